This design comes from an exercise in tuning for small area and a short achievable clock period on the open sky130 flow, not from production work.
At most, simulation tests tie the RTL to the original design; equivalence was not proved.
The runs stand in the order in which they began. Some may have run side by side, so a run need not build on the results above it, and the first need not be the original design.
Not every run is shown, and edits may drop behaviour that the tests do not exercise.
Function not checked in runs 10 and 12: the RTL went through the layout flow alone.
Power is estimated from default activity; no workload was simulated.

--- design.v ---
`timescale 1ns / 1ps
module dsp_mult #
(
    parameter WIDTH = 32
)
(
    input  wire                  clk,
    input  wire                  rst,
    input  wire [WIDTH-1:0]      input_a_tdata,
    input  wire                  input_a_tvalid,
    output wire                  input_a_tready,
    input  wire [WIDTH-1:0]      input_b_tdata,
    input  wire                  input_b_tvalid,
    output wire                  input_b_tready,
    input  wire [WIDTH-1:0]      input_c_tdata,
    input  wire                  input_c_tvalid,
    output wire                  input_c_tready,
    output wire [(WIDTH*2)-1:0]  output_tdata,
    output reg                   output_tvalid,
    input  wire                  output_tready
);
reg [WIDTH-1:0] input_a_reg_0;
reg [WIDTH-1:0] input_a_reg_1;
reg [WIDTH-1:0] input_b_reg_0;
reg [WIDTH-1:0] input_b_reg_1;
reg [WIDTH-1:0] input_c_reg_0;
reg [WIDTH-1:0] input_c_reg_1;
reg [(WIDTH*2)-1:0] output_reg_0;
reg [(WIDTH*2)-1:0] output_reg_1;
reg output_tvalid_reg1 , output_tvalid_reg2,output_tvalid_reg3;
assign input_a_tready = input_b_tvalid & output_tready?1:0;
assign input_b_tready = input_a_tvalid & output_tready?1:0;
assign input_c_tready = input_c_tvalid & output_tready?1:0;
assign output_tdata = output_reg_1;
always @(posedge clk) begin
    if (rst) begin
        input_a_reg_0 <= 0;
        input_a_reg_1 <= 0;
        input_b_reg_0 <= 0;
        input_b_reg_1 <= 0;
        input_c_reg_0 <= 0;
        input_c_reg_1 <= 0;
        output_reg_0 <= 0;
        output_reg_1 <= 0;
        output_tvalid_reg1<=0;
        output_tvalid_reg2<=0;
        output_tvalid_reg3<=0;
        output_tvalid <=0;
    end else begin
        if (input_a_tvalid & input_b_tvalid &input_c_tvalid & output_tready) begin
            input_a_reg_0 <= input_a_tdata;
            input_b_reg_0 <= input_b_tdata;
            input_c_reg_0 <= input_c_tdata;
            input_a_reg_1 <= input_a_reg_0;
            input_b_reg_1 <= input_b_reg_0;
            input_c_reg_1 <= input_c_reg_0;
            output_reg_0 <= ($signed(input_a_reg_1) * $signed(input_b_reg_1)) +  $signed(input_c_reg_1);
            output_reg_1 <= output_reg_0;
            output_tvalid_reg1<=input_a_tvalid & input_b_tvalid & input_c_tvalid;
            output_tvalid_reg2<=output_tvalid_reg1;
            output_tvalid_reg3<=output_tvalid_reg2;
            output_tvalid <= output_tvalid_reg3;
        end
        else begin 
        input_a_reg_0 <= 0;
        input_a_reg_1 <= 0;
        input_b_reg_0 <= 0;
        input_b_reg_1 <= 0;
        input_c_reg_0 <= 0;
        input_c_reg_1 <= 0;
        output_reg_0 <= 0;
        output_reg_1 <= 0;
        output_tvalid_reg1<=0;
        output_tvalid_reg2<=0;
        output_tvalid_reg3<=0;
        output_tvalid<=0;
        end
    end
end
endmodule
--- run.sh ---
#!/bin/bash
# synth_recipe.tcl (not shown) runs the flow's synth.tcl, then flattens the netlist and writes it again
# the make line also repeats each setting of config.mk as NAME=value (left out here)
make -C /OpenROAD-flow-scripts/flow DESIGN_CONFIG=/design/flow/config.mk WORK_HOME=/design/flow/orfs CLKGATE_MAP_FILE= SYNTH_SCRIPT=/design/flow/synth_recipe.tcl finish
--- config.mk ---
export PLATFORM = sky130hd
export DESIGN_NAME = dsp_mult
export DESIGN_NICKNAME = dsp_mult
export VERILOG_FILES = /design/flow/design.v
export SDC_FILE = /design/flow/constraint.sdc
export NUM_CORES = 4
export LEC_CHECK = 0
export CAP_MARGIN = 20
export CORE_MARGIN = 2
export CORE_UTILIZATION = 40
export SLEW_MARGIN = 20
--- constraint.sdc ---
create_clock -name core_clock -period 9.5 [get_ports {clk}]
set_input_delay 1.9000 -clock core_clock [delete_from_list [all_inputs] [get_ports {clk}]]
set_output_delay 1.9000 -clock core_clock [all_outputs]
set_load 0.01 [all_outputs]
==> results of run 1 <==
## cell usage in the layout (no fill, tap or decap), types with 9 or more instances in the layout
master	n
fa_1	1113
ha_1	215
nand2_1	574
a31oi_1	9
xor2_1	21
inv_1	1126
buf_4	70
clkbuf_16	40
a21o_1	26
a21oi_1	62
nand2b_1	9
dfxtp_1	294
and2_1	730
xnor2_1	43
dfxtp_2	30
nand4_1	12
o21bai_1	14
o21a_1	14
nand3_1	11
o21ai_0	25
nor2_1	101
clkdlybuf4s50_1	169
nor3_1	19
## flip-flops by register name, indices dropped and copies added (netlist names)
| signal | flops |
|---|---|
| output_reg_0 | 64 |
| output_reg_1 | 64 |
| input_a_reg_0 | 32 |
| input_a_reg_1 | 32 |
| input_b_reg_0 | 32 |
| input_b_reg_1 | 32 |
| input_c_reg_0 | 32 |
| input_c_reg_1 | 32 |
| output_tvalid | 1 |
| output_tvalid_reg1 | 1 |
| output_tvalid_reg2 | 1 |
| output_tvalid_reg3 | 1 |
## synthesized netlist by cell type, types with 7 or more instances
| cell | number |
|---|---|
| a21o_1 | 26 |
| a21oi_1 | 62 |
| inv_1 | 1127 |
| a31oi_1 | 9 |
| and2_1 | 730 |
| xnor2_1 | 43 |
| nor2_1 | 101 |
| o21bai_1 | 14 |
| and3_1 | 7 |
| o21ai_0 | 25 |
| nand3_1 | 11 |
| xor2_1 | 21 |
| clkbuf_1 | 240 |
| nor3_1 | 19 |
| nand2_1 | 574 |
| o21ai_1 | 8 |
| fa_1 | 1114 |
| nand4_1 | 12 |
| ha_1 | 215 |
| nand2b_1 | 9 |
| dfxtp_1 | 324 |
| o21a_1 | 14 |
## kinds of logic after synthesis
kind of cell / share of synthesized area [%]
xor gates and xnor gates: 1.21
AOI/OAI and AO/OA: 3.12
muxes: 0.0433
adders and majority gates: 54.1
DFF: 14.0
and+or+nand+nor: 16.4
buffers and inverters: 11.1
## worst paths after layout
check,to,cells past startpoint
worst min register to register,input_c_reg_1[30],1
worst max register to register,output_reg_0[57],26
worst max-delay path,output_reg_0[57],26
worst min-delay path,input_c_reg_1[30],1
## area by class of cell
cell class | count | area, um2
clock buffer | 53 | 1130
tap | 1512 | 1890
sequential | 324 | 6520
inverter | 1127 | 4240
timing repair buffer | 242 | 2280
multi-input combinational | 3089 | 34600
fill | 11100 | 63700
clock inverter | 18 | 198
antenna | 1 | 2.50
## what timing repair did
action | in CTS | in global routing
resized for setup | 0 | 1
endpoints found under the setup margin | 0 | 7
buffers inserted | 0 | 0
## through the flow
| stage | setup WS, ns | util (%) |
|---|---|---|
| finish | 0.692 | 44.4 |
| global route | 0.0805 | 44.4 |
| global placement | 0.648 | 43.2 |
| floorplan | 1.71 | - |
| detailed placement | 0.462 | 43.2 |
| CTS | 0.323 | 44.4 |
## routing by layer
layer,wire length [um],up-vias
met2,63700,766
met1,45500,16300
met4,6080,0
li1,-,13700
met5,0,-
met3,5810,219
## worst max-delay path, stage by stage (launching register included)
cell and delay [ns]:
dfxtp_2 0.71, nand2_1 0.24, inv_1 0.14, fa_1 0.41, inv_1 0.26, fa_1 0.52
fa_1 0.56, inv_1 0.07, fa_1 0.75, inv_1 0.37, fa_1 0.58, inv_1 0.05
fa_1 0.49, fa_1 0.49, inv_1 0.05, fa_1 0.47, inv_1 0.04, ha_1 0.39
nand3_1 0.13, nor2_1 0.15, and2_1 0.19, nand3_1 0.12, o41ai_1 0.72, or2_1 0.22
a31oi_1 0.13, a21oi_1 0.21, mux2i_1 0.21
==> results.yml, run 1 <==
setup_path:
  path_class: "flop to flop"
  cp_data_required_time_ns: 10.01
  crit_path_max_fanout: 32
  r2r-start: "input_b_reg_1[5]"
  critPathArrivalTime_ns: 9.32
  start_kind: "flop"
  crit_start: "input_b_reg_1[5]"
  reg2reg_slack_ns: 0.69
  worstSetupEndpointType: "flop"
logic_synthesis:
  yosysTopAreaCell: "fa_1"
  postSynth.asyncResetShare_pct: 0
  synth_edf_count: 0
  yosysSeqAreaShare_pct: 14.0
  synth_top_cell_area_share_pct: 48.3
  avgSynthCellArea_um2: 9.66
  synth_area_leaders: "fa_1 48%, dfxtp_1 14%, and2_1 9.9%"
  synth-seq-cells: 324
  synth.cell_area_um2: 46200
  synthCells: 4782
  synth_flop_cell: "dfxtp_1"
  ys_types: 63
  synth_nets: 6213
  yosysWarningCount: 1
die:
  core.rowCount: 124
  die_area_um2: 118000
  start_util_pct: 40.4
  core_um2: 115000
  ios: 170
  die_w_um: 344
  die_y_um: 344
finish:
  layoutNonFillerInstCount: 6366
  drive_above_1_share_pct: 4.00
  syn2layout_area_growth_pct: 10.0
  final_cell_area_um2: 50800
  final_nets: 6255
clock_network:
  numCtsBuffers: 40
  cts_tree: "built"
  path_clk_slew_ns: 0.07
  cts_sinks: 324
  clock_latency_ns: 0.63
  cts_hold_buf: 0
  h-tree-depth: 2
  clockRootBuffer: "clkbuf_16"
  clock_path_buffers: 3
sta:
  finalSetupViolCount: 0
  slew_headroom_pct: 26.4
  fin_crit_sh_pct: 92.7
  maxSlewViolCount: 0
  tightest_slew_ns: 1.10
  finalHoldViolations: 0
  period_minus_slack_ns: 8.81
  hold_ws_ns: 0.399
  fmax_mhz: 114
  tns_ns: 0
  rsz0062_at_grt: "false"
  finalClockSkew_ns: 0.0450
grt:
  met2_usage_pct: 38.6
  grt_pass1_vias: 33800
  grt_max_degree: 240
  grt_remaining_overflow: 0
  met3_usage_pct: 2.56
  grt_pass1_wl_um: 191000
  antenna_found_initial: 2
  busiest_layer: "met2"
  grt.total_usage_pct: 21.3
  grt.met1_usage_pct: 25.3
route:
  dr.pass1.iters: 5
  ant_nets: 0
  vias: 31000
  drc_errors: 0
  drt_iter0_drc: 1675
  routed_via_density: 4.86
  wl_per_cell_um: 19.0
  wl_um: 121000
placement:
  dpl_cell_area_um2: 49500
  dp.cells: 6294
  dp_hpwl_um: 97000
  gp_congestion: 0.869
  portBuffers: 169
flow_run:
  maxCapViolCount: 0
hold_path:
  hp-start: "input_c_reg_0[30]"
  hold_class: "flop to flop"
status:
  status: "no timing/DRC/antenna violations"
Power of run 1 is not shown: the default activity estimate is doubtful for this run.
## Run 2: large edit since run 1, in outline
design.v: 80 -> 2066 lines; modules unchanged: 0
  dsp_mult: edited, 79 -> 2046 lines, shown in part
  fa: new, 10 lines
  ha: new, 9 lines
==> module dsp_mult, changes in run 2, first 44 of 2085 lines <==
@@ -18,62 +18,2029 @@
     output reg                   output_tvalid,
     input  wire                  output_tready
 );
-reg [WIDTH-1:0] input_a_reg_0;
-reg [WIDTH-1:0] input_a_reg_1;
-reg [WIDTH-1:0] input_b_reg_0;
-reg [WIDTH-1:0] input_b_reg_1;
-reg [WIDTH-1:0] input_c_reg_0;
-reg [WIDTH-1:0] input_c_reg_1;
-reg [(WIDTH*2)-1:0] output_reg_0;
-reg [(WIDTH*2)-1:0] output_reg_1;
-reg output_tvalid_reg1 , output_tvalid_reg2,output_tvalid_reg3;
-assign input_a_tready = input_b_tvalid & output_tready?1:0;
-assign input_b_tready = input_a_tvalid & output_tready?1:0;
-assign input_c_tready = input_c_tvalid & output_tready?1:0;
-assign output_tdata = output_reg_1;
+assign input_a_tready = input_b_tvalid & output_tready;
+assign input_b_tready = input_a_tvalid & output_tready;
+assign input_c_tready = input_c_tvalid & output_tready;
+wire go = input_a_tvalid & input_b_tvalid & input_c_tvalid & output_tready;
+reg v1, v2, v3;
 always @(posedge clk) begin
-    if (rst) begin
-        input_a_reg_0 <= 0;
-        input_a_reg_1 <= 0;
-        input_b_reg_0 <= 0;
-        input_b_reg_1 <= 0;
-        input_c_reg_0 <= 0;
-        input_c_reg_1 <= 0;
-        output_reg_0 <= 0;
-        output_reg_1 <= 0;
-        output_tvalid_reg1<=0;
-        output_tvalid_reg2<=0;
-        output_tvalid_reg3<=0;
-        output_tvalid <=0;
-    end else begin
-        if (input_a_tvalid & input_b_tvalid &input_c_tvalid & output_tready) begin
-            input_a_reg_0 <= input_a_tdata;
-            input_b_reg_0 <= input_b_tdata;
-            input_c_reg_0 <= input_c_tdata;
-            input_a_reg_1 <= input_a_reg_0;
-            input_b_reg_1 <= input_b_reg_0;
-            input_c_reg_1 <= input_c_reg_0;
==> module fa as of run 2 <==
module fa (
    input  wire a,
    input  wire b,
    input  wire ci,
    output wire s,
    output wire co
);
assign s  = a ^ b ^ ci;
assign co = (a & b) | (a & ci) | (b & ci);
endmodule
==> module ha as of run 2 <==
module ha (
    input  wire a,
    input  wire b,
    output wire s,
    output wire co
);
assign s  = a ^ b;
assign co = a & b;
endmodule
removed: run.sh
==> flow/run.sh (new file) <==
#!/bin/bash
# The standard layout (standard.sh, unchanged synthesis) with two changes:
#  - the port buffers that global placement inserts are plain buf_1 cells instead
#    of the delay buffers buffer_ports picks by default;
#  - timing repair aims for a setup margin of 5.5 ns (the period less 5.5 ns).
set -euo pipefail
export BUFFER_PORTS_ARGS="-buffer_cell sky130_fd_sc_hd__buf_1"
export SETUP_SLACK_MARGIN=5.5
bash standard.sh > standard.log 2>&1
==> standard.sh (new file) <==
#!/bin/bash
# synth_recipe.tcl (not shown) runs the flow's synth.tcl, then flattens the netlist and writes it again
# the make line also repeats each setting of config.mk as NAME=value (left out here)
make -C /OpenROAD-flow-scripts/flow DESIGN_CONFIG=/design/flow/config.mk WORK_HOME=/design/flow/orfs CLKGATE_MAP_FILE= SYNTH_SCRIPT=/design/flow/synth_recipe.tcl "${@:-finish}"
--- a/config.mk
+++ b/config.mk
@@ -5,7 +5,11 @@
 export SDC_FILE = /design/flow/constraint.sdc
 export NUM_CORES = 4
 export LEC_CHECK = 0
+export ABC_AREA = 1
 export CAP_MARGIN = 20
 export CORE_MARGIN = 2
 export CORE_UTILIZATION = 40
+export CTS_BUF_LIST = sky130_fd_sc_hd__clkbuf_8
+export CTS_CLUSTER_SIZE = 40
 export SLEW_MARGIN = 20
+export SYNTH_HIERARCHICAL = 1
==> run 2 against run 1 <==
Against the previous run: still clean on timing, DRC and antenna; synthesized cell count fell by 42%; final cell count is 39% lower; flip-flop and latch count is 93 higher; first-iteration DRC count is 54% higher; via count is 26% lower; setup slack better by 4.7 ns; sequential share of layout area increased by 12 points; critical path type is now input pin to output pin.
==> results.yml, run 2 <==
setup_path:
  rr_worst_depth: 9
  crit_chain: "buf_8, nand2_2, inv_2, buf_6"
  cp_data_required_time_ns: 7.60
  cp_num_buf_inv: 3
  crit_start: "output_tready"
  path_class: "input pin to output pin"
  crit_path_max_fanout: 3
  slowest_stage: "buf_6"
  start_kind: "input pin"
  worstSetupEndpointType: "output pin"
  reg2reg_to: "cs2_30"
  cp_top_family: "buffers and inverters"
  r2r-start: "neg[13]"
  critPathArrivalTime_ns: 2.21
  reg2reg_slack_ns: 5.43
  cpPeakStageDelay_ns: 0.11
grt:
  met3_usage_pct: 8.73
  grt_remaining_overflow: 0
  grt_pass1_vias: 24600
  met2_usage_pct: 39.1
  grt_pass1_wl_um: 150000
  grt.met1_usage_pct: 30.9
  busiest_layer: "met2"
  antenna_found_initial: 5
  grt.total_usage_pct: 25.5
  grt_max_degree: 35
clock_network:
  numCtsBuffers: 78
  clock_path_buffers: 3
  cts_hold_buf: 0
  path_clk_slew_ns: 0.05
  clockRootBuffer: "clkbuf_8"
  cts_sinks: 417
  h-tree-depth: 3
  cts_tree: "built"
  clock_latency_ns: 0.74
logic_synthesis:
  synth_top_cell_area_share_pct: 32.1
  synth.most_common_cell: "xor2_1"
  synth_flop_cell: "dfxtp_1"
  ys_types: 34
  synth_nets: 3449
  synth.cell_area_um2: 30400
  avgSynthCellArea_um2: 11.0
  synth_edf_count: 0
  yosysSeqAreaShare_pct: 27.4
  synth-seq-cells: 417
  postSynth.asyncResetShare_pct: 0
  yosysTopAreaCell: "fa_1"
  synth_common_cells: "530 x xor2_1, 496 x o22ai_1, 487 x fa_1"
  synthCells: 2754
  synth_area_leaders: "fa_1 32%, dfxtp_1 27%, xor2_1 15%"
  yosysWarningCount: 7
die:
  core_um2: 75600
  die_y_um: 280
  die_area_um2: 78300
  ios: 170
  core.rowCount: 101
  die_w_um: 280
  start_util_pct: 40.2
sta:
  finalClockSkew_ns: 0.0555
  fin_crit_sh_pct: 43.3
  slew_headroom_pct: 46.6
  finalHoldViolations: 0
  period_minus_slack_ns: 4.11
  maxSlewViolCount: 0
  finalSetupViolCount: 0
  fmax_mhz: 243
  tightest_slew_ns: 0.800
  rsz0062_at_grt: "true"
  tns_ns: 0
route:
  wl_per_cell_um: 25.6
  wl_um: 100000
  routed_via_density: 5.89
  drc_errors: 0
  vias: 23000
  drt_iter0_drc: 2583
  dr.pass1.iters: 7
  ant_nets: 0
finish:
  postLayoutCoreUtil_pct: 45.2
  drive_above_1_share_pct: 11.0
  fillCellCount: 7015
  mostFrequentLayoutCells: "530 x xor2_1, 496 x o22ai_1, 487 x fa_1, 400 x dfxtp_1, 197 x inv_1"
  largest_registers: "r3: 64 flops, r4: 64 flops"
  syn2layout_area_growth_pct: 12.3
  final_nets: 3559
  layoutNonFillerInstCount: 3907
  final_cell_area_um2: 34100
  layout_commonest_cell: "xor2_1"
placement:
  dp_hpwl_um: 65500
  portBuffers: 169
  dpl_cell_area_um2: 31800
  gp_congestion: 0.977
  dp.cells: 3723
hold_path:
  hp-start: "r3[16]"
  min_path_cells: 0
  min_to: "r4[16]"
  hold_class: "flop to flop"
power_and_ir_drop:
  p_leak_nw: 14.4
  ir_worst_vdd_v: 0.000171
  power.density_nw_per_um2: 377
  finalPower_w: 0.0129
flow_run:
  maxCapViolCount: 0
status:
  status: "no timing/DRC/antenna violations"
## run 2: changes by cell type in the layout (fill, tap and decap cells not counted), moves of 86 or more
| cell | previous run | this run |
|---|---|---|
| inv_1 | 1126 | 197 |
| and2_1 | 730 | 0 |
| fa_1 | 1113 | 487 |
| xor2_1 | 21 | 530 |
| o22ai_1 | 1 | 496 |
| nand2_1 | 574 | 86 |
| clkdlybuf4s50_1 | 169 | 0 |
| buf_1 | 0 | 163 |
| ha_1 | 215 | 106 |
| dfxtp_1 | 294 | 400 |
| clkbuf_8 | 8 | 94 |
## run 2: worst reg2reg max path, cell delays in order, from the launching register on
cell and delay [ns]:
dfxtp_2 0.33, buf_8 0.37, inv_1 0.19, xor2_1 0.41, fa_1 0.50, fa_1 0.50
fa_1 0.49, fa_1 0.43, fa_1 0.38, ha_1 0.30
## run 2: how the worst max path moves through the flow
| stage | to | cells past startpoint |
|---|---|---|
| after floorplan | input_c_tready | 2 |
| after global placement | cs2_29 | 9 |
| after detailed placement | cs2_29 | 9 |
| after CTS | input_b_tready | 4 |
| after global routing | input_c_tready | 4 |
| final | input_c_tready | 4 |
## run 2: logic make-up after synthesis
kind of cell / Yosys count / synth area share (%)
AO/OA/AOI/OAI: 556 / 11.4
buffers and inverters: 452 / 5.78
flip-flops: 417 / 27.4
multiplexers: 15 / 0.555
XOR/XNOR: 555 / 16.0
adder cells (fa/ha/maj): 593 / 36.4
AND/OR/NAND/NOR: 166 / 2.43
## run 2: through the flow
step | worst slack [ns] | hold slack [ns]
after CTS | 5.39 | 0.313
after floorplan | 5.57 | 0.310
after global placement | 5.19 | 0.312
after detailed placement | 5.04 | 0.312
final | 5.39 | 0.313
after global routing | 5.37 | 0.328
## run 2: final cells by class
cell class / count / area, um2 / share of cell area, %
repair buffers: 284 / 1580 / 4.64
well taps: 978 / 1220 / 3.58
flip-flops and latches: 417 / 8370 / 24.5
clock inverters: 47 / 559 / 1.64
clock buffers: 93 / 1280 / 3.75
inverters: 197 / 788 / 2.31
multi-input cells: 1885 / 20300 / 59.5
diodes: 5 / 12.5 / 0.0366
repair inverters: 1 / 7.51 / 0.0220
## run 2: repair_timing
item / in CTS / in global routing
buffers inserted: 22 / 16
gates cloned: 1 / 0
pin swaps: 2 / 2
endpoints found under the setup margin: 42 / 17
resized for setup: 26 / 22
## run 2: modules after synthesis, one instance, submodules excluded
module | copies in the design | cells inside
dsp_mult | 1 | 2258
ha | 37 | 1
fa | 459 | 1
## run 2: report_power, final
part           internal, W  switching (W)  total, W
clock network      0.00120       0.000823   0.00203
logic              0.00339        0.00451   0.00790
registers          0.00265       0.000290   0.00294
## run 2: layer usage
layer / share of wire [%] / vias up
li1: - / 9365
met1: 37 / 11400
met4: 6.7 / 2
met2: 44 / 1673
met3: 12 / 519
met5: 0.046 / -
==> run 3, diff against run 2 <==
--- a/config.mk
+++ b/config.mk
@@ -9,7 +9,6 @@
 export CAP_MARGIN = 20
 export CORE_MARGIN = 2
 export CORE_UTILIZATION = 40
-export CTS_BUF_LIST = sky130_fd_sc_hd__clkbuf_8
-export CTS_CLUSTER_SIZE = 40
+export CTS_BUF_LIST = sky130_fd_sc_hd__clkbuf_4
 export SLEW_MARGIN = 20
 export SYNTH_HIERARCHICAL = 1
==> run 3 against run 2 <==
Against the previous run: still clean; synthesized cell count stayed put; combinational power hardly changed; die area stayed put; non-clock buffer count is 4 higher; synthesized area stayed put; worst hold slack worse by 0.039 ns; clock skew is 0.025 ns higher; first-iteration DRC count is 5.9% higher; clock power is 22% lower; setup slack better by 0.0037 ns.
==> results.yml, run 3 <==
status:
  status: "no timing/DRC/antenna violations"
die:
  start_util_pct: 40.2
  die_w_um: 280
  die_area_um2: 78300
  core_um2: 75600
  die_y_um: 280
  core.rowCount: 101
  ios: 170
flow_run:
  maxCapViolCount: 0
setup_path:
  critPathArrivalTime_ns: 2.21
  worstSetupEndpointType: "output pin"
  reg2reg_to: "cs2_30"
  crit_chain: "buf_8, nand2_2, inv_2, buf_6"
  path_class: "input pin to output pin"
  cp_data_required_time_ns: 7.60
  slowest_stage: "buf_6"
  rr_worst_depth: 10
  start_kind: "input pin"
  crit_path_max_fanout: 3
  cpPeakStageDelay_ns: 0.11
  reg2reg_slack_ns: 5.47
  r2r-start: "one[12]"
logic_synthesis:
  yosys-mux-area-fraction_pct: 0.555
  synthCells: 2754
  yosysTopAreaCell: "fa_1"
  synth_top_family_by_area: "adder cells"
  synth_edf_count: 0
  synthAdderAreaFrac_pct: 36.4
  synth_compound_area_share_pct: 11.4
  synth_top_cell_area_share_pct: 32.1
  synth.cell_area_um2: 30400
  ys_types: 34
  synth-xor-area-share_pct: 16.0
  postSynth.asyncResetShare_pct: 0
  avgSynthCellArea_um2: 11.0
  synthSimpleGateAreaFrac_pct: 2.43
  synth_flop_cell: "dfxtp_1"
  synth_nets: 3449
  yosysSeqAreaShare_pct: 27.4
  synth-seq-cells: 417
  synth_area_leaders: "fa_1 32%, dfxtp_1 27%, xor2_1 15%"
  synth_common_cells: "530 x xor2_1, 496 x o22ai_1, 487 x fa_1"
  synth.most_common_cell: "xor2_1"
  yosysWarningCount: 7
sta:
  maxSlewViolCount: 0
  fin_ws_ns: 5.39
  finalSetupViolCount: 0
  fin_crit_sh_pct: 43.3
  tns_ns: 0
  finalClockSkew_ns: 0.0809
  tightest_slew_ns: 0.850
  period_minus_slack_ns: 4.11
  hold_ws_ns: 0.274
  slew_headroom_pct: 42.7
  finalHoldViolations: 0
  rsz0062_at_grt: "true"
  fmax_mhz: 243
grt:
  antenna_found_initial: 6
  grt_pass1_wl_um: 151000
  grt_pass1_vias: 24900
  grt_max_degree: 35
  grt.total_usage_pct: 25.5
  grt_remaining_overflow: 0
clock_network:
  cts_tree: "built"
  cts_sinks: 417
  path_clk_slew_ns: 0.06
  clockRootBuffer: "clkbuf_4"
  numCtsBuffers: 113
  h-tree-depth: 3
  cts_hold_buf: 0
  clock_path_buffers: 3
  clock_latency_ns: 0.95
power_and_ir_drop:
  p_leak_nw: 14.2
  ir_worst_vdd_v: 0.000161
  power.density_nw_per_um2: 369
route:
  wl_per_cell_um: 25.1
  vias: 23400
  wl_um: 99900
  routed_via_density: 5.88
  drt_iter0_drc: 2736
  drc_errors: 0
  dr.pass1.iters: 19
  ant_nets: 0
hold_path:
  min_to: "r4[31]"
  min_path_cells: 0
  hold_class: "flop to flop"
  hp-start: "r3[31]"
finish:
  syn2layout_area_growth_pct: 11.1
  final_nets: 3598
  final_cell_area_um2: 33800
  layoutNonFillerInstCount: 3976
  layout_commonest_cell: "xor2_1"
  mostFrequentLayoutCells: "529 x xor2_1, 496 x o22ai_1, 487 x fa_1, 400 x dfxtp_1, 180 x inv_1"
  drive_above_1_share_pct: 12.5
  largest_registers: "r3: 64 flops, r4: 64 flops"
placement:
  dpl_cell_area_um2: 31800
  dp.cells: 3723
  gp_congestion: 0.977
  dp_hpwl_um: 65500
  portBuffers: 169
  place_ws_ns: 5.04
==> run 3: cell counts after synthesis <==
No cell type changed its count.
==> run 3: where the power goes <==
group / internal (W) / leakage [nW] / switching, W / total (W)
registers: 0.00265 / 3.51 / 0.000289 / 0.00294
clock network: 0.000785 / 0.845 / 0.000808 / 0.00159
logic: 0.00339 / 9.87 / 0.00453 / 0.00792
==> run 3: worst max path at each step <==
| stage | depth (start not counted) | slack [ns] | start | endpoint |
|---|---|---|---|---|
| after detailed placement | 9 | 5.04 | a1[0] | cs2_29 |
| after CTS | 4 | 5.39 | input_a_tvalid | input_b_tready |
| after global placement | 9 | 5.19 | a1[0] | cs2_29 |
| after floorplan | 2 | 5.57 | input_c_tvalid | input_c_tready |
| after global routing | 4 | 5.36 | input_b_tvalid | input_a_tready |
| final | 4 | 5.39 | output_tready | input_c_tready |
==> run 3: through the flow <==
step	power [W]	util (%)
final	0.0125	44.7
after global routing	0.0138	44.7
after CTS	0.0126	44.3
after detailed placement	0.0109	42.1
after global placement	0.0108	42.1
after floorplan	0.00834	-
==> run 3: cell families after synthesis <==
group                      after synthesis
DFF                                    417
and+or+nand+nor                        166
xor gates and xnor gates               555
adders and majority gates              593
muxes                                   15
AOI/OAI and AO/OA                      556
buffers and inverters                  452
==> run 3: critical path, delay by kind of cell <==
kind / cells / cell delay, ns
buf+inv: 3 / 0.25
simple gates: 1 / 0.06
==> run 3: timing repair <==
action                     CTS  global route
setup endpoints to repair   42            21
gates resized for setup     23            26
pin swaps                    2             1
gates cloned                 1             0
buffers inserted            18            24
==> run 3: area by class of cell <==
class | instances | area, um2
antenna | 6 | 15.0
clock buffer | 152 | 1140
clock inverter | 52 | 285
fill | 7083 | 41800
inverter | 197 | 788
multi-input combinational | 1885 | 20300
sequential | 417 | 8370
tap | 978 | 1220
timing repair buffer | 288 | 1620
timing repair inverter | 1 | 5.00
==> run 3: routing by layer <==
layer,up-vias,global-route usage [%],routed length (um)
met5,-,0,19
met4,2,15.4,6240
met3,526,8.94,12100
met2,1733,39.2,44600
met1,11600,30.8,37000
li1,9520,-,-
==> run 3: per-module statistics from Yosys (local to each module, per instance) <==
module	times used	flip-flops and latches	cell area, um2	cells
ha	37	0	12.5	1
fa	459	0	20.0	1
dsp_mult	1	417	20800	2258
==> run 4: too many edits to list; what changed since run 3 <==
design.v: 2066 -> 2062 lines; modules unchanged: 2
  dsp_mult: edited, 2046 -> 2042 lines, shown in part
==> module dsp_mult, changes in run 4, first 40 of 1906 lines <==
@@ -619,1180 +619,1176 @@
 fa u_fa13 (.a(pp1_4), .b(pp2_2), .ci(pp3_0), .s(fs13), .co(fc13));
 wire fs14, fc14;
 fa u_fa14 (.a(fc9), .b(fs12), .ci(fs13), .s(fs14), .co(fc14));
+wire hs0, hc0;
+ha u_ha0 (.a(fc10), .b(fs14), .s(hs0), .co(hc0));
 wire fs15, fc15;
 fa u_fa15 (.a(c1[7]), .b(pp0_7), .ci(pp1_5), .s(fs15), .co(fc15));
 wire fs16, fc16;
 fa u_fa16 (.a(pp2_3), .b(pp3_1), .ci(fc12), .s(fs16), .co(fc16));
-wire hs0, hc0;
-ha u_ha0 (.a(fc13), .b(fs15), .s(hs0), .co(hc0));
 wire fs17, fc17;
-fa u_fa17 (.a(c1[8]), .b(neg[4]), .ci(pp0_8), .s(fs17), .co(fc17));
+fa u_fa17 (.a(fc13), .b(fs15), .ci(fs16), .s(fs17), .co(fc17));
+wire hs1, hc1;
+ha u_ha1 (.a(fc14), .b(hc0), .s(hs1), .co(hc1));
 wire fs18, fc18;
-fa u_fa18 (.a(pp1_6), .b(pp2_4), .ci(pp3_2), .s(fs18), .co(fc18));
+fa u_fa18 (.a(c1[8]), .b(neg[4]), .ci(pp0_8), .s(fs18), .co(fc18));
 wire fs19, fc19;
-fa u_fa19 (.a(pp4_0), .b(fc15), .ci(fs17), .s(fs19), .co(fc19));
-wire hs1, hc1;
-ha u_ha1 (.a(fs18), .b(hc0), .s(hs1), .co(hc1));
+fa u_fa19 (.a(pp1_6), .b(pp2_4), .ci(pp3_2), .s(fs19), .co(fc19));
 wire fs20, fc20;
-fa u_fa20 (.a(c1[9]), .b(pp0_9), .ci(pp1_7), .s(fs20), .co(fc20));
+fa u_fa20 (.a(pp4_0), .b(fc15), .ci(fs18), .s(fs20), .co(fc20));
 wire fs21, fc21;
-fa u_fa21 (.a(pp2_5), .b(pp3_3), .ci(pp4_1), .s(fs21), .co(fc21));
-wire fs22, fc22;
-fa u_fa22 (.a(fc17), .b(fc18), .ci(fs20), .s(fs22), .co(fc22));
+fa u_fa21 (.a(fs19), .b(fc16), .ci(fs20), .s(fs21), .co(fc21));
 wire hs2, hc2;
-ha u_ha2 (.a(fs21), .b(fc19), .s(hs2), .co(hc2));
+ha u_ha2 (.a(fc17), .b(fs21), .s(hs2), .co(hc2));
+wire fs22, fc22;
+fa u_fa22 (.a(c1[9]), .b(pp0_9), .ci(pp1_7), .s(fs22), .co(fc22));
 wire fs23, fc23;
-fa u_fa23 (.a(c1[10]), .b(neg[5]), .ci(pp0_10), .s(fs23), .co(fc23));
==> run 4 against run 3 <==
Against the previous run: clock-buffer cell count is 7 lower; worst hold slack better by 0.047 ns; maximum frequency hardly changed; setup slack better by 0.0012 ns; utilization is essentially flat; total power decreased by 6.1%; synthesized area shrank 1.7%; largest cell class unchanged; highest routed layer unchanged.
==> results.yml, run 4 <==
route:
  ant_nets: 0
  vias: 22500
  wl_um: 97500
  drt_iter0_drc: 2267
  wl_per_cell_um: 24.9
  routed_via_density: 5.75
  dr.pass1.iters: 6
  drc_errors: 0
die:
  start_util_pct: 40.3
  die_y_um: 277
  die_w_um: 277
  core.rowCount: 100
  core_um2: 74200
  ios: 170
  die_area_um2: 77000
sta:
  tightest_slew_ns: 0.993
  finalHoldViolations: 0
  period_minus_slack_ns: 4.11
  rsz0062_at_grt: "true"
  finalSetupViolCount: 0
  maxSlewViolCount: 0
  finalClockSkew_ns: 0.0727
  fmax_mhz: 243
  slew_headroom_pct: 33.6
  fin_ws_ns: 5.39
  fin_crit_sh_pct: 43.3
  tns_ns: 0
logic_synthesis:
  synth.most_common_cell: "xor2_1"
  synth.cell_area_um2: 29900
  synth_nets: 3456
  avgSynthCellArea_um2: 10.9
  synth_edf_count: 0
  postSynth.asyncResetShare_pct: 0
  synth_common_cells: "529 x xor2_1, 496 x o22ai_1, 485 x fa_1"
  yosysWarningCount: 7
  ys_types: 33
  yosysTopAreaCell: "fa_1"
  synth-seq-cells: 380
  synth_flop_cell: "dfxtp_1"
  synthCells: 2742
  synth_top_cell_area_share_pct: 32.5
  synth_area_leaders: "fa_1 32%, dfxtp_1 25%, xor2_1 15%"
  yosysSeqAreaShare_pct: 25.4
placement:
  gp_congestion: 0.957
  portBuffers: 169
  dpl_cell_area_um2: 31300
  dp_hpwl_um: 64300
  place_ws_ns: 5.25
power_and_ir_drop:
  p_leak_nw: 14.0
  ir_worst_vdd_v: 0.000155
  finalPower_w: 0.0117
  combPwrFrac_pct: 64.6
  power.net_switching_w: 0.00522
  seqPwrFrac_pct: 22.7
  clkPwrFrac_pct: 12.6
  p_sw_share_pct: 44.6
  internal_power_w: 0.00648
  power.density_nw_per_um2: 353
clock_network:
  h-tree-depth: 3
  path_clk_slew_ns: 0.06
  clockRootBuffer: "clkbuf_4"
  cts_tree: "built"
  cts_sinks: 380
  cts_hold_buf: 0
  clock_latency_ns: 0.93
  numCtsBuffers: 104
  clock_path_buffers: 3
finish:
  syn2layout_area_growth_pct: 10.9
  drive_above_1_share_pct: 11.7
  largest_registers: "r3: 64 flops, r4: 64 flops"
  mostFrequentLayoutCells: "529 x xor2_1, 496 x o22ai_1, 484 x fa_1, 365 x dfxtp_1, 185 x inv_1"
  final_nets: 3584
  final_cell_area_um2: 33200
  layout_commonest_cell: "xor2_1"
  postLayoutCoreUtil_pct: 44.7
setup_path:
  rr_worst_depth: 9
  critPathArrivalTime_ns: 2.21
  cp_data_required_time_ns: 7.60
  crit_path_max_fanout: 3
  worstSetupEndpointType: "output pin"
  path_class: "input pin to output pin"
  start_kind: "input pin"
status:
  status: "no timing/DRC/antenna violations"
flow_run:
  maxCapViolCount: 0
grt:
  grt.total_usage_pct: 25.4
  grt_pass1_wl_um: 149000
  grt_pass1_vias: 24700
  antenna_found_initial: 2
  grt_remaining_overflow: 0
  grt_max_degree: 35
hold_path:
  hold_class: "flop to flop"
  min_path_cells: 0
==> run 4: cell count changes in the layout (fill, tap and decap cells not counted), moves of 3 or more <==
| cell | previous run | this run |
|---|---|---|
| clkinv_1 | 34 | 23 |
| clkbuf_4 | 152 | 145 |
| nor2_1 | 41 | 44 |
| fa_1 | 487 | 484 |
| ha_1 | 106 | 127 |
| dfxtp_1 | 400 | 365 |
| inv_1 | 180 | 185 |
| dfxtp_2 | 16 | 12 |
| clkinv_2 | 11 | 8 |
| nor2_2 | 6 | 3 |
| nand2_2 | 9 | 5 |
| buf_6 | 17 | 35 |
| buf_4 | 104 | 76 |
==> run 4: Yosys stat by module (local to each module, per instance) <==
module,flip-flops and latches,times used,cell area (um2)
fa,0,456,20.0
ha,0,56,12.5
dsp_mult,380,1,20100
==> run 4: logic make-up (layout without fill, tap and decap cells) <==
| family | Yosys count | in the layout | share of synthesized area (%) |
|---|---|---|---|
| other | 0 | 4 | 0 |
| AOI/OAI and AO/OA | 556 | 556 | 11.6 |
| adders and majority gates | 612 | 612 | 37.8 |
| DFF | 380 | 380 | 25.4 |
| muxes | 15 | 15 | 0.565 |
| xor gates and xnor gates | 555 | 555 | 16.3 |
| buffers and inverters | 458 | 662 | 5.95 |
| and+or+nand+nor | 166 | 166 | 2.42 |
==> run 4: stage by stage <==
stage / hold slack [ns] / cells
after floorplan: 0.310 / 2742
after global placement: 0.312 / 3704
after detailed placement: 0.312 / 3704
after CTS: 0.318 / 3906
after global routing: 0.329 / 3919
final: 0.321 / 3919
==> run 4: worst paths after layout <==
check / from / end / slack (ns)
setup / recovery: output_tready / input_c_tready / 5.39
hold / removal: r3[27] / r4[27] / 0.32
setup reg to reg: a1[10] / cs2_31 / 5.54
hold reg to reg: r3[27] / r4[27] / 0.32
==> run 4: final cells by class <==
type,instances,area (um2)
fillers,6915,41000
multi-input cells,1904,20500
flip-flops and latches,380,7630
repair buffers,277,1630
well taps,969,1210
clock buffers,145,1090
inverters,203,815
clock inverters,37,245
diodes,4,10.0
==> run 4: critical path, cell delays in order <==
cell and delay, ns:
buf_8 0.11, nand2_4 0.05, inv_2 0.04, buf_6 0.11
==> run 4: routing by layer <==
layer | vias to the layer above | GRT usage, % | share of wire (%)
met5 | - | 0 | 0.040
met4 | 2 | 13.0 | 4.8
met3 | 367 | 8.93 | 12
met2 | 1563 | 38.8 | 45
met1 | 11200 | 31.6 | 38
li1 | 9434 | - | -
==> run 4: power groups by stage <==
stage,registers [W],logic (W),clock network [W]
floorplan,0.00270,0.00512,0
global placement,0.00269,0.00740,0
detailed placement,0.00270,0.00760,0
CTS,0.00267,0.00767,0.00155
global route,0.00272,0.00868,0.00164
finish,0.00266,0.00756,0.00148
==> run 4: repair_timing <==
item	in CTS	in global routing
pin swaps	2	3
gates resized for setup	26	54
endpoints found under the setup margin	49	30
setup buffers	20	9
endpoints found under the hold margin	0	0
==> run 5, diff against run 4 <==
--- a/config.mk
+++ b/config.mk
@@ -9,6 +9,8 @@
 export CAP_MARGIN = 20
 export CORE_MARGIN = 2
 export CORE_UTILIZATION = 40
-export CTS_BUF_LIST = sky130_fd_sc_hd__clkbuf_4
+export CTS_BUF_LIST = sky130_fd_sc_hd__clkbuf_8
+export CTS_CLUSTER_DIAMETER = 50
+export CTS_CLUSTER_SIZE = 24
 export SLEW_MARGIN = 20
 export SYNTH_HIERARCHICAL = 1
==> run 5 against run 4 <==
Against the previous run: still clean on timing, DRC and antenna; clock-buffer cell count decreased by 88; total power decreased by 0.13%; synthesized cell count unchanged; non-clock buffer count unchanged; largest cell class unchanged.
==> results.yml, run 5 <==
logic_synthesis:
  synthCells: 2742
  synth_compound_area_share_pct: 11.6
  yosysSeqAreaShare_pct: 25.4
  synth_top_family_by_area: "adder cells"
  synthAdderAreaFrac_pct: 37.8
  synth_common_cells: "529 x xor2_1, 496 x o22ai_1, 485 x fa_1"
  ys_types: 33
  synth_area_leaders: "fa_1 32%, dfxtp_1 25%, xor2_1 15%"
  yosysWarningCount: 7
  synth.most_common_cell: "xor2_1"
  synth_edf_count: 0
  postSynth.asyncResetShare_pct: 0
  synth-seq-cells: 380
  avgSynthCellArea_um2: 10.9
  synth-xor-area-share_pct: 16.3
  yosysTopAreaCell: "fa_1"
  synth_flop_cell: "dfxtp_1"
  synth_nets: 3456
  synth.cell_area_um2: 29900
  synth_top_cell_area_share_pct: 32.5
  yosys-mux-area-fraction_pct: 0.565
  synthSimpleGateAreaFrac_pct: 2.42
route:
  drc_errors: 0
  drt_iter0_drc: 2461
  ant_nets: 0
  vias: 22200
  dr.pass1.iters: 6
  routed_via_density: 5.79
  wl_per_cell_um: 25.1
  wl_um: 96400
setup_path:
  cp_data_required_time_ns: 7.60
  path_class: "input pin to output pin"
  critPathArrivalTime_ns: 2.21
  start_kind: "input pin"
  worstSetupEndpointType: "output pin"
  crit_path_max_fanout: 3
finish:
  fillCellCount: 6864
  drive_above_1_share_pct: 9.68
  multi_input_area_um2: 20500
  ff_latch_area_um2: 7630
  final_nets: 3534
  layout_commonest_cell: "xor2_1"
  syn2layout_area_growth_pct: 10.8
  largest_registers: "r3: 64 flops, r4: 64 flops"
  mostFrequentLayoutCells: "529 x xor2_1, 496 x o22ai_1, 484 x fa_1, 365 x dfxtp_1, 191 x inv_1"
grt:
  antenna_found_initial: 3
  met3_usage_pct: 7.85
  busiest_layer: "met2"
  grt_pass1_vias: 24300
  grt.total_usage_pct: 25.0
  grt_remaining_overflow: 0
  grt.met1_usage_pct: 31.8
  met2_usage_pct: 38.0
  grt_max_degree: 35
  grt_pass1_wl_um: 147000
power_and_ir_drop:
  ir_worst_vdd_v: 0.000164
  power.density_nw_per_um2: 352
  p_leak_nw: 13.9
hold_path:
  hold_class: "flop to flop"
clock_network:
  cts_sinks: 380
  path_clk_slew_ns: 0.07
  clockRootBuffer: "clkbuf_8"
  cts_tree: "built"
  numCtsBuffers: 54
  clock_latency_ns: 0.72
  h-tree-depth: 2
  clock_path_buffers: 3
sta:
  rsz0062_at_grt: "true"
  finalHoldViolations: 0
  tns_ns: 0
  fmax_mhz: 243
  tightest_slew_ns: 0.824
  fin_crit_sh_pct: 43.3
  finalSetupViolCount: 0
  slew_headroom_pct: 44.9
  hold_ws_ns: 0.324
  period_minus_slack_ns: 4.11
  finalClockSkew_ns: 0.0696
  maxSlewViolCount: 0
die:
  ios: 170
  die_y_um: 277
  die_area_um2: 77000
  core.rowCount: 100
  core_um2: 74200
  start_util_pct: 40.3
  die_w_um: 277
placement:
  dp_hpwl_um: 64300
  portBuffers: 169
  gp_congestion: 0.957
status:
  status: "no timing/DRC/antenna violations"
flow_run:
  maxCapViolCount: 0
run 5: cell counts after synthesis:
No cell type changed its count.
run 5: report_power, final:
group | internal, W | switching (W)
combinational | 0.00327 | 0.00427
clock | 0.000724 | 0.000751
sequential | 0.00243 | 0.000223
total | 0.00643 | 0.00525
run 5: repair_timing:
action,4_1_cts,5_1_grt
pin swaps,2,3
gates resized for setup,27,59
hold buffers,0,0
setup endpoints to repair,49,29
buffers inserted,22,7
run 5: cell type report:
type / count / area share (%)
repair buffers: 277 / 5.01
flip-flops and latches: 380 / 23.0
inverters: 203 / 2.46
multi-input cells: 1904 / 62.0
clock buffers: 57 / 2.37
well taps: 969 / 3.66
diodes: 3 / 0.0227
clock inverters: 42 / 1.49
run 5: logic make-up after synthesis:
kind of cell	Yosys count
adder cells (fa/ha/maj)	612
AO/OA/AOI/OAI	556
XOR/XNOR	555
buffers and inverters	458
flip-flops	380
AND/OR/NAND/NOR	166
multiplexers	15
run 5: final timing paths:
path / slack (ns) / from / cells past startpoint / to
worst max-delay path: 5.39 / output_tready / 4 / input_c_tready
worst max register to register: 5.54 / one[14] / 9 / cs2_31
worst min register to register: 0.32 / r3[29] / 0 / r4[29]
worst min-delay path: 0.32 / r3[29] / 0 / r4[29]
run 5: modules after synthesis (local to each module, per instance):
module / cell area (um2) / cells inside
fa: 20.0 / 1
dsp_mult: 20100 / 2230
ha: 12.5 / 1
run 5: per-stage QoR:
step / instance area (um2) / cells / setup slack, ns / total power, W / utilization, %
final: 33100 / 3835 / 5.39 / 0.0117 / 44.7
after global routing: 33100 / 3835 / 5.38 / 0.0130 / 44.7
after CTS: 32900 / 3825 / 5.39 / 0.0119 / 44.3
after detailed placement: 31300 / 3704 / 5.25 / 0.0103 / 42.2
after global placement: 31300 / 3704 / 5.26 / 0.0101 / 42.2
after floorplan: 29900 / 2742 / 5.57 / 0.00782 / -
run 5: metal layers:
layer / wire length (um) / vias up
li1: - / 9276
met1: 36600 / 11000
met2: 42800 / 1540
met3: 11800 / 348
met4: 5240 / 0
met5: 0 / -
run 5: worst max-delay path, stage by stage:
cell,delay [ns]
buf_8,0.11
nand2_4,0.05
inv_2,0.04
buf_6,0.11
==> run 6, diff against run 5 <==
--- a/config.mk
+++ b/config.mk
@@ -8,7 +8,7 @@
 export ABC_AREA = 1
 export CAP_MARGIN = 20
 export CORE_MARGIN = 2
-export CORE_UTILIZATION = 40
+export CORE_UTILIZATION = 55
 export CTS_BUF_LIST = sky130_fd_sc_hd__clkbuf_8
 export CTS_CLUSTER_DIAMETER = 50
 export CTS_CLUSTER_SIZE = 24
==> run 6 against run 5 <==
Against the previous run: flip-flop and latch count did not move; combinational power is 0.9% lower; highest routed layer is now met5; clock skew fell by 0.0036 ns.
==> results.yml, run 6 <==
status:
  status: "no timing/DRC/antenna violations"
grt:
  grt_remaining_overflow: 0
  grt_max_degree: 35
  grt.total_usage_pct: 33.6
  grt_pass1_wl_um: 142000
  grt_pass1_vias: 23600
  antenna_found_initial: 1
die:
  core_um2: 53800
  core.rowCount: 85
  die_w_um: 237
  ios: 170
  die_y_um: 237
  die_area_um2: 56300
  start_util_pct: 55.6
setup_path:
  start_kind: "input pin"
  crit_path_max_fanout: 3
  critPathArrivalTime_ns: 2.21
  cp_data_required_time_ns: 7.60
  worstSetupEndpointType: "output pin"
  path_class: "input pin to output pin"
finish:
  drive_above_1_share_pct: 9.03
  layoutNonFillerInstCount: 3530
  postLayoutCoreUtil_pct: 60.0
  layout_commonest_cell: "xor2_1"
  final_cell_area_um2: 32300
  largest_registers: "r3: 64 flops, r4: 64 flops"
  mostFrequentLayoutCells: "527 x xor2_1, 496 x o22ai_1, 485 x fa_1, 363 x dfxtp_1, 187 x inv_1"
  syn2layout_area_growth_pct: 8.00
  fillCellCount: 4584
  antenna_cells: 0
  final_nets: 3519
logic_synthesis:
  yosysTopAreaCell: "fa_1"
  ys_types: 33
  synthCells: 2742
  synth-seq-cells: 380
  avgSynthCellArea_um2: 10.9
  synth.cell_area_um2: 29900
  yosysSeqAreaShare_pct: 25.4
  synth_top_cell_area_share_pct: 32.5
  synth.most_common_cell: "xor2_1"
  synth_flop_cell: "dfxtp_1"
  yosysWarningCount: 7
  synth_nets: 3456
  synth_area_leaders: "fa_1 32%, dfxtp_1 25%, xor2_1 15%"
  synth_common_cells: "529 x xor2_1, 496 x o22ai_1, 485 x fa_1"
  postSynth.asyncResetShare_pct: 0
  synth_edf_count: 0
sta:
  finalHoldViolations: 0
  finalClockSkew_ns: 0.0660
  period_minus_slack_ns: 4.11
  slew_headroom_pct: 36.8
  hold_ws_ns: 0.321
  fin_crit_sh_pct: 43.3
  tns_ns: 0
  fmax_mhz: 243
  tightest_slew_ns: 0.944
  maxSlewViolCount: 0
  finalSetupViolCount: 0
  rsz0062_at_grt: "true"
clock_network:
  cts_tree: "built"
  clockRootBuffer: "clkbuf_8"
  cts_sinks: 380
  clock_latency_ns: 0.67
  clock_path_buffers: 3
  h-tree-depth: 2
  numCtsBuffers: 38
  path_clk_slew_ns: 0.08
placement:
  dpl_cell_area_um2: 31000
  gp_congestion: 0.958
  portBuffers: 169
  dp.cells: 3429
  dp_hpwl_um: 60200
route:
  ant_nets: 0
  drc_errors: 0
  vias: 22200
  drt_iter0_drc: 2717
  wl_um: 93900
  routed_via_density: 6.30
  wl_per_cell_um: 26.6
  dr.pass1.iters: 6
power_and_ir_drop:
  power.density_nw_per_um2: 348
  p_leak_nw: 13.7
  ir_worst_vdd_v: 0.000188
hold_path:
  hold_class: "flop to flop"
flow_run:
  maxCapViolCount: 0
run 6: per-layer routing:
metal  track usage [%]  wire length (um)
met5                 0                13
met4              16.3              5200
met3              11.5             12700
met2              49.6             40100
met1              44.4             35900
run 6: what timing repair did:
| action | CTS | global route |
|---|---|---|
| resized for setup | 26 | 36 |
| buffers inserted | 18 | 14 |
| hold endpoints to repair | 0 | 0 |
| hold buffers | 0 | 0 |
| endpoints found under the setup margin | 64 | 41 |
| pin swaps | 1 | 3 |
run 6: cell families after synthesis:
kind of cell    Yosys count  synth area share [%]
fa+ha+maj               612                  37.8
mux                      15                 0.565
xor+xnor                555                  16.3
compound gates          556                  11.6
simple gates            166                  2.42
flops                   380                  25.4
buf+inv                 458                  5.95
run 6: worst paths after layout:
check	from	to	slack (ns)	cells after the start
hold reg to reg	r3[46]	r4[46]	0.32	0
hold / removal	r3[46]	r4[46]	0.32	0
setup / recovery	output_tready	input_c_tready	5.39	4
setup reg to reg	one[3]	cs2_30	5.53	10
run 6: layout make-up:
type / count / area, um2 / area share, %
Tap cell: 696 / 871 / 2.70
Timing Repair Buffer: 278 / 1610 / 4.97
Clock inverter: 27 / 249 / 0.771
Sequential cell: 380 / 7640 / 23.7
Clock buffer: 42 / 578 / 1.79
Inverter: 203 / 813 / 2.52
Multi-Input combinational cell: 1904 / 20500 / 63.6
run 6: power by group:
part	internal, W	switching (W)
Combinational	0.00324	0.00423
Sequential	0.00243	0.000218
Clock	0.000452	0.000648
run 6: per-module statistics from Yosys (local to each module, per instance):
module,copies in the design,cell area (um2)
ha,56,12.5
dsp_mult,1,20100
fa,456,20.0
run 6: worst max-delay path, cell delays in order:
cell and delay, ns:
buf_8 0.10, nand2_2 0.06, inv_2 0.04, buf_6 0.11
run 6: per-stage QoR:
| stage | worst slack [ns] | total power (W) |
|---|---|---|
| after floorplan | 5.57 | 0.00782 |
| after global placement | 5.24 | 0.00991 |
| after detailed placement | 5.07 | 0.0101 |
| after CTS | 5.39 | 0.0113 |
| after global routing | 5.37 | 0.0125 |
| final | 5.39 | 0.0112 |
==> run 7, diff against run 6 <==
==> flow/run.sh (replaced) <==
#!/bin/bash
# The standard layout (standard.sh, unchanged synthesis) with two changes:
#  - the port buffers that global placement inserts are plain buf_1 cells instead
#    of the delay buffers buffer_ports picks by default;
#  - timing repair aims for a setup margin of 5.4 ns (the period less 5.4 ns).
set -euo pipefail
export BUFFER_PORTS_ARGS="-buffer_cell sky130_fd_sc_hd__buf_1"
export SETUP_SLACK_MARGIN=5.4
bash standard.sh > standard.log 2>&1
--- a/config.mk
+++ b/config.mk
@@ -8,7 +8,7 @@
 export ABC_AREA = 1
 export CAP_MARGIN = 20
 export CORE_MARGIN = 2
-export CORE_UTILIZATION = 55
+export CORE_UTILIZATION = 40
 export CTS_BUF_LIST = sky130_fd_sc_hd__clkbuf_8
 export CTS_CLUSTER_DIAMETER = 50
 export CTS_CLUSTER_SIZE = 24
==> run 7 against run 6 <==
Against the previous run: maximum frequency about the same; first-iteration DRC count is 12% lower; critical path depth unchanged; global-route usage decreased by 8.6 points; clock skew hardly changed; register-to-register slack got worse by 0.14 ns; routed wire length grew 2.7%; synthesized area unchanged; synthesized cell count unchanged; largest cell class unchanged.
==> results.yml, run 7 <==
finish:
  postLayoutCoreUtil_pct: 44.5
  syn2layout_area_growth_pct: 10.4
  ff_latch_area_um2: 7630
  fillCellCount: 6893
  largest_registers: "r3: 64 flops, r4: 64 flops"
  mostFrequentLayoutCells: "529 x xor2_1, 496 x o22ai_1, 485 x fa_1, 365 x dfxtp_1, 192 x inv_1"
  final_nets: 3536
  layoutNonFillerInstCount: 3836
  layout_commonest_cell: "xor2_1"
  multi_input_area_um2: 20500
  drive_above_1_share_pct: 9.67
  final_cell_area_um2: 33000
logic_synthesis:
  synth-seq-cells: 380
  postSynth.asyncResetShare_pct: 0
  yosysWarningCount: 7
  synth_common_cells: "529 x xor2_1, 496 x o22ai_1, 485 x fa_1"
  ys_types: 33
  synth_top_cell_area_share_pct: 32.5
  synth_nets: 3456
  yosysTopAreaCell: "fa_1"
  synth_area_leaders: "fa_1 32%, dfxtp_1 25%, xor2_1 15%"
  synth.most_common_cell: "xor2_1"
  synth_edf_count: 0
  synth_flop_cell: "dfxtp_1"
  synthCells: 2742
  synth.cell_area_um2: 29900
  yosysSeqAreaShare_pct: 25.4
  avgSynthCellArea_um2: 10.9
setup_path:
  critPathArrivalTime_ns: 2.21
  worstSetupEndpointType: "output pin"
  cp_data_required_time_ns: 7.60
  path_class: "input pin to output pin"
  rr_worst_depth: 9
  crit_path_max_fanout: 3
  start_kind: "input pin"
  crit_start: "output_tready"
  r2r-start: "neg[13]"
sta:
  rsz0062_at_grt: "true"
  slew_headroom_pct: 47.4
  fmax_mhz: 243
  finalClockSkew_ns: 0.0658
  maxSlewViolCount: 0
  finalSetupViolCount: 0
  tightest_slew_ns: 0.787
  period_minus_slack_ns: 4.11
  hold_ws_ns: 0.324
  tns_ns: 0
  fin_crit_sh_pct: 43.3
  finalHoldViolations: 0
route:
  wl_um: 96400
  drt_iter0_drc: 2393
  dr.pass1.iters: 8
  ant_nets: 0
  drc_errors: 0
  wl_per_cell_um: 25.1
  vias: 22200
  routed_via_density: 5.78
die:
  ios: 170
  core_um2: 74200
  die_y_um: 277
  start_util_pct: 40.3
  die_w_um: 277
  die_area_um2: 77000
  core.rowCount: 100
status:
  status: "no timing/DRC/antenna violations"
grt:
  grt_pass1_vias: 24200
  grt_max_degree: 35
  grt_pass1_wl_um: 147000
  grt.total_usage_pct: 25.0
  grt_remaining_overflow: 0
  antenna_found_initial: 2
placement:
  dp_hpwl_um: 64300
  dp.cells: 3704
  dpl_cell_area_um2: 31300
  portBuffers: 169
  gp_congestion: 0.957
clock_network:
  numCtsBuffers: 54
  clock_path_buffers: 3
  cts_hold_buf: 0
  path_clk_slew_ns: 0.07
  cts_tree: "built"
  clockRootBuffer: "clkbuf_8"
  cts_sinks: 380
  h-tree-depth: 2
  clock_latency_ns: 0.72
power_and_ir_drop:
  power.density_nw_per_um2: 353
  p_leak_nw: 13.9
  ir_worst_vdd_v: 0.000163
hold_path:
  min_path_cells: 0
  hp-start: "r3[29]"
  hold_class: "flop to flop"
flow_run:
  maxCapViolCount: 0
run 7: changes by cell type in the layout (fill, tap and decap cells not counted), moves of 3 or more:
cell and delta:
buf_4 +14, clkinv_4 +3, dfxtp_4 -4, buf_6 -10, clkinv_2 -5, bufinv_16 +4
inv_1 +5, clkinv_8 +6, clkbuf_8 +15
run 7: repair_timing:
| action | 4_1_cts | 5_1_grt |
|---|---|---|
| setup buffers | 12 | 19 |
| endpoints found under the setup margin | 31 | 22 |
| resized for setup | 22 | 22 |
| pin swaps | 2 | 3 |
run 7: Yosys stat by module (local to each module, per instance):
| module | area [um2] | flops+latches |
|---|---|---|
| ha | 12.5 | 0 |
| dsp_mult | 20100 | 380 |
| fa | 20.0 | 0 |
run 7: cell type report:
type	count	area share, %
multi-input combinational	1904	62.2
sequential	380	23.1
timing repair buffer	279	4.71
tap	969	3.67
inverter	203	2.46
clock buffer	57	2.38
clock inverter	42	1.50
antenna	2	0.0152
run 7: per-stage QoR:
stage | total power [W] | setup slack, ns
after floorplan | 0.00782 | 5.57
after global placement | 0.0101 | 5.26
after detailed placement | 0.0103 | 5.25
after CTS | 0.0119 | 5.39
after global routing | 0.0130 | 5.36
final | 0.0117 | 5.39
run 7: report_power, final:
| part | total (W) | leakage, nW | switching, W | internal (W) |
|---|---|---|---|---|
| Combinational | 0.00754 | 10.0 | 0.00427 | 0.00326 |
| Sequential | 0.00266 | 3.20 | 0.000222 | 0.00243 |
| Clock | 0.00148 | 0.659 | 0.000752 | 0.000724 |
| Total | 0.0117 | 13.9 | 0.00525 | 0.00642 |
run 7: critical path, cell delays in order:
cell     delay (ns)
buf_8          0.11
nand2_4        0.05
inv_2          0.04
buf_6          0.11
run 7: path summary, 6_finish.rpt:
kind                                        to  slack (ns)
worst min register to register          r4[29]        0.32
worst max register to register          cs2_30        5.39
worst max-delay path            input_c_tready        5.39
worst min-delay path                    r4[29]        0.32
run 7: logic make-up after synthesis:
| logic type | Yosys count | synth area share [%] |
|---|---|---|
| adders and majority gates | 612 | 37.8 |
| AOI/OAI and AO/OA | 556 | 11.6 |
| xor gates and xnor gates | 555 | 16.3 |
| buffers and inverters | 458 | 5.95 |
| DFF | 380 | 25.4 |
| and+or+nand+nor | 166 | 2.42 |
| muxes | 15 | 0.565 |
run 7: routing by layer:
layer	up-vias	share of wire, %	global-route usage (%)	routed length (um)
met2	1533	44	38.1	42600
met5	-	0.19	1.69	179
met1	11000	38	31.6	36800
met3	360	12	7.61	11400
li1	9274	-	-	-
met4	2	5.6	13.2	5370
==> run 8, diff against run 7 <==
==> flow/run.sh (replaced) <==
#!/bin/bash
# The standard layout (standard.sh, unchanged synthesis) with two changes:
#  - the port buffers that global placement inserts are plain buf_1 cells instead
#    of the delay buffers buffer_ports picks by default;
#  - timing repair aims for a setup margin of 5.5 ns (the period less 5.5 ns).
set -euo pipefail
export BUFFER_PORTS_ARGS="-buffer_cell sky130_fd_sc_hd__buf_1"
export SETUP_SLACK_MARGIN=5.5
bash standard.sh > standard.log 2>&1
--- a/config.mk
+++ b/config.mk
@@ -8,9 +8,7 @@
 export ABC_AREA = 1
 export CAP_MARGIN = 20
 export CORE_MARGIN = 2
-export CORE_UTILIZATION = 40
+export CORE_UTILIZATION = 55
 export CTS_BUF_LIST = sky130_fd_sc_hd__clkbuf_8
-export CTS_CLUSTER_DIAMETER = 50
-export CTS_CLUSTER_SIZE = 24
 export SLEW_MARGIN = 20
 export SYNTH_HIERARCHICAL = 1
==> run 8 against run 7 <==
Against the previous run: global-route usage rose by 8.7 points; largest cell class unchanged; critical path depth unchanged; first-iteration DRC count is 12% higher; flip-flop and latch count unchanged; via count grew 0.49%.
==> results.yml, run 8 <==
logic_synthesis:
  synth_flop_cell: "dfxtp_1"
  synth.most_common_cell: "xor2_1"
  postSynth.asyncResetShare_pct: 0
  synth.cell_area_um2: 29900
  synth_top_cell_area_share_pct: 32.5
  synthCells: 2742
  synth-seq-cells: 380
  avgSynthCellArea_um2: 10.9
  yosysTopAreaCell: "fa_1"
  synth_area_leaders: "fa_1 32%, dfxtp_1 25%, xor2_1 15%"
  yosysWarningCount: 7
  synth_common_cells: "529 x xor2_1, 496 x o22ai_1, 485 x fa_1"
  synth_edf_count: 0
  synth_nets: 3456
  ys_types: 33
  yosysSeqAreaShare_pct: 25.4
setup_path:
  reg2reg_slack_ns: 5.55
  path_class: "input pin to output pin"
  r2r-start: "one[7]"
  cp_data_required_time_ns: 7.60
  endpoint: "input_b_tready"
  crit_start: "input_a_tvalid"
  start_kind: "input pin"
  critPathArrivalTime_ns: 2.21
  reg2reg_to: "cs1_32"
  crit_path_max_fanout: 2
  worstSetupEndpointType: "output pin"
  rr_worst_depth: 9
grt:
  antenna_found_initial: 3
  grt_max_degree: 35
  grt_pass1_vias: 23800
  grt_remaining_overflow: 0
  grt.total_usage_pct: 33.7
  grt_pass1_wl_um: 142000
route:
  wl_per_cell_um: 26.3
  vias: 22300
  drc_errors: 0
  drt_iter0_drc: 2681
  routed_via_density: 6.25
  ant_nets: 0
  wl_um: 93900
  dr.pass1.iters: 6
sta:
  finalHoldViolations: 0
  slew_headroom_pct: 36.7
  tns_ns: 0
  fmax_mhz: 243
  period_minus_slack_ns: 4.11
  fin_crit_sh_pct: 43.3
  fin_ws_ns: 5.39
  tightest_slew_ns: 0.939
  finalSetupViolCount: 0
  rsz0062_at_grt: "true"
  maxSlewViolCount: 0
  finalClockSkew_ns: 0.0384
die:
  die_w_um: 237
  die_y_um: 237
  die_area_um2: 56300
  ios: 170
  start_util_pct: 55.6
  core_um2: 53800
  core.rowCount: 85
status:
  status: "no timing/DRC/antenna violations"
power_and_ir_drop:
  power.net_switching_w: 0.00511
  p_leak_nw: 13.9
  seqPwrFrac_pct: 23.0
  internal_power_w: 0.00645
  clkPwrFrac_pct: 12.3
  ir_worst_vdd_v: 0.000177
  power.density_nw_per_um2: 354
  p_sw_share_pct: 44.2
  combPwrFrac_pct: 64.7
placement:
  gp_congestion: 0.958
  dp_hpwl_um: 60200
  place_ws_ns: 5.07
  portBuffers: 169
  dp.cells: 3429
hold_path:
  hold_class: "flop to flop"
clock_network:
  clock_latency_ns: 0.70
  cts_tree: "built"
  numCtsBuffers: 61
  cts_sinks: 380
  clockRootBuffer: "clkbuf_8"
  h-tree-depth: 2
  path_clk_slew_ns: 0.06
  clock_path_buffers: 3
finish:
  layoutNonFillerInstCount: 3564
  mostFrequentLayoutCells: "527 x xor2_1, 496 x o22ai_1, 484 x fa_1, 364 x dfxtp_1, 204 x inv_1"
  layout_commonest_cell: "xor2_1"
  fillCellCount: 4553
  final_nets: 3538
  syn2layout_area_growth_pct: 9.28
  largest_registers: "r3: 64 flops, r4: 64 flops"
  drive_above_1_share_pct: 9.52
flow_run:
  maxCapViolCount: 0
-- run 8: cell type report --
class	count	area (um2)	area share [%]
clock buffer	75	1030	3.16
clock inverter	31	205	0.628
antenna	1	2.50	0.00766
inverter	203	813	2.49
sequential	380	7630	23.4
multi-input combinational	1904	20600	62.9
tap	696	871	2.66
timing repair buffer	274	1570	4.79
-- run 8: power by group through the flow --
stage	registers (W)	clock network (W)	logic, W
final	0.00265	0.00142	0.00748
after global routing	0.00272	0.00155	0.00860
after CTS	0.00266	0.00148	0.00750
after detailed placement	0.00269	0	0.00743
after global placement	0.00267	0	0.00724
after floorplan	0.00270	0	0.00512
-- run 8: critical path, stage by stage --
cell and delay, ns:
clkbuf_2 0.11, nand2_4 0.06, inv_2 0.03, buf_6 0.11
-- run 8: per-module statistics from Yosys (local to each module, per instance) --
module    cell area, um2  cells
ha                  12.5      1
fa                  20.0      1
dsp_mult           20100   2230
-- run 8: worst min-delay path by stage --
stage                 from      to  cells after the start
floorplan            cs0_0   r3[0]                      0
global placement    r3[50]  r4[50]                      0
detailed placement  r3[40]  r4[40]                      0
CTS                 r3[46]  r4[46]                      0
global route        r3[46]  r4[46]                      0
finish              r3[46]  r4[46]                      0
-- run 8: metrics by stage --
stage / power, W / instance area, um2 / hold WS [ns] / util, %
after floorplan: 0.00782 / 29900 / 0.310 / -
after global placement: 0.00991 / 31000 / 0.310 / 57.6
after detailed placement: 0.0101 / 31000 / 0.312 / 57.6
after CTS: 0.0116 / 32400 / 0.318 / 60.3
after global routing: 0.0129 / 32700 / 0.324 / 60.7
final: 0.0116 / 32700 / 0.320 / 60.7
-- run 8: timing repair --
| item | CTS | global route |
|---|---|---|
| buffers inserted | 15 | 13 |
| hold buffers | 0 | 0 |
| pin swaps | 1 | 3 |
| endpoints found under the setup margin | 61 | 36 |
| resized for setup | 27 | 34 |
-- run 8: kinds of logic (layout without fill, tap and decap cells) --
group | count (synthesis) | count (layout) | share of synthesized area (%)
adders and majority gates | 612 | 612 | 37.8
AOI/OAI and AO/OA | 556 | 556 | 11.6
xor gates and xnor gates | 555 | 555 | 16.3
buffers and inverters | 458 | 583 | 5.95
DFF | 380 | 380 | 25.4
and+or+nand+nor | 166 | 166 | 2.42
muxes | 15 | 15 | 0.565
other | 0 | 1 | 0
-- run 8: routing by layer --
metal,part of all wire (%),vias up,track usage (%)
met2,42,1663,49.4
met5,0.029,-,0
met3,14,450,11.9
li1,-,9265,-
met1,38,10900,44.0
met4,6.0,4,17.7
==> run 9, diff against run 8 <==
--- a/config.mk
+++ b/config.mk
@@ -8,7 +8,9 @@
 export ABC_AREA = 1
 export CAP_MARGIN = 20
 export CORE_MARGIN = 2
-export CORE_UTILIZATION = 55
+export CORE_UTILIZATION = 65
 export CTS_BUF_LIST = sky130_fd_sc_hd__clkbuf_8
+export CTS_CLUSTER_DIAMETER = 50
+export CTS_CLUSTER_SIZE = 24
 export SLEW_MARGIN = 20
 export SYNTH_HIERARCHICAL = 1
==> run 9 against run 8 <==
Against the previous run: largest power group unchanged; worst hold slack lost 0.0095 ns; via count grew 1.2%; clock power shrank 24%; maximum frequency shrank 0.24%; critical path depth is the same; highest routed layer is now met4.
==> results.yml, run 9 <==
grt:
  grt_pass1_vias: 24000
  grt_max_degree: 35
  grt_pass1_wl_um: 140000
  grt_remaining_overflow: 0
  grt.total_usage_pct: 39.2
  antenna_found_initial: 1
finish:
  largest_registers: "r3: 64 flops, r4: 64 flops"
  syn2layout_area_growth_pct: 7.31
  fillCellCount: 3412
  drive_above_1_share_pct: 8.45
  mostFrequentLayoutCells: "527 x xor2_1, 496 x o22ai_1, 484 x fa_1, 363 x dfxtp_1, 190 x inv_1"
  layout_commonest_cell: "xor2_1"
  final_nets: 3505
sta:
  fin_ws_ns: 5.38
  tns_ns: 0
  finalClockSkew_ns: 0.0423
  finalSetupViolCount: 0
  tightest_slew_ns: 0.913
  rsz0062_at_grt: "true"
  period_minus_slack_ns: 4.12
  fmax_mhz: 243
  slew_headroom_pct: 38.5
  finalHoldViolations: 0
  maxSlewViolCount: 0
  fin_crit_sh_pct: 43.4
  hold_ws_ns: 0.310
clock_network:
  path_clk_slew_ns: 0.11
  clock_latency_ns: 0.68
  clockRootBuffer: "clkbuf_8"
  cts_hold_buf: 0
  h-tree-depth: 2
  numCtsBuffers: 34
  clock_path_buffers: 3
  cts_sinks: 380
  cts_tree: "built"
logic_synthesis:
  synth.most_common_cell: "xor2_1"
  yosysWarningCount: 7
  synth_flop_cell: "dfxtp_1"
  synth_nets: 3456
  ys_types: 33
  avgSynthCellArea_um2: 10.9
  yosysSeqAreaShare_pct: 25.4
  synth_top_cell_area_share_pct: 32.5
  synthCells: 2742
  synth_area_leaders: "fa_1 32%, dfxtp_1 25%, xor2_1 15%"
  synth-seq-cells: 380
  synth_common_cells: "529 x xor2_1, 496 x o22ai_1, 485 x fa_1"
  yosysTopAreaCell: "fa_1"
  postSynth.asyncResetShare_pct: 0
  synth.cell_area_um2: 29900
  synth_edf_count: 0
placement:
  place_ws_ns: 5.04
  dp_hpwl_um: 58800
  portBuffers: 169
  gp_congestion: 0.940
status:
  status: "no timing/DRC/antenna violations"
power_and_ir_drop:
  power.density_nw_per_um2: 355
  p_leak_nw: 13.6
  ir_worst_vdd_v: 0.000311
  internal_power_w: 0.00616
  p_sw_share_pct: 45.9
  combPwrFrac_pct: 67.2
  clkPwrFrac_pct: 9.5
  power.net_switching_w: 0.00523
  seqPwrFrac_pct: 23.3
setup_path:
  critPathArrivalTime_ns: 2.22
  cpPeakStageDelay_ns: 0.11
  crit_path_max_fanout: 3
  crit_chain: "buf_8, nand2_4, inv_2, buf_6"
  reg2reg_slack_ns: 5.48
  path_class: "input pin to output pin"
  start_kind: "input pin"
  slowest_stage: "buf_8"
  cp_data_required_time_ns: 7.60
  worstSetupEndpointType: "output pin"
route:
  routed_via_density: 6.60
  wl_per_cell_um: 26.9
  ant_nets: 0
  wl_um: 91800
  drt_iter0_drc: 2957
  dr.pass1.iters: 8
  vias: 22500
  drc_errors: 0
die:
  core.rowCount: 78
  die_w_um: 218
  ios: 170
  core_um2: 45400
  start_util_pct: 65.9
  die_y_um: 218
  die_area_um2: 47700
hold_path:
  hold_class: "flop to flop"
flow_run:
  maxCapViolCount: 0
run 9: path summary, 6_finish.rpt:
check,start,to,cells after the start
setup / recovery,output_tready,input_a_tready,4
setup reg to reg,two[7],cs1_32,9
hold reg to reg,r3[46],r4[46],0
hold / removal,r3[46],r4[46],0
run 9: cell type report:
type	count	area [um2]	area share, %
Clock inverter	26	289	0.901
Antenna cell	1	2.50	0.00780
Clock buffer	36	495	1.54
Timing Repair Buffer	266	1540	4.80
Sequential cell	380	7640	23.8
Multi-Input combinational cell	1904	20600	64.0
Tap cell	600	751	2.34
Timing Repair inverter	2	15.0	0.0468
Inverter	203	803	2.50
run 9: modules after synthesis (local to each module, per instance):
module | area, um2 | times used
dsp_mult | 20100 | 1
fa | 20.0 | 456
ha | 12.5 | 56
run 9: kinds of logic (layout without fill, tap and decap cells):
family | after synthesis | in the layout | share of synthesized area (%)
AOI/OAI and AO/OA | 556 | 556 | 11.6
adders and majority gates | 612 | 612 | 37.8
muxes | 15 | 15 | 0.565
and+or+nand+nor | 166 | 166 | 2.42
other | 0 | 1 | 0
xor gates and xnor gates | 555 | 555 | 16.3
DFF | 380 | 380 | 25.4
buffers and inverters | 458 | 533 | 5.95
run 9: worst max-delay path: cells and delay by family:
kind                   cells  cell delay (ns)
and+or+nand+nor            1             0.06
buffers and inverters      3             0.26
run 9: what timing repair did:
item,4_1_cts,5_1_grt
gates cloned,2,0
pin swaps,1,3
gates resized for setup,29,49
setup endpoints to repair,59,29
setup buffers,15,7
run 9: metal layers:
layer	routed length (um)	track usage, %
met4	5740	21.0
met5	0	0
met1	33300	50.6
met3	13700	15.0
met2	39100	57.0
run 9: power by group through the flow:
stage	combinational [W]	clock, W	sequential, W
finish	0.00766	0.00108	0.00265
global placement	0.00720	0	0.00268
floorplan	0.00512	0	0.00270
detailed placement	0.00750	0	0.00269
CTS	0.00760	0.00111	0.00266
global route	0.00867	0.00117	0.00271
run 9: per-stage QoR:
stage / cells / utilization [%] / power [W] / instance area (um2)
4_1_cts: 3410 / 70.2 / 0.0114 / 31900
3_5_place_dp: 3331 / 68.0 / 0.0102 / 30900
3_3_place_gp: 3331 / 68.0 / 0.00988 / 30900
2_1_floorplan: 2742 / - / 0.00782 / 29900
5_1_grt: 3417 / 70.7 / 0.0126 / 32100
6_report: 3418 / 70.7 / 0.0114 / 32100
## Run 10: large edit since run 9, in outline
design.v: 2062 -> 2044 lines; modules unchanged: 2
  dsp_mult: edited, 2042 -> 2024 lines, shown in part
==> module dsp_mult, changes in run 10, first 38 of 1857 lines <==
@@ -627,937 +627,937 @@
 fa u_fa16 (.a(pp2_3), .b(pp3_1), .ci(fc12), .s(fs16), .co(fc16));
 wire fs17, fc17;
 fa u_fa17 (.a(fc13), .b(fs15), .ci(fs16), .s(fs17), .co(fc17));
-wire hs1, hc1;
-ha u_ha1 (.a(fc14), .b(hc0), .s(hs1), .co(hc1));
 wire fs18, fc18;
-fa u_fa18 (.a(c1[8]), .b(neg[4]), .ci(pp0_8), .s(fs18), .co(fc18));
+fa u_fa18 (.a(fc14), .b(hc0), .ci(fs17), .s(fs18), .co(fc18));
 wire fs19, fc19;
-fa u_fa19 (.a(pp1_6), .b(pp2_4), .ci(pp3_2), .s(fs19), .co(fc19));
+fa u_fa19 (.a(c1[8]), .b(neg[4]), .ci(pp0_8), .s(fs19), .co(fc19));
 wire fs20, fc20;
-fa u_fa20 (.a(pp4_0), .b(fc15), .ci(fs18), .s(fs20), .co(fc20));
+fa u_fa20 (.a(pp1_6), .b(pp2_4), .ci(pp3_2), .s(fs20), .co(fc20));
 wire fs21, fc21;
-fa u_fa21 (.a(fs19), .b(fc16), .ci(fs20), .s(fs21), .co(fc21));
-wire hs2, hc2;
-ha u_ha2 (.a(fc17), .b(fs21), .s(hs2), .co(hc2));
+fa u_fa21 (.a(pp4_0), .b(fc15), .ci(fs19), .s(fs21), .co(fc21));
 wire fs22, fc22;
-fa u_fa22 (.a(c1[9]), .b(pp0_9), .ci(pp1_7), .s(fs22), .co(fc22));
+fa u_fa22 (.a(fs20), .b(fc16), .ci(fs21), .s(fs22), .co(fc22));
 wire fs23, fc23;
-fa u_fa23 (.a(pp2_5), .b(pp3_3), .ci(pp4_1), .s(fs23), .co(fc23));
+fa u_fa23 (.a(fc17), .b(fs22), .ci(fc18), .s(fs23), .co(fc23));
 wire fs24, fc24;
-fa u_fa24 (.a(fc18), .b(fc19), .ci(fs22), .s(fs24), .co(fc24));
+fa u_fa24 (.a(c1[9]), .b(pp0_9), .ci(pp1_7), .s(fs24), .co(fc24));
 wire fs25, fc25;
-fa u_fa25 (.a(fs23), .b(fc20), .ci(fs24), .s(fs25), .co(fc25));
-wire hs3, hc3;
-ha u_ha3 (.a(fc21), .b(fs25), .s(hs3), .co(hc3));
+fa u_fa25 (.a(pp2_5), .b(pp3_3), .ci(pp4_1), .s(fs25), .co(fc25));
 wire fs26, fc26;
-fa u_fa26 (.a(c1[10]), .b(neg[5]), .ci(pp0_10), .s(fs26), .co(fc26));
+fa u_fa26 (.a(fc19), .b(fc20), .ci(fs24), .s(fs26), .co(fc26));
 wire fs27, fc27;
==> run 10 against run 9 <==
Against the previous run: synthesized area decreased by 0.89%; clock-buffer cell count rose by 2; global-route usage grew 0.29 points; design area fell by 1.1%; first-iteration DRC count down 4.5%; combinational power fell by 3.4%; utilization down 0.46 points; maximum frequency shrank 0.53%; critical path type unchanged; largest cell class unchanged; highest routed layer is now met5.
==> results.yml, run 10 <==
setup_path:
  start_kind: "input pin"
  crit_path_max_fanout: 3
  worstSetupEndpointType: "output pin"
  critPathArrivalTime_ns: 2.24
  cp_data_required_time_ns: 7.60
  path_class: "input pin to output pin"
power_and_ir_drop:
  ir_worst_vdd_v: 0.000283
  p_leak_nw: 13.4
  power.density_nw_per_um2: 352
  finalPower_w: 0.0112
clock_network:
  clock_latency_ns: 0.67
  path_clk_slew_ns: 0.12
  cts_tree: "built"
  cts_hold_buf: 0
  numCtsBuffers: 35
  cts_sinks: 374
  h-tree-depth: 2
  clockRootBuffer: "clkbuf_8"
  clock_path_buffers: 3
logic_synthesis:
  synth_top_cell_area_share_pct: 33.0
  yosysSeqAreaShare_pct: 25.3
  synth_nets: 3440
  avgSynthCellArea_um2: 10.8
  synth-seq-cells: 374
  synth_edf_count: 0
  synth_area_leaders: "fa_1 33%, dfxtp_1 25%, xor2_1 16%"
  synth_common_cells: "530 x xor2_1, 497 x o22ai_1, 488 x fa_1"
  ys_types: 31
  synth.most_common_cell: "xor2_1"
  synth.cell_area_um2: 29600
  yosysTopAreaCell: "fa_1"
  postSynth.asyncResetShare_pct: 0
  synth_flop_cell: "dfxtp_1"
  yosysWarningCount: 7
  synthCells: 2737
placement:
  dp_hpwl_um: 58100
  gp_congestion: 0.984
  portBuffers: 169
finish:
  largest_registers: "r3: 64 flops, r4: 64 flops"
  mostFrequentLayoutCells: "528 x xor2_1, 497 x o22ai_1, 488 x fa_1, 359 x dfxtp_1, 204 x inv_1"
  final_nets: 3485
  layout_commonest_cell: "xor2_1"
  drive_above_1_share_pct: 7.62
  syn2layout_area_growth_pct: 7.10
die:
  die_y_um: 218
  die_w_um: 218
  die_area_um2: 47300
  ios: 170
  core.rowCount: 78
  start_util_pct: 65.6
  core_um2: 45200
route:
  wl_um: 90900
  drc_errors: 0
  wl_per_cell_um: 26.7
  routed_via_density: 6.55
  dr.pass1.iters: 6
  ant_nets: 0
  vias: 22300
  drt_iter0_drc: 2824
grt:
  grt_pass1_vias: 24300
  antenna_found_initial: 3
  grt.total_usage_pct: 39.5
  grt_max_degree: 35
  grt_remaining_overflow: 0
  grt_pass1_wl_um: 140000
sta:
  period_minus_slack_ns: 4.14
  rsz0062_at_grt: "true"
  fin_crit_sh_pct: 43.6
  finalSetupViolCount: 0
  finalHoldViolations: 0
  tns_ns: 0
  slew_headroom_pct: 33.2
  maxSlewViolCount: 0
  finalClockSkew_ns: 0.0492
  fmax_mhz: 241
  tightest_slew_ns: 0.991
  hold_ws_ns: 0.316
hold_path:
  hold_class: "flop to flop"
status:
  status: "no timing/DRC/antenna violations"
flow_run:
  maxCapViolCount: 0
[run 10: cell count changes in the layout (fill, tap and decap cells not counted), sizes merged, moves of 6 or more]
cell,change
dfxtp,-6
ha,-14
nand2,+12
inv,+9
[run 10: Yosys stat by module, one instance, submodules excluded]
module / cells inside / copies in the design / flops+latches
fa: 1 / 462 / 0
dsp_mult: 2231 / 1 / 374
ha: 1 / 44 / 0
[run 10: logic make-up (layout without fill, tap and decap cells)]
kind of cell / count (synthesis) / in the layout / share of synthesized area (%)
flops: 374 / 374 / 25.3
buf+inv: 467 / 537 / 6.12
xor+xnor: 555 / 555 / 16.4
simple gates: 178 / 178 / 2.44
other cells: 0 / 1 / 0
fa+ha+maj: 601 / 601 / 37.7
mux: 15 / 15 / 0.570
compound gates: 547 / 547 / 11.5
[run 10: repair_timing]
item / CTS / global route
endpoints found under the setup margin: 53 / 36
buffers inserted: 16 / 1
gates resized for setup: 20 / 20
cloned: 2 / 0
pin swaps: 1 / 2
[run 10: metal layers]
metal,routed length (um),track usage [%],part of all wire (%),vias to the layer above
met5,12,0,0.013,-
met1,32700,49.6,36,10900
li1,-,-,-,9107
met4,5680,21.3,6.2,2
met3,13900,17.2,15,505
met2,38700,57.4,43,1819
[run 10: worst max-delay path: stages]
cell and delay [ns]:
buf_8 0.10, nand2_1 0.06, inv_1 0.05, buf_2 0.13
[run 10: final cells by class]
class | instances | area [um2]
Multi-Input combinational cell | 1896 | 20400
Fill cell | 3381 | 13400
Sequential cell | 374 | 7520
Timing Repair Buffer | 261 | 1440
Inverter | 212 | 826
Tap cell | 600 | 751
Clock buffer | 38 | 523
Clock inverter | 24 | 313
Timing Repair inverter | 2 | 15.0
Antenna cell | 1 | 2.50
[run 10: through the flow]
| stage | setup WS (ns) | cells | utilization (%) | area (um2) |
|---|---|---|---|---|
| floorplan | 5.57 | 2737 | - | 29600 |
| detailed placement | 5.16 | 3326 | 67.7 | 30600 |
| global placement | 5.27 | 3326 | 67.7 | 30600 |
| CTS | 5.39 | 3406 | 70.1 | 31700 |
| global route | 5.34 | 3407 | 70.2 | 31700 |
| finish | 5.36 | 3408 | 70.3 | 31700 |
[run 10: path summary, 6_finish.rpt]
kind	endpoint	slack (ns)	cells after the start	startpoint
worst max-delay path	input_a_tready	5.36	4	output_tready
worst min-delay path	r4[45]	0.32	0	r3[45]
worst max register to register	cs1_25	5.55	8	neg[12]
worst min register to register	r4[45]	0.32	0	r3[45]
[run 10: power breakdown]
group	switching, W	leakage (nW)	total [W]	internal (W)
registers	0.000249	3.15	0.00264	0.00239
logic	0.00418	9.87	0.00740	0.00322
clock network	0.000628	0.427	0.00112	0.000493
==> run 11, diff against run 10 <==
==> design.v: back to that of run 4 <==
--- a/config.mk
+++ b/config.mk
@@ -14,3 +14,4 @@
 export CTS_CLUSTER_SIZE = 24
 export SLEW_MARGIN = 20
 export SYNTH_HIERARCHICAL = 1
+export TNS_END_PERCENT = 10
==> run 11 against run 10 <==
Against the previous run: via count is 0.73% higher; register-to-register slack worse by 0.13 ns; die area is 0.88% higher; clock-buffer cell count is 2 lower; first-iteration DRC count is 10% higher; design area is 0.76% higher; synthesized area is 0.89% higher; still clean; sequential power hardly changed; total power is 1.8% higher; critical endpoint is now input_b_tready; routed wire length is 0.52% higher.
==> results.yml, run 11 <==
status:
  status: "no timing/DRC/antenna violations"
logic_synthesis:
  synthCells: 2742
  synth-seq-cells: 380
  yosysTopAreaCell: "fa_1"
  synth.cell_area_um2: 29900
  synth_edf_count: 0
  synth_top_cell_area_share_pct: 32.5
  yosysSeqAreaShare_pct: 25.4
  ys_types: 33
  yosysWarningCount: 7
  synth_common_cells: "529 x xor2_1, 496 x o22ai_1, 485 x fa_1"
  synth_area_leaders: "fa_1 32%, dfxtp_1 25%, xor2_1 15%"
  avgSynthCellArea_um2: 10.9
  synth_nets: 3456
  synth.most_common_cell: "xor2_1"
  postSynth.asyncResetShare_pct: 0
  synth_flop_cell: "dfxtp_1"
finish:
  mostFrequentLayoutCells: "528 x xor2_1, 496 x o22ai_1, 485 x fa_1, 365 x dfxtp_1, 193 x inv_1"
  drive_above_1_share_pct: 8.29
  ff_latch_area_um2: 7640
  final_nets: 3509
  fillCellCount: 3417
  layout_commonest_cell: "xor2_1"
  largest_registers: "r3: 64 flops, r4: 64 flops"
  multi_input_area_um2: 20500
  syn2layout_area_growth_pct: 6.96
sta:
  tns_ns: 0
  finalSetupViolCount: 0
  maxSlewViolCount: 0
  finalClockSkew_ns: 0.0465
  slew_headroom_pct: 38.4
  period_minus_slack_ns: 4.11
  tightest_slew_ns: 0.914
  fin_crit_sh_pct: 43.3
  rsz0062_at_grt: "true"
  fmax_mhz: 243
  finalHoldViolations: 0
setup_path:
  cp_num_buf_inv: 3
  crit_chain: "buf_8, nand2_2, inv_1, buf_2"
  critPathArrivalTime_ns: 2.21
  crit_path_max_fanout: 3
  cpPeakStageDelay_ns: 0.13
  cp_data_required_time_ns: 7.60
  slowest_stage: "buf_2"
  path_class: "input pin to output pin"
  reg2reg_slack_ns: 5.42
  r2r-start: "one[1]"
  reg2reg_to: "cs1_22"
  start_kind: "input pin"
  cp_top_family: "buffers and inverters"
  rr_worst_depth: 9
  worstSetupEndpointType: "output pin"
grt:
  antenna_found_initial: 1
  grt_remaining_overflow: 0
  grt_pass1_wl_um: 139000
  grt_pass1_vias: 24000
  grt.total_usage_pct: 39.1
  grt_max_degree: 35
clock_network:
  cts_sinks: 380
  numCtsBuffers: 34
  cts_tree: "built"
  clock_path_buffers: 3
  clockRootBuffer: "clkbuf_8"
  h-tree-depth: 2
  path_clk_slew_ns: 0.11
  clock_latency_ns: 0.68
placement:
  gp_congestion: 0.940
  dp_hpwl_um: 58800
  portBuffers: 169
die:
  die_area_um2: 47700
  core_um2: 45400
  die_w_um: 218
  ios: 170
  start_util_pct: 65.9
  core.rowCount: 78
  die_y_um: 218
hold_path:
  min_path_cells: 0
  min_to: "r4[46]"
  hp-start: "r3[46]"
  hold_class: "flop to flop"
power_and_ir_drop:
  power.density_nw_per_um2: 355
  p_leak_nw: 13.6
  finalPower_w: 0.0114
  ir_worst_vdd_v: 0.000310
route:
  dr.pass1.iters: 9
  routed_via_density: 6.57
  ant_nets: 0
  vias: 22500
  wl_per_cell_um: 26.7
  drc_errors: 0
  drt_iter0_drc: 3110
  wl_um: 91400
flow_run:
  maxCapViolCount: 0
==> run 11: changes by cell type in the layout (fill, tap and decap cells not counted), sizes merged, moves of 3 or more <==
cell,before,now
nand3,9,12
clkinvlp,12,15
ha,113,127
fa,488,485
a31oi,6,9
nand4,3,6
buf,260,268
inv,215,207
a21o,2,6
dfxtp,374,380
nand2,111,99
==> run 11: stage by stage <==
| stage | instance area (um2) | cells | hold slack [ns] | setup slack [ns] | utilization, % |
|---|---|---|---|---|---|
| 5_1_grt | 32000 | 3421 | 0.314 | 5.37 | 70.5 |
| 6_report | 32000 | 3422 | 0.311 | 5.39 | 70.5 |
| 3_5_place_dp | 30900 | 3331 | 0.312 | 5.04 | 68.0 |
| 4_1_cts | 31800 | 3405 | 0.313 | 5.30 | 70.1 |
| 2_1_floorplan | 29900 | 2742 | 0.310 | 5.57 | - |
| 3_3_place_gp | 30900 | 3331 | 0.310 | 5.22 | 68.0 |
==> run 11: layout make-up <==
| type | instances | area share [%] |
|---|---|---|
| multi-input combinational | 1904 | 64.2 |
| sequential | 380 | 23.9 |
| timing repair buffer | 270 | 4.58 |
| inverter | 203 | 2.50 |
| tap | 600 | 2.35 |
| clock buffer | 36 | 1.55 |
| clock inverter | 26 | 0.904 |
| timing repair inverter | 2 | 0.0469 |
| antenna | 1 | 0.00782 |
==> run 11: layer usage <==
metal | global-route usage [%] | up-vias | part of all wire (%) | wire length (um)
met5 | 0.833 | - | 0.056 | 51
li1 | - | 9219 | - | -
met3 | 14.9 | 478 | 15 | 13700
met2 | 57.2 | 1849 | 43 | 39000
met1 | 50.4 | 10900 | 36 | 33200
met4 | 20.5 | 2 | 5.8 | 5340
==> run 11: power breakdown <==
| group | leakage, nW | internal (W) | total, W | switching [W] |
|---|---|---|---|---|
| registers | 3.20 | 0.00243 | 0.00265 | 0.000221 |
| clock network | 0.398 | 0.000432 | 0.00108 | 0.000648 |
| logic | 9.99 | 0.00328 | 0.00763 | 0.00434 |
| total | 13.6 | 0.00615 | 0.0114 | 0.00521 |
==> run 11: what timing repair did <==
action | 4_1_cts | 5_1_grt
gates resized for setup | 16 | 26
hold endpoints to repair | 0 | 0
buffers inserted | 10 | 16
pin swaps | 0 | 2
endpoints found under the setup margin | 59 | 40
cloned | 2 | 0
hold buffers | 0 | 0
==> run 11: Yosys stat by module, one instance, submodules excluded <==
| module | flops+latches | copies in the design | cells inside |
|---|---|---|---|
| dsp_mult | 380 | 1 | 2230 |
| fa | 0 | 456 | 1 |
| ha | 0 | 56 | 1 |
==> run 11: logic make-up after synthesis <==
logic type | Yosys count | share of synthesized area [%]
buf+inv | 458 | 5.95
simple gates | 166 | 2.42
compound gates | 556 | 11.6
fa+ha+maj | 612 | 37.8
mux | 15 | 0.565
xor+xnor | 555 | 16.3
flops | 380 | 25.4
==> run 11: how the worst max path moves through the flow <==
| stage | start | end | cells after the start |
|---|---|---|---|
| 2_1_floorplan | input_c_tvalid | input_c_tready | 2 |
| 3_3_place_gp | a1[0] | cs1_32 | 8 |
| 3_5_place_dp | a1[0] | cs2_29 | 9 |
| 4_1_cts | output_tready | input_c_tready | 4 |
| 5_1_grt | output_tready | input_a_tready | 4 |
| 6_report | output_tready | input_b_tready | 4 |
==> run 12, diff against run 11 <==
==> design.v: back to that of run 10 <==
==> flow/run.sh (replaced) <==
#!/bin/bash
# The standard layout (standard.sh, unchanged synthesis) with two changes:
#  - the port buffers that global placement inserts are plain buf_1 cells instead
#    of the delay buffers buffer_ports picks by default;
#  - timing repair aims for a setup margin of 5.7 ns (the period less 5.7 ns).
set -euo pipefail
export BUFFER_PORTS_ARGS="-buffer_cell sky130_fd_sc_hd__buf_1"
export SETUP_SLACK_MARGIN=5.7
bash standard.sh > standard.log 2>&1
--- a/config.mk
+++ b/config.mk
@@ -14,4 +14,3 @@
 export CTS_CLUSTER_SIZE = 24
 export SLEW_MARGIN = 20
 export SYNTH_HIERARCHICAL = 1
-export TNS_END_PERCENT = 10
==> run 12 against run 11 <==
Against the previous run: sequential power barely moved; critical endpoint is now input_a_tready; die area fell by 0.87%; register-to-register slack improved by 0.31 ns; largest power group unchanged.
==> results.yml, run 12 <==
power_and_ir_drop:
  power.density_nw_per_um2: 347
  p_leak_nw: 13.6
  ir_worst_vdd_v: 0.000256
grt:
  grt.total_usage_pct: 39.1
  grt_max_degree: 35
  grt_pass1_wl_um: 138000
  grt_pass1_vias: 23600
  met2_usage_pct: 56.4
  met3_usage_pct: 16.1
  grt.met1_usage_pct: 50.7
  busiest_layer: "met2"
  grt_remaining_overflow: 0
  antenna_found_initial: 1
status:
  status: "no timing/DRC/antenna violations"
logic_synthesis:
  ys_types: 31
  synth_nets: 3440
  synth-seq-cells: 374
  synth_top_cell_area_share_pct: 33.0
  synth-xor-area-share_pct: 16.4
  synth_flop_cell: "dfxtp_1"
  synth.cell_area_um2: 29600
  synth_edf_count: 0
  avgSynthCellArea_um2: 10.8
  synth_compound_area_share_pct: 11.5
  synth_common_cells: "530 x xor2_1, 497 x o22ai_1, 488 x fa_1"
  synth.most_common_cell: "xor2_1"
  postSynth.asyncResetShare_pct: 0
  synthCells: 2737
  yosysWarningCount: 7
  synth_top_family_by_area: "adder cells"
  yosysSeqAreaShare_pct: 25.3
  synthAdderAreaFrac_pct: 37.7
  synthSimpleGateAreaFrac_pct: 2.44
  synth_area_leaders: "fa_1 33%, dfxtp_1 25%, xor2_1 16%"
  yosys-mux-area-fraction_pct: 0.570
  yosysTopAreaCell: "fa_1"
clock_network:
  cts_hold_buf: 0
  cts_tree: "built"
  clockRootBuffer: "clkbuf_8"
  h-tree-depth: 2
  path_clk_slew_ns: 0.11
  clock_path_buffers: 3
  clock_latency_ns: 0.67
  cts_sinks: 374
  numCtsBuffers: 37
sta:
  fin_crit_sh_pct: 43.3
  tightest_slew_ns: 0.917
  rsz0062_at_grt: "true"
  tns_ns: 0
  slew_headroom_pct: 38.2
  finalSetupViolCount: 0
  period_minus_slack_ns: 4.11
  finalHoldViolations: 0
  maxSlewViolCount: 0
  fmax_mhz: 243
  finalClockSkew_ns: 0.0431
placement:
  portBuffers: 169
  dp_hpwl_um: 58800
  gp_congestion: 0.990
hold_path:
  hp-start: "r3[7]"
  hold_class: "flop to flop"
die:
  core.rowCount: 78
  core_um2: 45200
  ios: 170
  die_area_um2: 47300
  die_w_um: 218
  start_util_pct: 65.6
  die_y_um: 218
setup_path:
  r2r-start: "a1[7]"
  worstSetupEndpointType: "output pin"
  crit_path_max_fanout: 3
  cp_data_required_time_ns: 7.60
  start_kind: "input pin"
  path_class: "input pin to output pin"
  critPathArrivalTime_ns: 2.21
  crit_start: "output_tready"
finish:
  fillCellCount: 3421
  largest_registers: "r3: 64 flops, r4: 64 flops"
  drive_above_1_share_pct: 8.80
  mostFrequentLayoutCells: "525 x xor2_1, 492 x o22ai_1, 483 x fa_1, 356 x dfxtp_1, 201 x inv_1"
  layout_commonest_cell: "xor2_1"
  postLayoutCoreUtil_pct: 71.2
  final_nets: 3495
  syn2layout_area_growth_pct: 8.54
  ff_latch_area_um2: 7530
  multi_input_area_um2: 20500
route:
  dr.pass1.iters: 6
  wl_um: 90800
  drt_iter0_drc: 2918
  ant_nets: 0
  drc_errors: 0
  vias: 22500
  routed_via_density: 6.57
  wl_per_cell_um: 26.6
flow_run:
  maxCapViolCount: 0
==> run 12: changes by cell type after synthesis, sizes merged, moves of 3 or more <==
cell | before | now
dfxtp | 380 | 374
nand4 | 6 | 3
nand3 | 12 | 9
ha | 127 | 113
fa | 485 | 488
a31oi | 9 | 6
inv | 203 | 212
nand2 | 99 | 111
a21o | 6 | 2
==> run 12: final cells by class <==
cell class              instances  share of cell area [%]
repair buffers                271                    5.54
diodes                          2                  0.0156
inverters                     212                    2.60
clock buffers                  38                    1.63
well taps                     600                    2.33
multi-input cells            1896                    63.6
clock inverters                28                   0.875
flip-flops and latches        374                    23.4
==> run 12: layer usage <==
layer  vias to the layer above  share of wire, %
met5                         -              0.12
met4                         2               6.0
met3                       492                16
met2                      1919                42
met1                     10900                36
li1                       9149                 -
==> run 12: what timing repair did <==
item / in CTS / in global routing
cloned: 0 / 0
pin swaps: 0 / 2
endpoints found under the setup margin: 95 / 51
setup buffers: 22 / 3
gates resized for setup: 50 / 83
==> run 12: kinds of logic after synthesis <==
group,count (synthesis)
fa+ha+maj,601
xor+xnor,555
buf+inv,467
compound gates,547
mux,15
flops,374
simple gates,178
==> run 12: path summary, 6_finish.rpt <==
check / to / slack [ns] / cells after the start
worst max-delay path: input_a_tready / 5.39 / 4
worst min-delay path: r4[7] / 0.32 / 0
worst max register to register: cs2_31 / 5.73 / 10
worst min register to register: r4[7] / 0.32 / 0
==> run 12: metrics by stage <==
stage	instance area (um2)	worst slack, ns	instances	hold WS [ns]	total power [W]
after floorplan	29700	5.62	2737	0.310	0.00771
after global placement	30600	5.10	3328	0.310	0.00963
after detailed placement	30600	5.08	3328	0.312	0.0100
after CTS	31800	5.40	3416	0.315	0.0112
after global routing	32200	5.38	3419	0.319	0.0123
final	32200	5.39	3421	0.320	0.0112
==> run 12: where the power goes <==
group          internal (W)  leakage (nW)  switching, W
combinational       0.00325          10.0       0.00419
clock              0.000425         0.404      0.000656
sequential          0.00239          3.15      0.000248
total               0.00607          13.6       0.00510
==> run 12: modules after synthesis (local to each module, per instance) <==
module | cells | cell area [um2] | copies in the design | flip-flops and latches
fa | 1 | 20.0 | 462 | 0
dsp_mult | 2231 | 19800 | 1 | 374
ha | 1 | 12.5 | 44 | 0
==> run 12: worst max-delay path: stages <==
cell	delay, ns
buf_12	0.11
nand2_4	0.05
inv_2	0.04
buf_6	0.11
--- run 13: outline of the changes from run 12 ---
design.v: 2044 -> 2044 lines; modules unchanged: 2
  dsp_mult: edited, 2024 -> 2024 lines, shown in part
==> module dsp_mult, changes in run 13, first 40 of 1098 lines <==
@@ -29,564 +29,564 @@
     v3 <= go & ~rst & v2;
     output_tvalid <= go & ~rst & v3;
 end
-reg [31:0] a1, c1;
-reg [15:0] one, two, neg;
+reg [31:0] a1n, c1;
+reg [15:0] onen, twon, neg;
 wire [32:0] bx = {input_b_tdata, 1'b0};
 always @(posedge clk) begin
-    a1 <= input_a_tdata;
+    a1n <= ~input_a_tdata;
     c1 <= input_c_tdata;
 end
 genvar g;
 generate for (g = 0; g < 16; g = g + 1) begin : enc
     always @(posedge clk) begin
-        one[g] <= bx[2*g+1] ^ bx[2*g];
-        two[g] <= (bx[2*g+2] & ~bx[2*g+1] & ~bx[2*g]) | (~bx[2*g+2] & bx[2*g+1] & bx[2*g]);
+        onen[g] <= ~(bx[2*g+1] ^ bx[2*g]);
+        twon[g] <= ~((bx[2*g+2] & ~bx[2*g+1] & ~bx[2*g]) | (~bx[2*g+2] & bx[2*g+1] & bx[2*g]));
         neg[g] <= bx[2*g+2];
     end
 end endgenerate
-wire pp0_0 = ((a1[0] & one[0])) ^ neg[0];
-wire pp0_1 = ((a1[1] & one[0]) | (a1[0] & two[0])) ^ neg[0];
-wire pp0_2 = ((a1[2] & one[0]) | (a1[1] & two[0])) ^ neg[0];
-wire pp0_3 = ((a1[3] & one[0]) | (a1[2] & two[0])) ^ neg[0];
-wire pp0_4 = ((a1[4] & one[0]) | (a1[3] & two[0])) ^ neg[0];
-wire pp0_5 = ((a1[5] & one[0]) | (a1[4] & two[0])) ^ neg[0];
-wire pp0_6 = ((a1[6] & one[0]) | (a1[5] & two[0])) ^ neg[0];
-wire pp0_7 = ((a1[7] & one[0]) | (a1[6] & two[0])) ^ neg[0];
-wire pp0_8 = ((a1[8] & one[0]) | (a1[7] & two[0])) ^ neg[0];
-wire pp0_9 = ((a1[9] & one[0]) | (a1[8] & two[0])) ^ neg[0];
-wire pp0_10 = ((a1[10] & one[0]) | (a1[9] & two[0])) ^ neg[0];
-wire pp0_11 = ((a1[11] & one[0]) | (a1[10] & two[0])) ^ neg[0];
-wire pp0_12 = ((a1[12] & one[0]) | (a1[11] & two[0])) ^ neg[0];
-wire pp0_13 = ((a1[13] & one[0]) | (a1[12] & two[0])) ^ neg[0];
-wire pp0_14 = ((a1[14] & one[0]) | (a1[13] & two[0])) ^ neg[0];
-wire pp0_15 = ((a1[15] & one[0]) | (a1[14] & two[0])) ^ neg[0];
==> flow/run.sh (replaced) <==
#!/bin/bash
# The standard layout (standard.sh, unchanged synthesis) with two changes:
#  - the port buffers that global placement inserts are plain buf_1 cells instead
#    of the delay buffers buffer_ports picks by default;
#  - timing repair aims for a setup margin of 5.5 ns (the period less 5.5 ns).
set -euo pipefail
export BUFFER_PORTS_ARGS="-buffer_cell sky130_fd_sc_hd__buf_1"
export SETUP_SLACK_MARGIN=5.5
bash standard.sh > standard.log 2>&1
==> run 13 against run 12 <==
Against the previous run: critical endpoint is now input_b_tready; combinational power rose by 3.0%; routed wire length about the same; synthesized area fell by 0.16%; die area fell by 0.16%; final cell count shrank 1.7%; still clean; largest power group unchanged; maximum frequency decreased by 0.36%; clock power is 4% lower; design area shrank 1.9%; flip-flop and latch count is the same.
==> results.yml, run 13 <==
clock_network:
  numCtsBuffers: 34
  cts_tree: "built"
  cts_sinks: 374
  clockRootBuffer: "clkbuf_8"
  path_clk_slew_ns: 0.09
  clock_path_buffers: 3
  clock_latency_ns: 0.66
  h-tree-depth: 2
finish:
  mostFrequentLayoutCells: "528 x xor2_1, 496 x o22ai_1, 488 x fa_1, 331 x dfxtp_1, 162 x buf_1"
  layoutNonFillerInstCount: 3363
  antenna_cells: 0
  largest_registers: "r3: 64 flops, r4: 64 flops"
  final_nets: 3440
  layout_commonest_cell: "xor2_1"
  drive_above_1_share_pct: 8.29
  fillCellCount: 3374
  syn2layout_area_growth_pct: 6.68
sta:
  tns_ns: 0
  tightest_slew_ns: 0.834
  finalSetupViolCount: 0
  fin_crit_sh_pct: 43.4
  maxSlewViolCount: 0
  rsz0062_at_grt: "true"
  fmax_mhz: 242
  fin_ws_ns: 5.37
  period_minus_slack_ns: 4.13
  finalHoldViolations: 0
  finalClockSkew_ns: 0.0657
  slew_headroom_pct: 44.4
route:
  dr.pass1.iters: 6
  wl_met3_um: 13500
  met2_length_um: 38300
  wl_met1_um: 33500
  routed_via_density: 6.66
  drt_iter0_drc: 3070
  vias: 22400
  drc_errors: 0
  wl_um: 90800
  ant_nets: 0
  wl_per_cell_um: 27.0
  highest_layer: "met4"
power_and_ir_drop:
  p_sw_share_pct: 46.1
  finalPower_w: 0.0115
  internal_power_w: 0.00618
  power.density_nw_per_um2: 363
  ir_worst_vdd_v: 0.000256
  combPwrFrac_pct: 66.9
  power.net_switching_w: 0.00529
  clkPwrFrac_pct: 9.1
  seqPwrFrac_pct: 24.1
  p_leak_nw: 13.2
logic_synthesis:
  yosysTopAreaCell: "fa_1"
  synth_top_cell_area_share_pct: 33.0
  synth-seq-cells: 374
  avgSynthCellArea_um2: 10.9
  postSynth.asyncResetShare_pct: 0
  yosysWarningCount: 7
  synthCells: 2719
  synth_nets: 3422
  synth_common_cells: "528 x xor2_1, 496 x o22ai_1, 488 x fa_1"
  synth_edf_count: 0
  synth_area_leaders: "fa_1 33%, dfxtp_1 25%, xor2_1 16%"
  yosysSeqAreaShare_pct: 25.3
  ys_types: 34
  synth.most_common_cell: "xor2_1"
  synth.cell_area_um2: 29600
  synth_flop_cell: "dfxtp_1"
die:
  die_y_um: 217
  die_area_um2: 47200
  start_util_pct: 65.5
  core_um2: 45200
  ios: 170
  core.rowCount: 78
  die_w_um: 217
placement:
  portBuffers: 169
  dp_hpwl_um: 55500
  dp.cells: 3269
  gp_congestion: 0.941
  place_ws_ns: 5.31
grt:
  grt_remaining_overflow: 0
  grt_max_degree: 35
  grt_pass1_vias: 24000
  antenna_found_initial: 1
  grt_pass1_wl_um: 138000
  grt.total_usage_pct: 38.9
setup_path:
  crit_start: "input_a_tvalid"
  endpoint: "input_b_tready"
  critPathArrivalTime_ns: 2.23
  r2r-start: "neg[5]"
  rr_worst_depth: 8
  reg2reg_slack_ns: 5.53
  path_class: "input pin to output pin"
  start_kind: "input pin"
  crit_path_max_fanout: 2
  worstSetupEndpointType: "output pin"
  cp_data_required_time_ns: 7.60
  reg2reg_to: "cs2_30"
status:
  status: "no timing/DRC/antenna violations"
hold_path:
  hold_class: "flop to flop"
flow_run:
  maxCapViolCount: 0
==> run 13: metrics by stage <==
step,cell area [um2],hold WS (ns),utilization (%)
after floorplan,29600,0.310,-
final,31600,0.325,69.9
after global placement,30300,0.310,67.2
after global routing,31600,0.327,69.9
after detailed placement,30300,0.312,67.2
after CTS,31300,0.329,69.4
==> run 13: layout make-up <==
| class | count | area (um2) | area share [%] |
|---|---|---|---|
| Inverter | 163 | 622 | 1.97 |
| Timing Repair Buffer | 254 | 1380 | 4.37 |
| Clock inverter | 28 | 303 | 0.959 |
| Sequential cell | 374 | 7610 | 24.1 |
| Multi-Input combinational cell | 1910 | 20400 | 64.7 |
| Tap cell | 600 | 751 | 2.38 |
| Clock buffer | 34 | 468 | 1.48 |
==> run 13: modules after synthesis (local to each module, per instance) <==
module    times used  flip-flops and latches
dsp_mult           1                     374
ha                44                       0
fa               462                       0
==> run 13: power groups by stage <==
stage                     combinational, W  sequential [W]  clock [W]
after detailed placement           0.00760         0.00278          0
after CTS                          0.00767         0.00275    0.00107
after global routing               0.00874         0.00281    0.00113
after global placement             0.00731         0.00277          0
final                              0.00767         0.00276    0.00104
after floorplan                    0.00527         0.00269          0
==> run 13: how the worst min path moves through the flow <==
stage	depth (start not counted)	endpoint	startpoint	slack [ns]
floorplan	0	r3[0]	cs0_0	0.31
global placement	0	r4[13]	r3[13]	0.31
detailed placement	0	r3[3]	cs0_3	0.31
CTS	0	r4[46]	r3[46]	0.33
global route	0	r4[58]	r3[58]	0.33
finish	0	r4[46]	r3[46]	0.32
==> run 13: worst max-delay path: stages <==
cell and delay (ns):
buf_6 0.10, nand2_2 0.07, inv_1 0.04, buf_2 0.12
==> run 13: kinds of logic after synthesis <==
kind of cell,after synthesis,synth area share [%]
DFF,374,25.3
buffers and inverters,435,5.72
xor gates and xnor gates,570,16.9
adders and majority gates,601,37.8
AOI/OAI and AO/OA,562,11.8
and+or+nand+nor,177,2.53
==> run 13: what timing repair did <==
action | in CTS | in global routing
pin swaps | 1 | 6
hold buffers | 0 | 0
buffers inserted | 26 | 6
resized for setup | 16 | 58
endpoints found under the setup margin | 15 | 38
==> run 13: routing by layer <==
layer / up-vias / global-route usage (%)
li1: 9039 / -
met5: - / 0.521
met2: 1923 / 56.6
met1: 10900 / 51.0
met3: 547 / 14.7
met4: 0 / 19.8
==> run 14, diff against run 13 <==
--- a/config.mk
+++ b/config.mk
@@ -10,7 +10,5 @@
 export CORE_MARGIN = 2
 export CORE_UTILIZATION = 65
 export CTS_BUF_LIST = sky130_fd_sc_hd__clkbuf_8
-export CTS_CLUSTER_DIAMETER = 50
-export CTS_CLUSTER_SIZE = 24
 export SLEW_MARGIN = 20
 export SYNTH_HIERARCHICAL = 1
==> run 14 against run 13 <==
Against the previous run: worst hold slack got worse by 0.0040 ns; maximum frequency decreased by 0.23%; flip-flop and latch count unchanged; non-clock buffer count decreased by 2; highest routed layer unchanged; clock-buffer cell count increased by 36; still clean; sequential power about the same; sequential share of layout area decreased by 0.36 points; register-to-register slack improved by 0.03 ns; critical endpoint unchanged; largest cell class unchanged; critical path type unchanged; utilization increased by 1.1 points; final cell count increased by 1.2%.
==> results.yml, run 14 <==
power_and_ir_drop:
  internal_power_w: 0.00661
  ir_worst_vdd_v: 0.000255
  seqPwrFrac_pct: 23.2
  power.net_switching_w: 0.00530
  p_leak_nw: 13.5
  combPwrFrac_pct: 64.4
  p_sw_share_pct: 44.5
  power.density_nw_per_um2: 371
  clkPwrFrac_pct: 12.4
die:
  die_w_um: 217
  core_um2: 45200
  die_y_um: 217
  ios: 170
  core.rowCount: 78
  die_area_um2: 47200
  start_util_pct: 65.5
status:
  status: "no timing/DRC/antenna violations"
route:
  wl_per_cell_um: 26.8
  dr.pass1.iters: 8
  drc_errors: 0
  wl_um: 91100
  routed_via_density: 6.62
  drt_iter0_drc: 2921
  ant_nets: 0
  vias: 22500
setup_path:
  path_class: "input pin to output pin"
  worstSetupEndpointType: "output pin"
  critPathArrivalTime_ns: 2.24
  r2r-start: "a1n[7]"
  cp_data_required_time_ns: 7.60
  crit_start: "input_a_tvalid"
  start_kind: "input pin"
  crit_path_max_fanout: 2
clock_network:
  clockRootBuffer: "clkbuf_8"
  cts_sinks: 374
  path_clk_slew_ns: 0.06
  cts_tree: "built"
  numCtsBuffers: 58
  h-tree-depth: 2
  clock_latency_ns: 0.70
  clock_path_buffers: 3
logic_synthesis:
  synth.most_common_cell: "xor2_1"
  synth_flop_cell: "dfxtp_1"
  synth_edf_count: 0
  yosysSeqAreaShare_pct: 25.3
  yosysTopAreaCell: "fa_1"
  synth_nets: 3422
  synthCells: 2719
  synth_top_cell_area_share_pct: 33.0
  ys_types: 34
  synth_area_leaders: "fa_1 33%, dfxtp_1 25%, xor2_1 16%"
  synth-seq-cells: 374
  avgSynthCellArea_um2: 10.9
  synth_common_cells: "528 x xor2_1, 496 x o22ai_1, 488 x fa_1"
  synth.cell_area_um2: 29600
  postSynth.asyncResetShare_pct: 0
  yosysWarningCount: 7
finish:
  multi_input_area_um2: 20400
  mostFrequentLayoutCells: "528 x xor2_1, 496 x o22ai_1, 488 x fa_1, 329 x dfxtp_1, 163 x inv_1"
  antenna_cells: 0
  layout_commonest_cell: "xor2_1"
  ff_latch_area_um2: 7610
  largest_registers: "r3: 64 flops, r4: 64 flops"
  fillCellCount: 3305
  postLayoutCoreUtil_pct: 70.9
  final_nets: 3462
  syn2layout_area_growth_pct: 8.33
  drive_above_1_share_pct: 9.31
sta:
  rsz0062_at_grt: "true"
  fmax_mhz: 242
  finalSetupViolCount: 0
  maxSlewViolCount: 0
  tightest_slew_ns: 0.823
  finalClockSkew_ns: 0.0494
  period_minus_slack_ns: 4.14
  slew_headroom_pct: 45.1
  fin_crit_sh_pct: 43.5
  tns_ns: 0
  finalHoldViolations: 0
grt:
  grt_pass1_vias: 24300
  busiest_layer: "met2"
  met3_usage_pct: 15.6
  grt_max_degree: 35
  grt.met1_usage_pct: 51.1
  grt_remaining_overflow: 0
  met2_usage_pct: 56.4
  antenna_found_initial: 1
  grt.total_usage_pct: 39.1
  grt_pass1_wl_um: 139000
flow_run:
  maxCapViolCount: 0
hold_path:
  hold_class: "flop to flop"
  hp-start: "r3[46]"
placement:
  gp_congestion: 0.941
  dp_hpwl_um: 55500
  portBuffers: 169
==> run 14: cell counts after synthesis <==
No cell type changed its count.
==> run 14: logic make-up after synthesis <==
| kind of cell | share of synthesized area, % |
|---|---|
| adder cells (fa/ha/maj) | 37.8 |
| AO/OA/AOI/OAI | 11.8 |
| AND/OR/NAND/NOR | 2.53 |
| buffers and inverters | 5.72 |
| XOR/XNOR | 16.9 |
| flip-flops | 25.3 |
==> run 14: timing repair <==
action	4_1_cts	5_1_grt
hold endpoints to repair	0	0
buffers inserted	26	4
resized for setup	14	53
setup endpoints to repair	14	33
hold buffers	0	0
pin swaps	1	4
==> run 14: layout make-up <==
cell class              count  area share, %
multi-input cells        1910           63.7
flip-flops and latches    374           23.8
repair buffers            252           4.20
clock buffers              70           3.01
well taps                 600           2.34
inverters                 163           1.93
clock inverters            35           1.05
==> run 14: metal layers <==
metal  vias up  part of all wire, %  wire length [um]
met3       525                   15             13600
met1     11000                   37             33700
met5         -                    0                 0
met4         0                  6.1              5530
li1       9100                    -                 -
met2      1946                   42             38300
==> run 14: per-module statistics from Yosys, one instance, submodules excluded <==
module	copies in the design	cells	flops+latches	area (um2)
fa	462	1	0	20.0
dsp_mult	1	2213	374	19800
ha	44	1	0	12.5
==> run 14: worst max-delay path, cell delays in order <==
cell and delay, ns:
clkbuf_2 0.11, nand2_1 0.07, inv_1 0.03, buf_2 0.13
==> run 14: through the flow <==
step	hold WS, ns	worst slack (ns)	instances	area [um2]	power (W)
after floorplan	0.310	5.57	2719	29600	0.00795
final	0.321	5.36	3404	32100	0.0119
after global routing	0.317	5.36	3404	32100	0.0131
after CTS	0.317	5.39	3400	31900	0.0120
after global placement	0.310	5.30	3269	30300	0.0101
after detailed placement	0.312	5.31	3269	30300	0.0104
==> run 14: power groups by stage <==
| stage | Combinational [W] | Clock [W] | Sequential [W] |
|---|---|---|---|
| 2_1_floorplan | 0.00527 | 0 | 0.00269 |
| 3_3_place_gp | 0.00731 | 0 | 0.00277 |
| 3_5_place_dp | 0.00760 | 0 | 0.00278 |
| 4_1_cts | 0.00769 | 0.00151 | 0.00275 |
| 5_1_grt | 0.00874 | 0.00159 | 0.00281 |
| 6_report | 0.00767 | 0.00148 | 0.00276 |
==> run 14: path summary, 6_finish.rpt <==
path,endpoint,slack [ns],cells after the start
max,input_b_tready,5.36,4
min,r4[46],0.32,0
max reg2reg,cs2_29,5.56,9
min reg2reg,r4[46],0.32,0

[static timing again, ports no longer ideal]
How much do the figures lean on ideal ports? The routed layouts below were timed once more, with nothing changed but the port constraints. Step 1 sets driving cells, clkbuf_16 on the clock port and buf_2 on the other inputs (assumed; they add their load-dependent delay and slew). Step 2 moves the port delays by t, midway between the first and last clock arrival at a register: inputs arrive t later, outputs are due t later. That takes back most of the time a late clock gives input paths. a / b / c = no drivers / after step 1 / after step 2; a / b = the first two.
run	t (ns)	slack for setup (ns)	worst hold slack (ns)	latest minus earliest clock arrival (ns)
run 1	0.682	0.692 / 0.692 / 0.692	0.399 / 0.399 / 0.399	0.045 / 0.045
run 2	0.781	5.386 / 5.346 / 5.346	0.313 / 0.313 / 0.313	0.059 / 0.058
run 3	0.976	5.389 / 5.349 / 5.349	0.274 / 0.274 / 0.274	0.084 / 0.084
run 4	0.958	5.390 / 5.347 / 5.347	0.321 / 0.321 / 0.321	0.072 / 0.072
run 5	0.746	5.390 / 5.347 / 5.347	0.324 / 0.324 / 0.324	0.072 / 0.072
run 6	0.689	5.386 / 5.341 / 5.341	0.321 / 0.321 / 0.321	0.068 / 0.068
run 7	0.749	5.390 / 5.347 / 5.347	0.324 / 0.324 / 0.324	0.069 / 0.068
run 8	0.744	5.388 / 5.349 / 5.349	0.320 / 0.320 / 0.320	0.038 / 0.039
run 9	0.708	5.378 / 5.337 / 5.337	0.310 / 0.310 / 0.310	0.042 / 0.043
run 10	0.703	5.356 / 5.318 / 5.318	0.316 / 0.316 / 0.316	0.049 / 0.049
run 11	0.707	5.391 / 5.342 / 5.342	0.311 / 0.311 / 0.311	0.046 / 0.046
run 12	0.701	5.387 / 5.341 / 5.341	0.320 / 0.320 / 0.320	0.046 / 0.047
run 13	0.685	5.372 / 5.311 / 4.816	0.325 / 0.325 / 0.325	0.066 / 0.065
run 14	0.732	5.363 / 5.333 / 4.730	0.321 / 0.321 / 0.321	0.051 / 0.050
After both steps every run listed still meets setup and hold. For run 14, which loses most, drivers alone change the setup slack by -0.030 ns; drivers and shift together by -0.633 ns.
